This is an optimization exercise on Yosys and OpenROAD, whose aim is small area and a short achievable clock period, not a production implementation.
Only simulation tests tie the RTL to the original design; equivalence was not proved.
Order is by start time. A run may have started before the one above it ended, and the first run may already hold edits.
Some runs may be left out. An edit can pass the tests and still lose a function that they never use.
Power and IR drop assume default switching activity.

$ cat flow/design.v
module alu(
    input [31:0] a,
    input [31:0] b,
    input [3:0] alu_control,
    output reg [31:0] result,
    output wire zero
);
    localparam ALU_ADD = 4'b0000;
    localparam ALU_SUB = 4'b0001;
    localparam ALU_AND = 4'b0010;
    localparam ALU_OR  = 4'b0011;
    localparam ALU_XOR = 4'b0100;
    localparam ALU_SLL = 4'b0101;
    localparam ALU_SRL = 4'b0110;
    localparam ALU_SRA = 4'b0111;
    localparam ALU_SLT = 4'b1000;
    localparam ALU_SLTU = 4'b1001;
    assign zero = (result == 32'b0);
    always @(*) begin
        case(alu_control)
            ALU_ADD: result = a + b;  
            ALU_SUB: result = a - b;  
            ALU_AND: result = a & b;  
            ALU_OR:  result = a | b;  
            ALU_XOR: result = a ^ b;  
            ALU_SLL: result = a << b[4:0];  
            ALU_SRL: result = a >> b[4:0];  
            ALU_SRA: result = $signed(a) >>> b[4:0];  
            ALU_SLT: result = ($signed(a) < $signed(b)) ? 32'b1 : 32'b0;  
            ALU_SLTU: result = (a < b) ? 32'b1 : 32'b0;  
            default: result = 32'b0;  
        endcase
end
endmodule
module alu_control(
    input [1:0] alu_op,           
    input [2:0] funct3,           
    input [6:0] funct7,           
    output reg [3:0] alu_control  
);
    localparam ALU_ADD = 4'b0000;
    localparam ALU_SUB = 4'b0001;
    localparam ALU_AND = 4'b0010;
    localparam ALU_OR  = 4'b0011;
    localparam ALU_XOR = 4'b0100;
    localparam ALU_SLL = 4'b0101;  
    localparam ALU_SRL = 4'b0110;  
    localparam ALU_SRA = 4'b0111;  
    localparam ALU_SLT = 4'b1000;  
    localparam ALU_SLTU = 4'b1001;  
    localparam ALU_OP_LOAD_STORE = 2'b00;  
    localparam ALU_OP_BRANCH = 2'b01;      
    localparam ALU_OP_R_TYPE = 2'b10;      
    localparam ALU_OP_I_TYPE = 2'b11;      
     always @(*) begin
        case(alu_op)
            ALU_OP_LOAD_STORE: begin
                alu_control = ALU_ADD;
            end
            ALU_OP_BRANCH: begin
                alu_control = ALU_SUB;
            end
            ALU_OP_R_TYPE: begin
                case(funct3)
                    3'b000: begin
                        if (funct7[5]) 
                            alu_control = ALU_SUB;
                        else
                            alu_control = ALU_ADD;
                    end
                    3'b001: alu_control = ALU_SLL;   
                    3'b010: alu_control = ALU_SLT;   
                    3'b011: alu_control = ALU_SLTU;  
                    3'b100: alu_control = ALU_XOR;   
                    3'b101: begin
                        if (funct7[5]) 
                            alu_control = ALU_SRA;
                        else
                            alu_control = ALU_SRL;
                    end
                    3'b110: alu_control = ALU_OR;    
                    3'b111: alu_control = ALU_AND;   
                    default: alu_control = ALU_ADD;  
                endcase
            end
            ALU_OP_I_TYPE: begin
                case(funct3)
                    3'b000: alu_control = ALU_ADD;   
                    3'b001: alu_control = ALU_SLL;   
                    3'b010: alu_control = ALU_SLT;   
                    3'b011: alu_control = ALU_SLTU;  
                    3'b100: alu_control = ALU_XOR;   
                    3'b101: begin
                        if (funct7[5]) 
                            alu_control = ALU_SRA;
                        else
                            alu_control = ALU_SRL;
                    end
                    3'b110: alu_control = ALU_OR;    
                    3'b111: alu_control = ALU_AND;   
                    default: alu_control = ALU_ADD;  
                endcase
            end
            default: alu_control = ALU_ADD;  
        endcase
    end
endmodule
module branch_predictor(
    input clk,
    input reset,
    input [31:0] branch_pc,      
    input branch_outcome,        
    input branch_resolved,       
    output reg branch_prediction  
);
    always @(*) begin
        branch_prediction = (branch_pc[2] == 1'b0) ? 1'b0 : 1'b1;
    end
endmodule
module pipelined_control_unit(
    input [6:0] opcode,
    input [2:0] funct3,
    input [6:0] funct7,
    input stall,
    input flush,
    output reg [1:0] alu_op,
    output reg alu_src,
    output reg reg_write,
    output reg mem_to_reg,
    output reg mem_write,
    output reg mem_read,
    output reg branch,
    output reg jump,
    output reg pc_write
);
    localparam R_TYPE = 7'b0110011;
    localparam I_TYPE_ALU = 7'b0010011;
    localparam I_TYPE_LD = 7'b0000011;
    localparam S_TYPE = 7'b0100011;
    localparam B_TYPE = 7'b1100011;
    localparam J_TYPE_JAL = 7'b1101111;
    localparam I_TYPE_JALR = 7'b1100111;
    reg [1:0] alu_op_temp;
    reg alu_src_temp;
    reg mem_to_reg_temp;
    reg reg_write_temp;
    reg mem_read_temp;
    reg mem_write_temp;
    reg branch_temp;
    reg jump_temp;
    always @(*) begin
        alu_op_temp = 2'b00;
        alu_src_temp = 1'b0;
        mem_to_reg_temp = 1'b0;
        reg_write_temp = 1'b0;
        mem_read_temp = 1'b0;
        mem_write_temp = 1'b0;
        branch_temp = 1'b0;
        jump_temp = 1'b0;
        case(opcode)
            R_TYPE: begin
                alu_op_temp = 2'b10;      
                alu_src_temp = 1'b0;      
                mem_to_reg_temp = 1'b0;   
                reg_write_temp = 1'b1;    
                mem_read_temp = 1'b0;     
                mem_write_temp = 1'b0;    
                branch_temp = 1'b0;       
                jump_temp = 1'b0;         
            end
            I_TYPE_ALU: begin
                alu_op_temp = 2'b11;      
                alu_src_temp = 1'b1;      
                mem_to_reg_temp = 1'b0;   
                reg_write_temp = 1'b1;    
                mem_read_temp = 1'b0;     
                mem_write_temp = 1'b0;    
                branch_temp = 1'b0;       
                jump_temp = 1'b0;         
            end
            I_TYPE_LD: begin
                alu_op_temp = 2'b00;      
                alu_src_temp = 1'b1;      
                mem_to_reg_temp = 1'b1;   
                reg_write_temp = 1'b1;    
                mem_read_temp = 1'b1;     
                mem_write_temp = 1'b0;    
                branch_temp = 1'b0;       
                jump_temp = 1'b0;         
            end
            S_TYPE: begin
                alu_op_temp = 2'b00;      
                alu_src_temp = 1'b1;      
                mem_to_reg_temp = 1'b0;   
                reg_write_temp = 1'b0;    
                mem_read_temp = 1'b0;     
                mem_write_temp = 1'b1;    
                branch_temp = 1'b0;       
                jump_temp = 1'b0;         
            end
            B_TYPE: begin
                alu_op_temp = 2'b01;      
                alu_src_temp = 1'b0;      
                mem_to_reg_temp = 1'b0;   
                reg_write_temp = 1'b0;    
                mem_read_temp = 1'b0;     
                mem_write_temp = 1'b0;    
                branch_temp = 1'b1;       
                jump_temp = 1'b0;         
            end
            J_TYPE_JAL: begin
                alu_op_temp = 2'b00;      
                alu_src_temp = 1'b0;      
                mem_to_reg_temp = 1'b0;   
                reg_write_temp = 1'b1;    
                mem_read_temp = 1'b0;     
                mem_write_temp = 1'b0;    
                branch_temp = 1'b0;       
                jump_temp = 1'b1;         
            end
            I_TYPE_JALR: begin
                alu_op_temp = 2'b00;      
                alu_src_temp = 1'b1;      
                mem_to_reg_temp = 1'b0;   
                reg_write_temp = 1'b1;    
                mem_read_temp = 1'b0;     
                mem_write_temp = 1'b0;    
                branch_temp = 1'b0;       
                jump_temp = 1'b1;         
            end
             default: begin
                alu_op_temp = 2'b00;
                alu_src_temp = 1'b0;
                mem_to_reg_temp = 1'b0;
                reg_write_temp = 1'b0;
                mem_read_temp = 1'b0;
                mem_write_temp = 1'b0;
                branch_temp = 1'b0;
                jump_temp = 1'b0;
            end
        endcase
    end
     always @(*) begin
        if (flush) begin
            alu_op = 2'b00;
            alu_src = 1'b0;
            mem_to_reg = 1'b0;
            reg_write = 1'b0;
            mem_read = 1'b0;
            mem_write = 1'b0;
            branch = 1'b0;
            jump = 1'b0;
            pc_write = 1'b1;
        end
        else if (stall) begin
            alu_op = alu_op_temp;
            alu_src = alu_src_temp;
            mem_to_reg = mem_to_reg_temp;
            reg_write = 1'b0;        
            mem_read = 1'b0;         
            mem_write = 1'b0;        
            branch = branch_temp;
            jump = jump_temp;
            pc_write = 1'b0;         
        end
        else begin
            alu_op = alu_op_temp;
            alu_src = alu_src_temp;
            mem_to_reg = mem_to_reg_temp;
            reg_write = reg_write_temp;
            mem_read = mem_read_temp;
            mem_write = mem_write_temp;
            branch = branch_temp;
            jump = jump_temp;
            pc_write = 1'b1;         
        end
    end
endmodule
module forwarding_unit(
    input [4:0] id_ex_rs1_addr,   
    input [4:0] id_ex_rs2_addr,   
    input [4:0] ex_mem_rd_addr,   
    input [4:0] mem_wb_rd_addr,   
    input ex_mem_reg_write,       
    input mem_wb_reg_write,       
    output reg [1:0] forward_a,   
    output reg [1:0] forward_b,   
    input [4:0] mem_mem_rs2_addr,  
    input mem_mem_write,           
    output reg forward_mem         
);
    localparam NO_FORWARD = 2'b00;     
    localparam FORWARD_FROM_WB = 2'b01;  
    localparam FORWARD_FROM_MEM = 2'b10;  
    always @(*) begin
        forward_a = NO_FORWARD;
        forward_b = NO_FORWARD;
        if (ex_mem_reg_write && ex_mem_rd_addr != 5'b0 && 
            ex_mem_rd_addr == id_ex_rs1_addr) begin
            forward_a = FORWARD_FROM_MEM;
        end
        if (ex_mem_reg_write && ex_mem_rd_addr != 5'b0 && 
            ex_mem_rd_addr == id_ex_rs2_addr) begin
            forward_b = FORWARD_FROM_MEM;
        end
        if (mem_wb_reg_write && mem_wb_rd_addr != 5'b0 && 
            mem_wb_rd_addr == id_ex_rs1_addr && 
            !(ex_mem_reg_write && ex_mem_rd_addr != 5'b0 && ex_mem_rd_addr == id_ex_rs1_addr)) begin
            forward_a = FORWARD_FROM_WB;
        end
        if (mem_wb_reg_write && mem_wb_rd_addr != 5'b0 && 
            mem_wb_rd_addr == id_ex_rs2_addr && 
            !(ex_mem_reg_write && ex_mem_rd_addr != 5'b0 && ex_mem_rd_addr == id_ex_rs2_addr)) begin
            forward_b = FORWARD_FROM_WB;
        end
    end
    always @(*) begin
        forward_mem = 1'b0;  
        if (mem_mem_write && mem_wb_reg_write && mem_wb_rd_addr != 5'b0 && 
            mem_wb_rd_addr == mem_mem_rs2_addr) begin
            forward_mem = 1'b1;
        end
    end
endmodule
module hazard_detection_unit(
    input [4:0] if_id_rs1_addr,       
    input [4:0] if_id_rs2_addr,       
    input [4:0] id_ex_rd_addr,        
    input id_ex_mem_read,             
    input branch_taken,               
    input jump,                       
    output reg stall_pipeline,        
    output reg flush_pipeline         
);
    always @(*) begin
        stall_pipeline = 1'b0;
        flush_pipeline = 1'b0;
        if (id_ex_mem_read && 
            ((id_ex_rd_addr == if_id_rs1_addr && if_id_rs1_addr != 5'b0) || 
             (id_ex_rd_addr == if_id_rs2_addr && if_id_rs2_addr != 5'b0))) begin
            stall_pipeline = 1'b1;    
        end
        if (branch_taken || jump) begin
            flush_pipeline = 1'b1;    
        end
    end
endmodule
module immediate_gen(
    input [31:0] instruction,         
    output reg [31:0] immediate       
);
    wire [6:0] opcode;
    assign opcode = instruction[6:0];
    always @(*) begin
        case(opcode)
            7'b0000011: begin  
                immediate = {{20{instruction[31]}}, instruction[31:20]};
            end
            7'b0010011: begin  
                if (instruction[14:12] == 3'b001 || instruction[14:12] == 3'b101) begin
                    immediate = {27'b0, instruction[24:20]};  
                end else begin
                    immediate = {{20{instruction[31]}}, instruction[31:20]};
                end
            end
            7'b0100011: begin  
                immediate = {{20{instruction[31]}}, instruction[31:25], instruction[11:7]};
            end
            7'b1100011: begin  
                immediate = {{20{instruction[31]}}, instruction[7], instruction[30:25], 
                             instruction[11:8], 1'b0};
            end
            7'b0110111: begin  
                immediate = {instruction[31:12], 12'b0};
            end
            7'b0010111: begin  
                immediate = {instruction[31:12], 12'b0};
            end
            7'b1101111: begin  
                immediate = {{12{instruction[31]}}, instruction[19:12], instruction[20], 
                             instruction[30:21], 1'b0};
            end
            7'b1100111: begin  
                immediate = {{20{instruction[31]}}, instruction[31:20]};
            end
            default: begin
                immediate = 32'b0;  
            end
        endcase
    end
endmodule
module register_file(
    input clk,                     
    input reset,                   
    input [4:0] rs1_addr,          
    input [4:0] rs2_addr,          
    input [4:0] rd_addr,           
    input [31:0] write_data,       
    input reg_write,               
    output [31:0] rs1_data,        
    output [31:0] rs2_data         
);
    reg [31:0] registers [0:31];
    integer i;
    always @(posedge clk) begin
        if (reset) begin
            for (i = 0; i < 32; i = i + 1) begin
                registers[i] <= 32'b0;
            end
        end
        else if (reg_write && rd_addr != 5'b0) begin
            registers[rd_addr] <= write_data;
        end
    end
    assign rs1_data = (rs1_addr == 5'b0) ? 32'b0 : registers[rs1_addr];
    assign rs2_data = (rs2_addr == 5'b0) ? 32'b0 : registers[rs2_addr];
endmodule
module risc_v_pipeline_cpu(
    input clk,                   
    input reset,                 
    output [31:0] instr_addr,    
    input [31:0] instruction,    
    output [31:0] data_addr,     
    output [31:0] data_write,    
    input [31:0] data_read,      
    output mem_write_en,         
    output mem_read_en           
);
    reg [31:0] pc;
    wire [31:0] pc_next;
    wire [31:0] pc_plus4;
    wire [31:0] branch_target;
    wire pc_write;
    wire [31:0] if_instruction;
    reg [31:0] if_id_pc;
    reg [31:0] if_id_instruction;
    wire if_id_write;            
    wire if_id_flush;            
    wire [4:0] id_rs1_addr, id_rs2_addr, id_rd_addr;
    wire [31:0] id_rs1_data, id_rs2_data;
    wire [31:0] id_immediate;
    wire [2:0] id_funct3;
    wire [6:0] id_funct7;
    wire [1:0] id_alu_op;
    wire id_alu_src;
    wire id_mem_to_reg;
    wire id_reg_write;
    wire id_mem_read;
    wire id_mem_write;
    wire id_branch;
    wire id_jump;
    wire stall_pipeline;
    wire flush_pipeline;
    reg [31:0] id_ex_pc;
    reg [31:0] id_ex_rs1_data;
    reg [31:0] id_ex_rs2_data;
    reg [31:0] id_ex_immediate;
    reg [4:0] id_ex_rs1_addr;
    reg [4:0] id_ex_rs2_addr;
    reg [4:0] id_ex_rd_addr;
    reg [2:0] id_ex_funct3;
    reg [6:0] id_ex_funct7;
    reg [1:0] id_ex_alu_op;
    reg id_ex_alu_src;
    reg id_ex_mem_to_reg;
    reg id_ex_reg_write;
    reg id_ex_mem_read;
    reg id_ex_mem_write;
    reg id_ex_branch;
    reg id_ex_jump;
    wire [3:0] ex_alu_control;
    wire [31:0] ex_alu_result;
    wire ex_zero_flag;
    wire ex_branch_taken;
    wire [1:0] forward_a, forward_b;
    reg [31:0] ex_alu_input_a, ex_alu_input_b;
    reg [31:0] ex_alu_input_b_mux_out;
    reg [31:0] ex_mem_pc_plus4;
    reg [31:0] ex_mem_branch_target;
    reg ex_mem_zero_flag;
    reg ex_mem_branch_taken;
    reg [31:0] ex_mem_alu_result;
    reg [31:0] ex_mem_rs2_data;
    reg [4:0] ex_mem_rd_addr;
    reg [2:0] ex_mem_funct3;
    reg ex_mem_mem_to_reg;
    reg ex_mem_reg_write;
    reg ex_mem_mem_read;
    reg ex_mem_mem_write;
    reg ex_mem_branch;
    reg ex_mem_jump;
    wire mem_pc_src;
    wire [31:0] mem_read_data;
    reg [31:0] mem_wb_alu_result;
    reg [31:0] mem_wb_read_data;
    reg [4:0] mem_wb_rd_addr;
    reg mem_wb_mem_to_reg;
    reg mem_wb_reg_write;
    wire [31:0] wb_write_data;
    wire branch_prediction;
    wire branch_resolved;
    wire actual_branch_outcome;
    always @(posedge clk or posedge reset) begin
        if (reset)
            pc <= 32'h00000000;
        else if (pc_write)
            pc <= pc_next;
    end
    assign pc_plus4 = pc + 32'd4;
    assign pc_next = mem_pc_src ? ex_mem_branch_target : pc_plus4;
    assign instr_addr = pc;
    assign if_instruction = instruction;
    branch_predictor branch_pred(
        .clk(clk),
        .reset(reset),
        .branch_pc(id_ex_pc),
        .branch_outcome(actual_branch_outcome),
        .branch_resolved(branch_resolved),
        .branch_prediction(branch_prediction)
    );
    always @(posedge clk or posedge reset) begin
        if (reset) begin
            if_id_pc <= 32'h00000000;
            if_id_instruction <= 32'h00000000;
        end
        else if (if_id_flush) begin
            if_id_pc <= 32'h00000000;
            if_id_instruction <= 32'h00000000;
        end
        else if (if_id_write) begin
            if_id_pc <= pc;
            if_id_instruction <= if_instruction;
        end
    end
    assign id_rs1_addr = if_id_instruction[19:15];
    assign id_rs2_addr = if_id_instruction[24:20];
    assign id_rd_addr = if_id_instruction[11:7];
    assign id_funct3 = if_id_instruction[14:12];
    assign id_funct7 = if_id_instruction[31:25];
    register_file registers(
        .clk(clk),
        .reset(reset),
        .rs1_addr(id_rs1_addr),
        .rs2_addr(id_rs2_addr),
        .rd_addr(mem_wb_rd_addr),
        .write_data(wb_write_data),
        .reg_write(mem_wb_reg_write),
        .rs1_data(id_rs1_data),
        .rs2_data(id_rs2_data)
    );
    immediate_gen imm_gen(
        .instruction(if_id_instruction),
        .immediate(id_immediate)
    );
    pipelined_control_unit control_unit(
        .opcode(if_id_instruction[6:0]),
        .funct3(id_funct3),
        .funct7(id_funct7),
        .stall(stall_pipeline),
        .flush(flush_pipeline),
        .alu_op(id_alu_op),
        .alu_src(id_alu_src),
        .mem_to_reg(id_mem_to_reg),
        .reg_write(id_reg_write),
        .mem_read(id_mem_read),
        .mem_write(id_mem_write),
        .branch(id_branch),
        .jump(id_jump),
        .pc_write(pc_write)
    );
    hazard_detection_unit hazard_detect(
        .if_id_rs1_addr(id_rs1_addr),
        .if_id_rs2_addr(id_rs2_addr),
        .id_ex_rd_addr(id_ex_rd_addr),
        .id_ex_mem_read(id_ex_mem_read),
        .branch_taken(ex_mem_branch_taken),
        .jump(id_ex_jump),
        .stall_pipeline(stall_pipeline),
        .flush_pipeline(flush_pipeline)
    );
    assign if_id_write = ~stall_pipeline;
    assign if_id_flush = flush_pipeline;
    always @(posedge clk or posedge reset) begin
        if (reset) begin
            id_ex_pc <= 32'h00000000;
            id_ex_rs1_data <= 32'h00000000;
            id_ex_rs2_data <= 32'h00000000;
            id_ex_immediate <= 32'h00000000;
            id_ex_rs1_addr <= 5'b00000;
            id_ex_rs2_addr <= 5'b00000;
            id_ex_rd_addr <= 5'b00000;
            id_ex_funct3 <= 3'b000;
            id_ex_funct7 <= 7'b0000000;
            id_ex_alu_op <= 2'b00;
            id_ex_alu_src <= 1'b0;
            id_ex_mem_to_reg <= 1'b0;
            id_ex_reg_write <= 1'b0;
            id_ex_mem_read <= 1'b0;
            id_ex_mem_write <= 1'b0;
            id_ex_branch <= 1'b0;
            id_ex_jump <= 1'b0;
        end
        else if (flush_pipeline) begin
            id_ex_pc <= 32'h00000000;
            id_ex_rs1_data <= 32'h00000000;
            id_ex_rs2_data <= 32'h00000000;
            id_ex_immediate <= 32'h00000000;
            id_ex_rs1_addr <= 5'b00000;
            id_ex_rs2_addr <= 5'b00000;
            id_ex_rd_addr <= 5'b00000;
            id_ex_funct3 <= 3'b000;
            id_ex_funct7 <= 7'b0000000;
            id_ex_alu_op <= 2'b00;
            id_ex_alu_src <= 1'b0;
            id_ex_mem_to_reg <= 1'b0;
            id_ex_reg_write <= 1'b0;
            id_ex_mem_read <= 1'b0;
            id_ex_mem_write <= 1'b0;
            id_ex_branch <= 1'b0;
            id_ex_jump <= 1'b0;
        end
        else begin
            id_ex_pc <= if_id_pc;
            id_ex_rs1_data <= id_rs1_data;
            id_ex_rs2_data <= id_rs2_data;
            id_ex_immediate <= id_immediate;
            id_ex_rs1_addr <= id_rs1_addr;
            id_ex_rs2_addr <= id_rs2_addr;
            id_ex_rd_addr <= id_rd_addr;
            id_ex_funct3 <= id_funct3;
            id_ex_funct7 <= id_funct7;
            id_ex_alu_op <= id_alu_op;
            id_ex_alu_src <= id_alu_src;
            id_ex_mem_to_reg <= id_mem_to_reg;
            id_ex_reg_write <= id_reg_write;
            id_ex_mem_read <= id_mem_read;
            id_ex_mem_write <= id_mem_write;
            id_ex_branch <= id_branch;
            id_ex_jump <= id_jump;
        end
    end
    alu_control alu_ctrl(
        .alu_op(id_ex_alu_op),
        .funct3(id_ex_funct3),
        .funct7(id_ex_funct7),
        .alu_control(ex_alu_control)
    );
    forwarding_unit forwarding(
        .id_ex_rs1_addr(id_ex_rs1_addr),
        .id_ex_rs2_addr(id_ex_rs2_addr),
        .ex_mem_rd_addr(ex_mem_rd_addr),
        .mem_wb_rd_addr(mem_wb_rd_addr),
        .ex_mem_reg_write(ex_mem_reg_write),
        .mem_wb_reg_write(mem_wb_reg_write),
        .forward_a(forward_a),
        .forward_b(forward_b),
        .mem_mem_rs2_addr(5'b00000),
        .mem_mem_write(ex_mem_mem_write),
        .forward_mem()
    );
    always @(*) begin
        case (forward_a)
            2'b00: ex_alu_input_a = id_ex_rs1_data;            
            2'b01: ex_alu_input_a = wb_write_data;             
            2'b10: ex_alu_input_a = ex_mem_alu_result;         
            default: ex_alu_input_a = id_ex_rs1_data;
        endcase
    end
    always @(*) begin
        case (forward_b)
            2'b00: ex_alu_input_b_mux_out = id_ex_rs2_data;    
            2'b01: ex_alu_input_b_mux_out = wb_write_data;     
            2'b10: ex_alu_input_b_mux_out = ex_mem_alu_result;  
            default: ex_alu_input_b_mux_out = id_ex_rs2_data;
        endcase
    end
    always @(*) begin
        ex_alu_input_b = id_ex_alu_src ? id_ex_immediate : ex_alu_input_b_mux_out;
    end
    alu alu_unit(
        .a(ex_alu_input_a),
        .b(ex_alu_input_b),
        .alu_control(ex_alu_control),
        .result(ex_alu_result),
        .zero(ex_zero_flag)
    );
    assign branch_target = id_ex_pc + id_ex_immediate;
    assign ex_branch_taken = (id_ex_branch & ex_zero_flag) | id_ex_jump;
    assign branch_resolved = id_ex_branch | id_ex_jump;
    assign actual_branch_outcome = ex_branch_taken;
    always @(posedge clk or posedge reset) begin
        if (reset) begin
            ex_mem_pc_plus4 <= 32'h00000000;
            ex_mem_branch_target <= 32'h00000000;
            ex_mem_zero_flag <= 1'b0;
            ex_mem_branch_taken <= 1'b0;
            ex_mem_alu_result <= 32'h00000000;
            ex_mem_rs2_data <= 32'h00000000;
            ex_mem_rd_addr <= 5'b00000;
            ex_mem_funct3 <= 3'b000;
            ex_mem_mem_to_reg <= 1'b0;
            ex_mem_reg_write <= 1'b0;
            ex_mem_mem_read <= 1'b0;
            ex_mem_mem_write <= 1'b0;
            ex_mem_branch <= 1'b0;
            ex_mem_jump <= 1'b0;
        end
        else begin
            ex_mem_pc_plus4 <= pc_plus4;
            ex_mem_branch_target <= branch_target;
            ex_mem_zero_flag <= ex_zero_flag;
            ex_mem_branch_taken <= ex_branch_taken;
            ex_mem_alu_result <= ex_alu_result;
            ex_mem_rs2_data <= ex_alu_input_b_mux_out;
            ex_mem_rd_addr <= id_ex_rd_addr;
            ex_mem_funct3 <= id_ex_funct3;
            ex_mem_mem_to_reg <= id_ex_mem_to_reg;
            ex_mem_reg_write <= id_ex_reg_write;
            ex_mem_mem_read <= id_ex_mem_read;
            ex_mem_mem_write <= id_ex_mem_write;
            ex_mem_branch <= id_ex_branch;
            ex_mem_jump <= id_ex_jump;
        end
    end
    assign mem_pc_src = ex_mem_branch_taken;
    assign data_addr = ex_mem_alu_result;
    assign data_write = ex_mem_rs2_data;
    assign mem_write_en = ex_mem_mem_write;
    assign mem_read_en = ex_mem_mem_read;
    assign mem_read_data = data_read;
    always @(posedge clk or posedge reset) begin
        if (reset) begin
            mem_wb_alu_result <= 32'h00000000;
            mem_wb_read_data <= 32'h00000000;
            mem_wb_rd_addr <= 5'b00000;
            mem_wb_mem_to_reg <= 1'b0;
            mem_wb_reg_write <= 1'b0;
        end
        else begin
            mem_wb_alu_result <= ex_mem_alu_result;
            mem_wb_read_data <= mem_read_data;
            mem_wb_rd_addr <= ex_mem_rd_addr;
            mem_wb_mem_to_reg <= ex_mem_mem_to_reg;
            mem_wb_reg_write <= ex_mem_reg_write;
        end
    end
    assign wb_write_data = mem_wb_mem_to_reg ? mem_wb_read_data : mem_wb_alu_result;
endmodule
$ cat flow/run.sh
#!/bin/bash
# synth_recipe.tcl (not shown) runs the flow's synth.tcl, then flattens the netlist and writes it again
# the make line also repeats each setting of config.mk as NAME=value (left out here)
make -C /OpenROAD-flow-scripts/flow DESIGN_CONFIG=/design/flow/config.mk WORK_HOME=/design/flow/orfs CLKGATE_MAP_FILE= SYNTH_SCRIPT=/design/flow/synth_recipe.tcl finish
$ cat flow/config.mk
export PLATFORM = sky130hd
export DESIGN_NAME = risc_v_pipeline_cpu
export DESIGN_NICKNAME = risc_v_pipeline_cpu
export VERILOG_FILES = /design/flow/design.v
export SDC_FILE = /design/flow/constraint.sdc
export NUM_CORES = 4
export LEC_CHECK = 0
export CAP_MARGIN = 20
export CORE_MARGIN = 2
export CORE_UTILIZATION = 40
export SLEW_MARGIN = 20
$ cat flow/constraint.sdc
create_clock -name core_clock -period 9.0 [get_ports {clk}]
set_input_delay 1.8000 -clock core_clock [delete_from_list [all_inputs] [get_ports {clk}]]
set_output_delay 1.8000 -clock core_clock [all_outputs]
set_load 0.01 [all_outputs]
==> run summary, run 1 <==
The initial antenna violation count is 6. In the synthesized netlist, the number of instances is approximately 6.1k. The floorplan has around 160 rows.

The first-pass iteration count of the detailed router is 6. The top fanout value on the critical path came out at 33. In this run the tightest slew margin relative to its limit is around a fifth. The worst-case setup slack after placement is roughly 1.2 ns. The number of hold-repair buffers added at the cts stage came out at 0.

The growth of design area from synthesis to finish is 13.4%. The share of the clock period used by the worst path after layout came out at between 80 and 90%. The number of buffer cells added on primary ports came out at 163. The async set-reset flop share out of synthesis came out at approximately 30%. By area, the combinational part of the netlist is dominated by multiplexers. The fraction of layout instances using a drive strength above 1 is 20.5%. The static leakage power is 34.0 nW. The synthesized-area fraction occupied by xor and xnor cells is 0.733%.

Summing all placed instances gives a cell area of 82500 um2. The cell area power density came out at 225 nW/um2. The hold path startpoint is id_ex_reg_write. The depth of the worst register-to-register path came out at 23.

The number of global-route vias before repair is 54.6k. The critical path depth in cells came out at 23. The worst setup path is captured at a flop. The combined global-route utilization of all metal layers came out at 28.3%. The largest delay contributor family on the critical path is compound AO/OA/AOI/OAI gates.

The via count of the routed design came out at 55.4k. The clock network accounts for 33.5% of the total power. The slew at the pin closest to its max-slew limit came out at 1.18 ns. The arrival time at the worst endpoint is just under 9 ns.

The number of primary I/O pins came out at 164. The fraction of the yosys area taken by sequential cells came out at 53.4%. The horizontal die dimension is 445 um. The deepest level of the CTS H-tree came out at 4. TritonCTS built the clock tree.

The critical path goes through buf_4, mux2i_4, buf_4, nand2_1, o21ai_0, o21ai_0, mux2_2, ha_1, a21oi_1, o21a_1, a31oi_1, a31oi_1, o21ai_0, a21oi_1, o41ai_1, a21boi_0, o31ai_1, a21oi_1, o21bai_1, o221ai_1, a21o_1, or4_1, o41ai_2. Per report_power, the combinational group accounts for 24.6% of the total. The cell at the slowest stage of the critical path is dfrtp_4. The number of nets in the layout is around 6.3k.

The placed wire-length estimate after detailed placement came out at roughly 180 mm. In this run the critical register-to-register path is launched from mem_wb_mem_to_reg. In the layout the commonest cells are 1349 x nor2_1, 1024 x edfxtp_1, 643 x mux4_2. The number of maximum-capacitance constraint violations came out at 0. The die outline area came out at 198000 um2. The least setup slack across all paths after layout came out at 0.979 ns.

The synthesized area per cell came out at 12.8 um2. The largest stage delay on the critical path came out at between 0.8 and 0.9 ns. The final number of setup-violating endpoints came out at 0. The switching share of power came out at 33.9%. The fraction of the mapped netlist area in adder cells came out at roughly 2.2%.

The number of remaining DRC errors came out at 0. After clock tree synthesis, the repair step resized 0 gates. The height of the die came out at 445 um. The number of DRC violations after detailed-routing iteration 0 is 7896. The register-to-register setup slack came out at 0.98 ns. The register with the most flip-flops in the layout has roughly 1.0k of them. The starting density of the core came out at 40.3%. The largest clock skew in the final design came out at 0.0935 ns. The path class of the tightest hold or removal check is reg -> reg. Among all flip-flop cells after synthesis, the most frequent one is edfxtp_1.

The peak supply drop came out at around 0.20 mV. The via density per instance came out at 6.35. The flow ran to the end and the layout has no timing, DRC or antenna violations. The clock slew seen by the registers of the worst setup and hold paths is 0.06 ns. The hold violation total from the final report is 0.

The global route total overflow is 0. At the end of routability-driven placement, the weighted congestion stood at between 1 and 1.5. The worst hold path terminates at ex_mem_reg_write. The root buffer cell is clkbuf_16. After floorplanning, the core was sized to cover 193000 um2.

Summed over all failing endpoints, the final setup total negative slack is 0 ns. The launching element type of the critical path is a flop. For this run, the top clock speed supported by timing is 125 MHz. The required time reported for the critical path endpoint came out at 9.70 ns. The library cell used most frequently in the layout, excluding fill and tap cells, is nor2_1.

The number of synthesized register bits is 1453. The terminus of the critical flop-to-flop path is ex_mem_branch_taken. By startpoint and endpoint, the worst setup path is classified as reg -> reg. The total number of yosys warnings came out at 9. Counting flops per register, the top entry is registers.registers.

The critical path contains buffers and inverters numbering 2 combined. The antenna violation net count after detailed routing came out at 0. In this run, synthesis inferred 1024 flip-flops with an integrated enable. The clock period minus worst slack is 8.02 ns. The maximum clock path buffer count came out at 3. Buffers inserted during clock tree synthesis total 162. Setup repair after global routing left no endpoint under its margin. The internal power of the cells totals 0.0131 W. The post-layout instance area came out at 88000 um2. Multiplexer cells account for 22.9% of the synthesized area. The number of instances on the worst hold path is 0. Synthesis instantiated 97 different standard cells from the library. Clock latency on the worst-skew pair, taken at its later pin, is 0.86 ns. The synthesized-area fraction occupied by and/or/nand/nor cells is between 10% and 20%.

The power share of the sequential group is roughly two fifths. The complex-gate fraction of the synthesized area is 6.80%. Post-CTS timing repair inserted 0 buffers for setup. The final count of pins violating max slew is 0. The largest net degree at the start of global routing is 122.

The cell area after technology mapping came out at 77600 um2. The clock sink count is 1453. The reported net switching power came out at between 0.006 and 0.007 W. The total wire length came out at 282 mm. The first global-routing pass estimated 402 mm of wire. Dividing the detail-routed wire length by the instance count gives about 32 um.
==> per-layer routing <==
| layer | vias up | share of wire [%] | track usage (%) |
|---|---|---|---|
| li1 | 22700 | - | - |
| met1 | 28500 | 37 | 37.5 |
| met2 | 3564 | 47 | 44.7 |
| met3 | 668 | 11 | 6.37 |
| met4 | 10 | 4.9 | 12.4 |
| met5 | - | 0.061 | 0.440 |
==> cell type report <==
cell class / count / area, um2
antenna: 1 / 2.50
clock buffer: 216 / 4370
clock inverter: 84 / 933
fill: 17000 / 105000
inverter: 124 / 473
multi-input combinational: 3973 / 34300
sequential: 1453 / 41500
tap: 2526 / 3160
timing repair buffer: 358 / 3250
==> worst register-to-register path, stage by stage, from the launching register on <==
cell and delay, ns:
dfrtp_4 0.88, buf_4 0.62, mux2i_4 0.33, buf_4 0.38
nand2_1 0.09, o21ai_0 0.10, o21ai_0 0.14, mux2_2 0.31
ha_1 0.44, a21oi_1 0.19, o21a_1 0.14, a31oi_1 0.36
a31oi_1 0.26, o21ai_0 0.51, a21oi_1 0.18, o41ai_1 0.49
a21boi_0 0.26, o31ai_1 0.62, a21oi_1 0.16, o21bai_1 0.27
o221ai_1 0.17, a21o_1 0.21, or4_1 0.57, o41ai_2 0.21
==> stage by stage <==
stage	utilization, %	instances	total power, W	hold slack [ns]
global route	45.7	8734	0.0204	0.370
CTS	45.6	8727	0.0197	0.348
detailed placement	42.9	8427	0.0131	0.335
global placement	42.9	8427	0.0131	0.343
floorplan	-	6083	0.0109	0.331
finish	45.7	8735	0.0198	0.357
==> how the worst max path moves through the flow <==
| stage | start | end |
|---|---|---|
| after floorplan | reset | registers.registers[10][0] |
| after global placement | mem_wb_mem_to_reg | ex_mem_branch_taken |
| after detailed placement | ex_mem_rd_addr[2] | ex_mem_branch_taken |
| after CTS | ex_mem_rd_addr[2] | ex_mem_branch_taken |
| after global routing | mem_wb_mem_to_reg | ex_mem_branch_taken |
| final | mem_wb_mem_to_reg | ex_mem_branch_taken |
==> cells by family (layout without fill, tap and decap cells) <==
| group | count (synthesis) | after routing |
|---|---|---|
| simple gates | 1983 | 1983 |
| flops | 1453 | 1453 |
| mux | 969 | 969 |
| compound gates | 791 | 791 |
| buf+inv | 657 | 782 |
| fa+ha+maj | 133 | 133 |
| xor+xnor | 65 | 65 |
| other cells | 1 | 33 |
==> power groups by stage <==
| stage | registers, W | logic, W | clock network (W) |
|---|---|---|---|
| after floorplan | 0.00808 | 0.00284 | 0 |
| final | 0.00832 | 0.00487 | 0.00664 |
| after global routing | 0.00835 | 0.00510 | 0.00699 |
| after CTS | 0.00830 | 0.00470 | 0.00672 |
| after global placement | 0.00842 | 0.00465 | 0 |
| after detailed placement | 0.00843 | 0.00468 | 0 |
==> synthesized netlist by cell type, drive strengths merged (17+ instances only) <==
cell / instances / share of area, %
a21o: 35 / 0.34
a21oi: 169 / 1.1
a221oi: 24 / 0.33
a22oi: 28 / 0.27
a31oi: 28 / 0.23
and2: 64 / 0.52
and3: 19 / 0.15
buf: 121 / 0.76
clkbuf: 412 / 2.0
dfrtp: 429 / 14
edfxtp: 1024 / 40
ha: 130 / 2.1
inv: 123 / 0.59
mux2: 40 / 0.58
mux2i: 286 / 3.7
mux4: 643 / 19
nand2: 290 / 1.4
nand2b: 20 / 0.16
nand3: 87 / 0.56
nor2: 1352 / 6.5
nor2b: 18 / 0.15
nor3: 60 / 0.39
o211ai: 37 / 0.36
o21ai: 226 / 1.5
o21bai: 17 / 0.18
o221ai: 40 / 0.52
o22ai: 46 / 0.37
xnor2: 49 / 0.55
==> run 2, diff against run 1 <==
==> flow/design.v (replaced) <==
module risc_v_pipeline_cpu(
    input clk,
    input reset,
    output [31:0] instr_addr,
    input [31:0] instruction,
    output [31:0] data_addr,
    output [31:0] data_write,
    input [31:0] data_read,
    output mem_write_en,
    output mem_read_en
);
    reg [31:0] pc;
    reg [31:0] ifid_ins;
    reg        ifid_v;
    reg        ex_rw, ex_mr, ex_mw, ex_br, ex_jp;
    reg        ex_m2r;
    reg [4:0]  ex_rd;
    reg [31:0] ex_a, ex_r2;
    reg [11:0] ex_imm;
    reg [31:0] ex_tgt;
    reg        ex_fa, ex_fs, ex_bM, ex_bI, ex_bR;
    reg        ex_sub, ex_arith, ex_and, ex_or, ex_xor, ex_sl, ex_sh, ex_sra;
    reg        ex_slt, ex_sltu;
    reg        mm_rw, mm_mr, mm_mw, mm_tk;
    reg        mm_m2r;
    reg [4:0]  mm_rd;
    reg [31:0] mm_res, mm_sd, mm_tgt;
    reg        wb_rw;
    reg [4:0]  wb_rd;
    reg [31:0] wb_d;
    reg [32*32-1:0] rf;    
    wire [6:0] op  = ifid_ins[6:0];
    wire [4:0] rs1 = ifid_ins[19:15];
    wire [4:0] rs2 = ifid_ins[24:20];
    wire [4:0] rd  = ifid_ins[11:7];
    wire [2:0] f3  = ifid_ins[14:12];
    wire       f75 = ifid_ins[30];
    wire isR    = (op == 7'b0110011);
    wire isI    = (op == 7'b0010011);
    wire isLD   = (op == 7'b0000011);
    wire isST   = (op == 7'b0100011);
    wire isB    = (op == 7'b1100011);
    wire isJAL  = (op == 7'b1101111);
    wire isJALR = (op == 7'b1100111);
    wire d_rw  = isR | isI | isLD | isJAL | isJALR;
    wire d_src = isI | isLD | isST | isJALR;
    wire flush = mm_tk | ex_jp;
    wire stall = ifid_v & ex_mr &
                 (((ex_rd == rs1) & (rs1 != 5'd0)) | ((ex_rd == rs2) & (rs2 != 5'd0)));
    reg [31:0] rf1, rf2;
    integer k;
    always @(*) begin
        rf1 = 32'd0;
        rf2 = 32'd0;
        for (k = 1; k < 32; k = k + 1) begin
            rf1 = rf1 | ({32{rs1 == k}} & rf[k*32 +: 32]);
            rf2 = rf2 | ({32{rs2 == k}} & rf[k*32 +: 32]);
        end
    end
    wire sel_ld = mm_m2r & ~reset;
    wire sel_al = ~mm_m2r & ~reset;
    wire [31:0] wb_next = ({32{sel_ld}} & data_read) | ({32{sel_al}} & mm_res);
    wire wbh1 = mm_rw & (mm_rd == rs1);
    wire wbh2 = mm_rw & (mm_rd == rs2);
    wire fa_n = ex_rw & (ex_rd == rs1);
    wire fs_n = ex_rw & (ex_rd == rs2);
    wire useF3 = op[4] & ~op[6];
    wire f3_0 = (f3 == 3'b000), f3_1 = (f3 == 3'b001), f3_2 = (f3 == 3'b010),
         f3_3 = (f3 == 3'b011), f3_4 = (f3 == 3'b100), f3_5 = (f3 == 3'b101),
         f3_6 = (f3 == 3'b110), f3_7 = (f3 == 3'b111);
    wire [31:0] immI = {{20{ifid_ins[31]}}, ifid_ins[31:20]};
    wire [31:0] immB = {{20{ifid_ins[31]}}, ifid_ins[7], ifid_ins[30:25], ifid_ins[11:8], 1'b0};
    wire [31:0] immJ = {{12{ifid_ins[31]}}, ifid_ins[19:12], ifid_ins[20], ifid_ins[30:21], 1'b0};
    wire [31:0] timm = op[3] ? immJ : (op[2] ? immI : immB);
    wire [31:0] cs_s = {~(pc[31:2] ^ timm[31:2]), pc[1:0] ^ timm[1:0]};
    wire [31:0] cs_c = {(pc[30:2] | timm[30:2]), pc[1:0] & timm[1:0], 1'b0};
    wire [31:0] tgt  = cs_s + cs_c;
    assign instr_addr = pc;
    always @(posedge clk or posedge reset) begin
        if (reset)
            pc <= 32'd0;
        else if (mm_tk)
            pc <= mm_tgt;
        else if (~stall | ex_jp)
            pc <= pc + 32'd4;
    end
    always @(posedge clk or posedge reset) begin
        if (reset)
            ifid_v <= 1'b0;
        else if (flush)
            ifid_v <= 1'b0;
        else if (~stall)
            ifid_v <= 1'b1;
    end
    always @(posedge clk) begin
        if (~stall)
            ifid_ins <= instruction;
    end
    always @(posedge clk or posedge reset) begin
        if (reset) begin
            ex_rw <= 1'b0; ex_mr <= 1'b0; ex_mw <= 1'b0; ex_br <= 1'b0; ex_jp <= 1'b0;
        end else if (flush) begin
            ex_rw <= 1'b0; ex_mr <= 1'b0; ex_mw <= 1'b0; ex_br <= 1'b0; ex_jp <= 1'b0;
        end else begin
            ex_rw <= ifid_v & ~stall & d_rw & (rd != 5'd0);
            ex_mr <= ifid_v & ~stall & isLD;
            ex_mw <= ifid_v & ~stall & isST;
            ex_br <= ifid_v & isB;
            ex_jp <= ifid_v & (isJAL | isJALR);
        end
    end
    always @(posedge clk) begin
        ex_m2r <= isLD;
        ex_rd  <= rd;
        ex_a   <= wbh1 ? wb_next : rf1;
        ex_r2  <= wbh2 ? wb_next : rf2;
        ex_imm <= isST ? {ifid_ins[31:25], ifid_ins[11:7]} : ifid_ins[31:20];
        ex_tgt <= tgt;
        ex_fa  <= fa_n;
        ex_fs  <= fs_n;
        ex_bM  <= ~d_src & fs_n;
        ex_bI  <= d_src;
        ex_bR  <= ~d_src & ~fs_n;
        ex_sub   <= useF3 & ((f3_0 & f75 & op[5]) | f3_2 | f3_3);
        ex_arith <= ~useF3 | f3_0;
        ex_and   <= useF3 & f3_7;
        ex_or    <= useF3 & f3_6;
        ex_xor   <= useF3 & f3_4;
        ex_sl    <= useF3 & f3_1;
        ex_sh    <= useF3 & (f3_1 | f3_5);
        ex_sra   <= useF3 & f3_5 & f75;
        ex_slt   <= useF3 & f3_2;
        ex_sltu  <= useF3 & f3_3;
    end
    wire [31:0] opA = ex_fa ? mm_res : ex_a;
    wire [31:0] sd  = ex_fs ? mm_res : ex_r2;
    wire [31:0] opB = ({32{ex_bM}} & mm_res) |
                      ({32{ex_bI}} & {{20{ex_imm[11]}}, ex_imm}) |
                      ({32{ex_bR}} & ex_r2);
    wire [31:0] addB = opB ^ {32{ex_sub}};
    wire [32:0] sum  = {1'b0, opA} + {1'b0, addB} + {32'd0, ex_sub};
    wire ltu = ~sum[32];
    wire lt  = (opA[31] ^ opB[31]) ? opA[31] : sum[31];
    function [31:0] rev32(input [31:0] x);
        integer j;
        for (j = 0; j < 32; j = j + 1) rev32[j] = x[31 - j];
    endfunction
    wire [31:0] sh_in  = ex_sl ? rev32(opA) : opA;
    wire        fill   = ex_sra & opA[31];
    wire [63:0] sh_ext = {{32{fill}}, sh_in} >> opB[4:0];
    wire [31:0] sh_out = ex_sl ? rev32(sh_ext[31:0]) : sh_ext[31:0];
    wire [31:0] res = ({32{ex_arith}} & sum[31:0]) |
                      ({32{ex_and}} & (opA & opB)) |
                      ({32{ex_or}}  & (opA | opB)) |
                      ({32{ex_xor}} & (opA ^ opB)) |
                      ({32{ex_sh}}  & sh_out) |
                      {31'd0, (ex_slt & lt) | (ex_sltu & ltu)};
    wire tk = (ex_br & (opA == sd)) | ex_jp;
    always @(posedge clk or posedge reset) begin
        if (reset) begin
            mm_rw <= 1'b0; mm_mr <= 1'b0; mm_mw <= 1'b0; mm_tk <= 1'b0;
        end else begin
            mm_rw <= ex_rw; mm_mr <= ex_mr; mm_mw <= ex_mw; mm_tk <= tk;
        end
    end
    always @(posedge clk) begin
        mm_m2r <= ex_m2r;
        mm_rd  <= ex_rd;
        mm_res <= res;
        mm_sd  <= sd;
        mm_tgt <= ex_tgt;
    end
    assign data_addr    = mm_res;
    assign data_write   = mm_sd;
    assign mem_write_en = mm_mw;
    assign mem_read_en  = mm_mr;
    always @(posedge clk or posedge reset) begin
        if (reset)
            wb_rw <= 1'b0;
        else
            wb_rw <= mm_rw;
    end
    always @(posedge clk) begin
        wb_rd <= mm_rd;
        wb_d  <= wb_next;
    end
    integer w;
    always @(posedge clk) begin
        for (w = 1; w < 32; w = w + 1)
            if (reset | (wb_rw & (wb_rd == w)))
                rf[w*32 +: 32] <= wb_d;
    end
endmodule
==> run summary, run 2 <==
The flow ran to the end and the layout has no timing, DRC or antenna violations. The combined global-route utilization of all metal layers is 34.9% (+6.6 points). The placed cell area is 65700 um2 (-20%). The number of cells upsized or downsized after cts is 0 (unchanged). STA classifies the critical path startpoint as a flop. The number of flip-flops in the largest register came out at 992 (-3.1%). The final hold slack came out at 0.315 ns (-0.0423 ns).

The antenna violation net count after detailed routing came out at 0 (unchanged). The fraction of the yosys area taken by sequential cells is 61.1% (+7.7 points). The library cells used most frequently in the layout, excluding fill and tap cells, are 1024 x edfxtp_1, 441 x a22oi_1, 263 x a221oi_1, 263 x dfxtp_1, 236 x a22o_1.

The clock sink count is 1335 (-8.1%). More flip-flops sit in one register than any other, and that register is rf. The initial antenna violation count is 16 (+10). The peak supply drop was 0.182 mV (-8.3%). The synthesized area per cell came out at 12.8 um2 (-0.44%). The unique cell type count in the Yosys netlist is 92 (-5.2%). The clock tree from TritonCTS is done. The least setup slack across all paths after layout came out at 3.62 ns (+2.64 ns). The number of hold-repair buffers added at the cts stage is 0 (unchanged).

The fraction of layout instances using a drive strength above 1 is 12.4% (-8.0 points). The top fanout value on the critical path is 38 (+15%). The number of DRC violations after detailed-routing iteration 0 is 11.1k (+40%). The total wire length came to 281 mm (-0.32%). The slew at the pin closest to its max-slew limit came out at 1.31 ns (+0.125 ns). The number of synthesized flops with an enable pin came out at 1024 (unchanged). The final count of pins violating max slew came out at 0 (unchanged). The cell area power density is 284 nW/um2 (+26%).

The relative max-transition margin was 12.2% (-8.2 points). The number of buffer cells added on primary ports is 163 (unchanged). The placed wire-length estimate after detailed placement is 164 mm (-8.1%). The deepest level of the CTS H-tree is 4 (unchanged). The worst-case setup slack after placement is 3.78 ns (+2.53 ns). The height of the die is 394 um (-11%). The total number of yosys warnings is 1 (-8). The number of primary I/O pins came out at 164 (unchanged). The final number of setup-violating endpoints is 0 (unchanged).

The number of synthesized register bits is 1335 (-8.1%). The share of the clock period used by the worst path after layout came out at 59.8% (-29 points). Ranked by total cell area, the synthesized netlist is headed by edfxtp_1 51%, dfxtp_1 8.8%, a22oi_1 5.4%. Setup repair after global routing left no endpoint under its margin. The average wire per cell in the routed design is 39.8 um (+23%). The global route total overflow was 0 (unchanged).

The die outline area was 155000 um2 (-21%). The peak clock frequency supported by timing came out at 186 MHz (+49%). The first-pass iteration count of the detailed router came out at 14 (+8). The most frequent standard cell in the layout excluding fill and tap cells is edfxtp_1. The number of nets in the layout is 5136 (-18%). The area share of the largest cell type after synthesis is 50.5% (+11 points). In the synthesized netlist, the cells that appear most often are 1024 x edfxtp_1, 441 x a22oi_1, 280 x nor2_1. The placer congestion estimate came out at 1.00 (-1.7%). The latest clock arrival within the worst-skew pair came out at 0.81 ns (-0.05 ns).

The hold violation total from the final report came out at 0 (unchanged). The maximum clock path buffer count was 3 (unchanged). The async set-reset flop share out of synthesis came to 3.22% (-26 points). The number of global-route vias before repair is 47.3k (-13%). The area of the core came out at 152000 um2 (-21%). By instance count, the leading cell after synthesis is edfxtp_1. The clock slew seen by the registers of the worst setup and hold paths came out at 0.07 ns (about the same). edfxtp_1 takes more of the synthesized area than any other cell. The clock period minus worst slack came out at 5.38 ns (-2.64 ns).

The number of maximum-capacitance constraint violations came out at 0 (unchanged). The static leakage power came out at 25.1 nW (-26%). The via density per instance is 7.14 (+13%). The cell count after synthesis came out at 4767 (-21%).

The first-pass GRT wire length is 380 mm (-5.5%). The row count came out at 143 (-11%). The post-CTS repair timing setup buffer count is 0 (unchanged).

The starting density of the core is 40.2% (-0.14 points). The critical path endpoint category is a flop. The growth of design area from synthesis to finish is 15.8%. The arrival time at the worst endpoint came to 6.07 ns (-2.65 ns).

The post-layout instance area was 70500 um2 (-20%). The share of the core filled with cells in the final layout came to 46.5% (+0.82 points). The via count of the routed design came out at 50.5k (-8.9%). The kind of critical path is reg -> reg. The number of buffers inserted during clock tree synthesis came out at 139 (-14%). The largest clock skew in the final design came to 0.0424 ns (-0.0510 ns). The tightest min-delay check is of the reg -> reg type. The horizontal die dimension was 394 um (-11%). The aggregate negative setup slack is 0 ns (unchanged). The cell area after technology mapping came out at 60900 um2 (-22%). The cell sitting at the root of the clock tree is a clkbuf_16. The largest net degree at the start of global routing is 65 (-47%). The required time reported for the critical path endpoint was 9.68 ns (-0.02 ns). For this run, the leading register cell type out of synthesis is edfxtp_1. The number of remaining DRC errors was 0 (unchanged).
==> run 2: changes by cell type after synthesis, moves of 131 or more <==
| cell | delta |
|---|---|
| mux2i_1 | -205 |
| dfrtp_1 | -386 |
| a221oi_1 | +243 |
| clkbuf_1 | -142 |
| a22o_1 | +235 |
| nand2_1 | -139 |
| a22oi_1 | +413 |
| nor2_1 | -1071 |
| mux4_2 | -614 |
| dfxtp_1 | +268 |
| nand4_1 | +131 |
==> run 2: power by group <==
group / switching (W) / total, W / internal [W] / leakage (nW)
Sequential: 0.00122 / 0.00951 / 0.00828 / 13.3
Combinational: 0.00284 / 0.00451 / 0.00167 / 9.59
Clock: 0.00261 / 0.00599 / 0.00338 / 2.29
==> run 2: path summary, 6_finish.rpt <==
check	cells past startpoint	startpoint	slack, ns	to
worst max-delay path	18	ex_bR	3.62	mm_res[26]
worst min-delay path	0	ex_tgt[4]	0.31	mm_tgt[4]
worst max register to register	18	ex_bR	3.62	mm_res[26]
worst min register to register	0	ex_tgt[4]	0.31	mm_tgt[4]
max in group asynchronous	3	reset	6.40	mm_tk
min in group asynchronous	3	reset	2.13	wb_rw
==> run 2: cell families after synthesis <==
group | Yosys count | synth area share, %
AO/OA/AOI/OAI | 1547 | 19.3
XOR/XNOR | 133 | 1.93
adder cells (fa/ha/maj) | 159 | 3.29
buffers and inverters | 499 | 3.20
flip-flops | 1335 | 61.1
multiplexers | 182 | 3.96
AND/OR/NAND/NOR | 912 | 7.24
==> run 2: cell type report <==
class | count | area, um2
inverters | 182 | 686
flip-flops and latches | 1335 | 37200
clock inverters | 74 | 892
fillers | 13300 | 81000
repair buffers | 320 | 2810
diodes | 14 | 35.0
well taps | 2030 | 2540
multi-input cells | 2933 | 22500
clock buffers | 181 | 3830
==> run 2: routing by layer <==
| layer | up-vias | track usage, % | wire length [um] |
|---|---|---|---|
| met2 | 5087 | 50.1 | 116000 |
| met5 | - | 1.35 | 493 |
| met4 | 25 | 24.1 | 24500 |
| met3 | 1404 | 14.8 | 45500 |
| li1 | 19600 | - | - |
| met1 | 24400 | 42.1 | 94400 |
==> run 2: metrics by stage <==
step / std cells / power [W]
finish: 7069 / 0.0200
global route: 7059 / 0.0206
CTS: 7054 / 0.0198
detailed placement: 6799 / 0.0139
global placement: 6799 / 0.0139
floorplan: 4767 / 0.0117
==> run 2: critical path: stages, from the launching register on <==
cell and delay (ns):
dfxtp_1 0.30, buf_4 0.34, a22oi_1 0.16, nand2_1 0.12
buf_4 0.33, inv_1 0.07, buf_4 0.28, xnor2_1 0.27
inv_1 0.10, fa_1 0.43, nor2b_1 0.22, o311ai_1 0.14
a2111oi_1 0.91, o21ai_1 0.33, a211oi_1 0.42, or2_1 0.21
a41o_1 0.20, xor2_1 0.07, a221o_1 0.35
==> run 3, diff against run 2 <==
--- a/flow/design.v
+++ b/flow/design.v
@@ -16,11 +16,14 @@
     reg        ex_m2r;
     reg [4:0]  ex_rd;
     reg [31:0] ex_a, ex_r2;
-    reg [11:0] ex_imm;
-    reg [31:0] ex_tgt;
-    reg        ex_fa, ex_fs, ex_bM, ex_bI, ex_bR;
-    reg        ex_sub, ex_arith, ex_and, ex_or, ex_xor, ex_sl, ex_sh, ex_sra;
-    reg        ex_slt, ex_sltu;
+    reg [20:0] ex_imm;
+    reg        ex_bub;
+    reg        ex_fa, ex_fs, ex_bMp, ex_bMn, ex_bI, ex_bR;
+    reg        ex_fa_n, ex_fs_n, ex_bMp_n, ex_bMn_n, ex_bI_n, ex_bR_n;
+    reg        ex_sub, ex_arith, ex_and, ex_or, ex_xor, ex_sl, ex_sr, ex_sra;
+    reg        ex_sltx, ex_slts;
+    reg        ex_shM;
+    reg [4:0]  ex_shX;
     reg        mm_rw, mm_mr, mm_mw, mm_tk;
     reg        mm_m2r;
     reg [4:0]  mm_rd;
@@ -29,6 +32,7 @@
     reg [4:0]  wb_rd;
     reg [31:0] wb_d;
     reg [32*32-1:0] rf;    
+    reg        rst_q;      
     wire [6:0] op  = ifid_ins[6:0];
     wire [4:0] rs1 = ifid_ins[19:15];
     wire [4:0] rs2 = ifid_ins[24:20];
@@ -68,13 +72,12 @@
     wire f3_0 = (f3 == 3'b000), f3_1 = (f3 == 3'b001), f3_2 = (f3 == 3'b010),
          f3_3 = (f3 == 3'b011), f3_4 = (f3 == 3'b100), f3_5 = (f3 == 3'b101),
          f3_6 = (f3 == 3'b110), f3_7 = (f3 == 3'b111);
-    wire [31:0] immI = {{20{ifid_ins[31]}}, ifid_ins[31:20]};
-    wire [31:0] immB = {{20{ifid_ins[31]}}, ifid_ins[7], ifid_ins[30:25], ifid_ins[11:8], 1'b0};
-    wire [31:0] immJ = {{12{ifid_ins[31]}}, ifid_ins[19:12], ifid_ins[20], ifid_ins[30:21], 1'b0};
-    wire [31:0] timm = op[3] ? immJ : (op[2] ? immI : immB);
-    wire [31:0] cs_s = {~(pc[31:2] ^ timm[31:2]), pc[1:0] ^ timm[1:0]};
-    wire [31:0] cs_c = {(pc[30:2] | timm[30:2]), pc[1:0] & timm[1:0], 1'b0};
-    wire [31:0] tgt  = cs_s + cs_c;
+    wire sub_n = useF3 & ((f3_0 & f75 & op[5]) | f3_2 | f3_3);
+    wire [20:0] immI = {{9{ifid_ins[31]}}, ifid_ins[31:20]};
+    wire [20:0] immS = {{9{ifid_ins[31]}}, ifid_ins[31:25], ifid_ins[11:7]};
+    wire [20:0] immB = {{9{ifid_ins[31]}}, ifid_ins[7], ifid_ins[30:25], ifid_ins[11:8], 1'b0};
+    wire [20:0] immJ = {ifid_ins[31], ifid_ins[19:12], ifid_ins[20], ifid_ins[30:21], 1'b0};
+    wire [20:0] imm_n = isJAL ? immJ : isB ? immB : ((isST ? immS : immI) ^ {21{sub_n}});
     assign instr_addr = pc;
     always @(posedge clk or posedge reset) begin
         if (reset)
@@ -113,49 +116,68 @@
         ex_m2r <= isLD;
         ex_rd  <= rd;
         ex_a   <= wbh1 ? wb_next : rf1;
-        ex_r2  <= wbh2 ? wb_next : rf2;
-        ex_imm <= isST ? {ifid_ins[31:25], ifid_ins[11:7]} : ifid_ins[31:20];
-        ex_tgt <= tgt;
+        ex_r2  <= (wbh2 ? wb_next : rf2) ^ {32{sub_n}};
+        ex_imm <= imm_n;
+        ex_bub <= stall;
         ex_fa  <= fa_n;
         ex_fs  <= fs_n;
-        ex_bM  <= ~d_src & fs_n;
+        ex_bMp <= ~d_src & fs_n & ~sub_n;
+        ex_bMn <= ~d_src & fs_n & sub_n;
         ex_bI  <= d_src;
         ex_bR  <= ~d_src & ~fs_n;
-        ex_sub   <= useF3 & ((f3_0 & f75 & op[5]) | f3_2 | f3_3);
+        ex_fa_n  <= ~fa_n;
+        ex_fs_n  <= ~fs_n;
+        ex_bMp_n <= ~(~d_src & fs_n & ~sub_n);
+        ex_bMn_n <= ~(~d_src & fs_n & sub_n);
+        ex_bI_n  <= ~d_src;
+        ex_bR_n  <= ~(~d_src & ~fs_n);
+        ex_sub   <= sub_n;
         ex_arith <= ~useF3 | f3_0;
         ex_and   <= useF3 & f3_7;
         ex_or    <= useF3 & f3_6;
         ex_xor   <= useF3 & f3_4;
         ex_sl    <= useF3 & f3_1;
-        ex_sh    <= useF3 & (f3_1 | f3_5);
+        ex_sr    <= useF3 & f3_5;
         ex_sra   <= useF3 & f3_5 & f75;
-        ex_slt   <= useF3 & f3_2;
-        ex_sltu  <= useF3 & f3_3;
-    end
-    wire [31:0] opA = ex_fa ? mm_res : ex_a;
-    wire [31:0] sd  = ex_fs ? mm_res : ex_r2;
-    wire [31:0] opB = ({32{ex_bM}} & mm_res) |
-                      ({32{ex_bI}} & {{20{ex_imm[11]}}, ex_imm}) |
-                      ({32{ex_bR}} & ex_r2);
-    wire [31:0] addB = opB ^ {32{ex_sub}};
-    wire [32:0] sum  = {1'b0, opA} + {1'b0, addB} + {32'd0, ex_sub};
-    wire ltu = ~sum[32];
-    wire lt  = (opA[31] ^ opB[31]) ? opA[31] : sum[31];
-    function [31:0] rev32(input [31:0] x);
-        integer j;
-        for (j = 0; j < 32; j = j + 1) rev32[j] = x[31 - j];
-    endfunction
-    wire [31:0] sh_in  = ex_sl ? rev32(opA) : opA;
-    wire        fill   = ex_sra & opA[31];
-    wire [63:0] sh_ext = {{32{fill}}, sh_in} >> opB[4:0];
-    wire [31:0] sh_out = ex_sl ? rev32(sh_ext[31:0]) : sh_ext[31:0];
-    wire [31:0] res = ({32{ex_arith}} & sum[31:0]) |
-                      ({32{ex_and}} & (opA & opB)) |
-                      ({32{ex_or}}  & (opA | opB)) |
-                      ({32{ex_xor}} & (opA ^ opB)) |
-                      ({32{ex_sh}}  & sh_out) |
-                      {31'd0, (ex_slt & lt) | (ex_sltu & ltu)};
+        ex_sltx  <= useF3 & (f3_2 | f3_3);
+        ex_slts  <= useF3 & f3_2;
+        ex_shM   <= ~d_src & fs_n;
+        ex_shX   <= d_src ? ifid_ins[24:20] : (wbh2 ? wb_next[4:0] : rf2[4:0]);
+    end
+    wire [31:0] immA = {{20{ex_imm[11]}}, ex_imm[11:0]};
+    wire [31:0] opA, sd, opB;
+    assign opA[15:0]  = ex_fa ? mm_res[15:0] : ex_a[15:0];
+    assign opA[31:16] = ex_fa_n ? ex_a[31:16] : mm_res[31:16];
+    assign sd[15:0]   = ex_fs ? mm_res[15:0] : ex_r2[15:0];
+    assign sd[31:16]  = ex_fs_n ? ex_r2[31:16] : mm_res[31:16];
+    assign opB[15:0]  = ({16{ex_bMp}} & mm_res[15:0]) |
+                        ({16{ex_bMn}} & ~mm_res[15:0]) |
+                        ({16{ex_bI}}  & immA[15:0]) |
+                        ({16{ex_bR}}  & ex_r2[15:0]);
+    assign opB[31:16] = ~(({16{ex_bMp_n}} | ~mm_res[31:16]) &
+                          ({16{ex_bMn_n}} | mm_res[31:16]) &
+                          ({16{ex_bI_n}}  | ~immA[31:16]) &
+                          ({16{ex_bR_n}}  | ~ex_r2[31:16]));
+    wire ea = ex_slts & opA[31];
+    wire eb = ex_slts ? opB[31] : 1'b1;
+    wire [32:0] sum  = {ea, opA} + {eb, opB} + {32'd0, ex_sub};
+    wire [4:0]  shamt = ex_shM ? mm_res[4:0] : ex_shX;
+    wire [31:0] shl = opA << shamt;
+    wire        fill = ex_sra & opA[31];
+    wire [63:0] shr = {{32{fill}}, opA} >> shamt;
+    wire [31:0] other = ({32{ex_and}} & (opA & opB)) |
+                        ({32{ex_or}}  & (opA | opB)) |
+                        ({32{ex_xor}} & (opA ^ opB)) |
+                        ({32{ex_sl}}  & shl) |
+                        ({32{ex_sr}}  & shr[31:0]);
+    wire [31:0] res = ({32{ex_arith}} & sum[31:0]) | other |
+                      {31'd0, ex_sltx & sum[32]};
     wire tk = (ex_br & (opA == sd)) | ex_jp;
+    wire [31:0] t_y = {{11{ex_imm[20]}}, ex_imm};
+    wire [31:0] t_z = ex_bub ? 32'hFFFFFFFC : 32'hFFFFFFF8;
+    wire [31:0] t_s = pc ^ t_y ^ t_z;
+    wire [31:0] t_c = {(pc[30:0] & t_y[30:0]) | (pc[30:0] & t_z[30:0]) | (t_y[30:0] & t_z[30:0]), 1'b0};
+    wire [31:0] tgt = t_s + t_c;
     always @(posedge clk or posedge reset) begin
         if (reset) begin
             mm_rw <= 1'b0; mm_mr <= 1'b0; mm_mw <= 1'b0; mm_tk <= 1'b0;
@@ -168,7 +190,7 @@
         mm_rd  <= ex_rd;
         mm_res <= res;
         mm_sd  <= sd;
-        mm_tgt <= ex_tgt;
+        mm_tgt <= tgt;
     end
     assign data_addr    = mm_res;
     assign data_write   = mm_sd;
@@ -183,11 +205,12 @@
     always @(posedge clk) begin
         wb_rd <= mm_rd;
         wb_d  <= wb_next;
+        rst_q <= reset;
     end
     integer w;
     always @(posedge clk) begin
         for (w = 1; w < 32; w = w + 1)
-            if (reset | (wb_rw & (wb_rd == w)))
+            if (rst_q | (wb_rw & (wb_rd == w)))
                 rf[w*32 +: 32] <= wb_d;
     end
 endmodule
==> flow/flow/run.sh (new file) <==
#!/bin/bash
# Standard ORFS layout, with a stronger setup target for repair_timing.
# The SDC (clock period, I/O delays) is the standard flow's and is not changed.
set -euo pipefail
bash standard.sh SETUP_SLACK_MARGIN=6 finish > make_finish.log 2>&1
==> flow/standard.sh (new file) <==
#!/bin/bash
# synth_recipe.tcl (not shown) runs the flow's synth.tcl, then flattens the netlist and writes it again
# the make line also repeats each setting of config.mk as NAME=value (left out here)
make -C /OpenROAD-flow-scripts/flow DESIGN_CONFIG=/design/flow/config.mk WORK_HOME=/design/flow/orfs CLKGATE_MAP_FILE= SYNTH_SCRIPT=/design/flow/synth_recipe.tcl "${@:-finish}"
--- a/flow/config.mk
+++ b/flow/config.mk
@@ -7,5 +7,8 @@
 export LEC_CHECK = 0
 export CAP_MARGIN = 20
 export CORE_MARGIN = 2
-export CORE_UTILIZATION = 40
+export CORE_UTILIZATION = 55
+export CTS_CLUSTER_DIAMETER = 60
+export CTS_CLUSTER_SIZE = 20
 export SLEW_MARGIN = 20
+export TNS_END_PERCENT = 10
removed: flow/run.sh
==> run summary, run 3 <==
The run finished with no timing, DRC or antenna violations. The worst min-delay path category is reg -> reg. The clock sink count is 1327 (-0.60%).

The number of flip-flops in the largest register came out at 992 (unchanged). The horizontal die dimension was 341 um (-14%). The slew at the pin closest to its max-slew limit is 1.23 ns (-0.0749 ns). The placed cell area is 66200 um2 (+0.86%). The top fanout value on the critical path is 7 (-82%). The total wire length was 290 mm (+3.1%).

The number of global-route vias before repair was 49.8k (+5.3%). The critical path goes through clkdlybuf4s15_2. The number of buffer and inverter stages on the critical path is 1 (-4). The slowest stage of the critical path is the dfxtp_2 cell. The area of the core is 112000 um2 (-26%).

The initial antenna violation count came out at 12 (-4). Among all flip-flop cells after synthesis, the most frequent one is edfxtp_1. The number of DRC violations after detailed-routing iteration 0 is 11.8k (+6.8%). The row count came out at 123 (-14%).

The largest net degree at the start of global routing came out at 68 (+4.6%). The least setup slack across all paths after layout is 5.66 ns (+2.04 ns). The root buffer cell is clkbuf_16. The placed wire-length estimate after detailed placement came out at 160 mm (-2.3%). The peak clock frequency supported by timing was 299 MHz (+61%). The largest stage delay on the critical path came to 0.49 ns (-0.42 ns). The number of primary I/O pins came out at 164 (unchanged). The total of fill cells in the finished design came to 8610 (-35%). The cell count after synthesis came out at 5161 (+8.3%). The number of nets in the layout is 5616 (+9.3%). The via density per instance is 7.67 (+7.5%).

The first-pass iteration count of the detailed router is 12 (-2). The number of buffer cells added on primary ports is 163 (unchanged). rf holds more flip-flops than any other register. The cell area power density is 275 nW/um2 (-3.2%). The cell area after technology mapping is 62300 um2 (+2.4%). The largest clock skew in the final design came to 0.0468 ns (+0.00438 ns). The final count of pins violating max slew is 0 (unchanged). The post-layout instance area came out at 73200 um2 (+3.7%). In the layout the commonest cells are 1024 x edfxtp_1, 661 x a22oi_1, 354 x nand2_1. The most numerous cell in the Yosys netlist is edfxtp_1. The fraction of layout instances using a drive strength above 1 is 16.8% (+4.4 points). The starting density of the core came out at 55.4% (+15 points).

The number of buffers inserted during clock tree synthesis is 111 (-20%). The global route total overflow is 0 (unchanged). Setup repair after global routing could not meet its margin everywhere.

The synthesized area per cell was 12.1 um2 (-5.4%). The latest clock arrival within the worst-skew pair came out at 0.76 ns (-0.05 ns). The clock period minus worst slack came to 3.34 ns (-2.04 ns).

The critical path endpoint category is a primary output. The die outline area came out at 116000 um2 (-25%). The relative max-transition margin is 17.7% (+5.6 points). The worst-case setup slack after placement is 4.75 ns (+0.976 ns). Of all cell types, the one taking the most synthesized area is edfxtp_1. The static leakage power is 27.5 nW (+9.6%). The number of synthesized register bits came out at 1327 (-0.60%). The final number of setup-violating endpoints came to 0 (unchanged). The required time reported for the critical path endpoint came out at 7.20 ns (-2.48 ns). The share of the clock period used by the worst path after layout came out at 37.1% (-23 points). The arrival time at the worst endpoint is 1.54 ns (-4.53 ns).

The number of maximum-capacitance constraint violations is 0 (unchanged). The via count of the routed design came out at 53.9k (+6.8%). The worst setup path is of the reg -> out kind. The aggregate negative setup slack came out at 0 ns (unchanged). The placer congestion estimate is 1.00 (-0.46%). The area share of the largest cell type after synthesis came out at 49.3% (-1.2 points).

The number of remaining DRC errors is 0 (unchanged). The launching element type of the critical path is a flop. The register-to-register setup slack is 5.68 ns (+2.06 ns). The first-pass GRT wire length is 392 mm (+3.3%). Ranked by total cell area, the synthesized netlist is headed by edfxtp_1 49%, dfxtp_1 8.4%, a22oi_1 8.0%. The hold violation total from the final report is 0 (unchanged). The clock slew seen by the registers of the worst setup and hold paths came to 0.08 ns (about the same). The antenna violation net count after detailed routing is 0 (unchanged).

The unique cell type count in the Yosys netlist is 92 (unchanged). The height of the die came to 341 um (-14%). The total number of yosys warnings was 1 (unchanged). The growth of design area from synthesis to finish is 17.4%. The cell family contributing the most delay on the critical path is flip-flops. The library cell used most frequently in the layout, excluding fill and tap cells, is edfxtp_1. The deepest level of the CTS H-tree is 3 (-1).

The number of synthesized flops with an enable pin is 1024 (unchanged). The clock tree from TritonCTS is done. The async set-reset flop share out of synthesis came out at 3.24% (+0.019 points). The fraction of the yosys area taken by sequential cells is 59.4% (-1.7 points).

The combined global-route utilization of all metal layers came to 48.5% (+14 points). The maximum clock path buffer count came out at 3 (unchanged). The peak supply drop is 0.216 mV (+19%). Sorting the synthesized cells by how often they occur yields 1024 x edfxtp_1, 665 x a22oi_1, 371 x nand2_1. The average wire per cell in the routed design came to 41.3 um (+3.8%).
==> run 3: changes by cell type in the layout (fill, tap and decap cells not counted), sizes merged, moves of 41 or more <==
cell / before / now
a21oi: 193 / 152
nand4: 144 / 90
inv: 194 / 274
clkbuf: 182 / 126
a22oi: 441 / 665
mux2i: 102 / 212
buf: 157 / 320
a221oi: 263 / 134
dlygate4sd2: 0 / 92
clkdlybuf4s50: 162 / 64
nand2: 151 / 371
a22o: 236 / 131
==> run 3: per-stage QoR <==
stage,hold WS [ns],util (%),total power [W],std cells
after floorplan,0.310,-,0.0119,5161
after global placement,0.313,58.9,0.0141,6625
after detailed placement,0.318,58.9,0.0141,6625
after CTS,0.334,64.1,0.0196,6951
after global routing,0.341,65.0,0.0207,7019
final,0.335,65.0,0.0201,7026
==> run 3: logic make-up (layout without fill, tap and decap cells) <==
group           after synthesis  after routing  synth area share (%)
compound gates             1573           1573                  18.9
xor+xnor                    125            125                  1.76
fa+ha+maj                   129            129                  2.64
buf+inv                     565            921                  3.68
flops                      1327           1327                  59.4
mux                         273            273                  4.80
other cells                   0              7                     0
simple gates               1169           1171                  8.77
==> run 3: timing repair <==
| item | in CTS | in global routing |
|---|---|---|
| buffers inserted | 113 | 66 |
| resized for setup | 394 | 105 |
| gates cloned | 2 | 1 |
| pin swaps | 52 | 48 |
| endpoints found under the setup margin | 229 | 254 |
| hold buffers | 0 | 0 |
==> run 3: worst register-to-register path, cell delays in order, from the launching register on <==
cell and delay, ns:
dfxtp_1 0.36, buf_12 0.24, mux2i_4 0.50, inv_1 0.22
and2_1 0.39, nor2_1 0.21, a21oi_1 0.13, mux2_2 0.36
and2_1 0.16, o21ai_0 0.42, o2111ai_1 0.19
==> run 3: final cells by class <==
cell class                      instances  area [um2]  share of cell area [%]
Multi-Input combinational cell       3271       25000                    34.2
Tap cell                             1500        1880                    2.57
Timing Repair Buffer                  482        4260                    5.82
Clock inverter                         86        1090                    1.49
Antenna cell                            7        17.5                  0.0239
Sequential cell                      1327       37200                    50.8
Inverter                              228         860                    1.18
Clock buffer                          125        2870                    3.93
==> run 3: final timing paths <==
kind / from / cells after the start / end
hold / removal: ex_m2r / 0 / mm_m2r
setup / recovery: mm_res[2] / 1 / data_addr[2]
setup reg to reg: ex_fa_n / 10 / mm_res[14]
min in group asynchronous: reset / 3 / wb_rw
max in group asynchronous: reset / 3 / pc[13]
hold reg to reg: ex_m2r / 0 / mm_m2r
==> run 3: report_power, final <==
part	leakage, nW	internal [W]	total [W]	switching (W)
sequential	13.2	0.00824	0.00951	0.00127
combinational	12.4	0.00202	0.00529	0.00327
clock	1.93	0.00264	0.00531	0.00266
==> run 3: metal layers <==
metal	GRT usage (%)	wire length, um	up-vias
met5	0.980	379	-
met4	30.2	23600	14
met3	20.9	50100	1546
met2	69.3	119000	5600
met1	60.4	96800	25900
li1	-	-	20900
==> run 4, diff against run 3 <==
--- a/flow/design.v
+++ b/flow/design.v
@@ -160,16 +160,21 @@
                           ({16{ex_bR_n}}  | ~ex_r2[31:16]));
     wire ea = ex_slts & opA[31];
     wire eb = ex_slts ? opB[31] : 1'b1;
-    wire [32:0] sum  = {ea, opA} + {eb, opB} + {32'd0, ex_sub};
+    wire [33:0] sumx = {ea, opA, 1'b1} + {eb, opB, ex_sub};
+    wire [32:0] sum  = sumx[33:1];
     wire [4:0]  shamt = ex_shM ? mm_res[4:0] : ex_shX;
-    wire [31:0] shl = opA << shamt;
-    wire        fill = ex_sra & opA[31];
-    wire [63:0] shr = {{32{fill}}, opA} >> shamt;
+    function [31:0] rev32(input [31:0] x);
+        integer j;
+        for (j = 0; j < 32; j = j + 1) rev32[j] = x[31 - j];
+    endfunction
+    wire [31:0] sh_in = ex_sl ? rev32(opA) : opA;
+    wire        fill  = ex_sra & opA[31];
+    wire [63:0] shr   = {{32{fill}}, sh_in} >> shamt;
+    wire [31:0] sh_out = ex_sl ? rev32(shr[31:0]) : shr[31:0];
     wire [31:0] other = ({32{ex_and}} & (opA & opB)) |
                         ({32{ex_or}}  & (opA | opB)) |
                         ({32{ex_xor}} & (opA ^ opB)) |
-                        ({32{ex_sl}}  & shl) |
-                        ({32{ex_sr}}  & shr[31:0]);
+                        ({32{ex_sl | ex_sr}} & sh_out);
     wire [31:0] res = ({32{ex_arith}} & sum[31:0]) | other |
                       {31'd0, ex_sltx & sum[32]};
     wire tk = (ex_br & (opA == sd)) | ex_jp;
==> run summary, run 4 <==
The reported net switching power is 0.00712 W (-1.3%). The row count came out at 122 (-0.81%). STA classifies the critical path endpoint as a flop. The switching share of power came out at 35.3% (-0.56 points). The power share of the sequential group came out at 47.4% (about the same). The number of DRC violations after detailed-routing iteration 0 is 12.4k (+4.8%). The number of buffer cells added on primary ports came out at 163 (unchanged). The launching element type of the critical path is a flop. The clock slew seen by the registers of the worst setup and hold paths is 0.08 ns (about the same). The largest net degree at the start of global routing is 65 (-4.4%). The run finished with no timing, DRC or antenna violations. The unique cell type count in the Yosys netlist was 82 (-11%).

The combined global-route utilization of all metal layers came out at 48.1% (-0.38 points). The arrival time at the worst endpoint came to 4.16 ns (+2.62 ns). The clock tree from TritonCTS is done. The number of remaining DRC errors is 0 (unchanged). The placed wire-length estimate after detailed placement is 159 mm (-0.60%).

The total wire length is 287 mm (-1.1%). The cell area power density came out at 277 nW/um2 (+0.60%). The final number of setup-violating endpoints is 0 (unchanged).

The placer congestion estimate was 0.996 (-0.36%). The static leakage power was 26.7 nW (-3.0%). The aggregate negative setup slack is 0 ns (unchanged). The latest clock arrival within the worst-skew pair was 0.78 ns (+0.02 ns). The area share of the largest cell type after synthesis came to 50.0% (+0.67 points). The height of the die came out at 338 um (-0.67%).

The slew at the pin closest to its max-slew limit came out at 1.23 ns (-0.00283 ns). The number of global-route vias before repair is 48.8k (-2.0%). Counting instances in the post-synthesis netlist gives the leading cell types as 1024 x edfxtp_1, 464 x a22oi_1, 284 x nor2_1.

The register with the most flip-flops is rf. The worst hold path belongs to the class reg -> reg. The tree is rooted in a clkbuf_16. The clock period minus worst slack is 3.48 ns (+0.137 ns). The placed cell area came out at 65700 um2 (-0.88%). The relative max-transition margin is 17.8% (+0.082 points). The fraction of layout instances using a drive strength above 1 is 19.3% (+2.4 points). The least setup slack across all paths after layout is 5.52 ns (-0.137 ns). The number of buffers inserted during clock tree synthesis is 111 (unchanged).

The cell count after synthesis is 4900 (-5.1%). The synthesized area per cell is 12.5 um2 (+3.9%). edfxtp_1 takes more of the synthesized area than any other cell. The horizontal die dimension is 338 um (-0.67%). The antenna violation net count after detailed routing came out at 0 (unchanged).

The average wire per cell in the routed design is 42.3 um (+2.5%). The number of hold-repair buffers added at the cts stage is 0 (unchanged). Leaving out fill and tap cells, the most frequent cells in the layout are 1024 x edfxtp_1, 463 x a22oi_1, 270 x buf_4.

The fraction of the yosys area taken by sequential cells came out at 60.2% (+0.81 points). The post-layout instance area was 72900 um2 (-0.31%). The total of fill cells in the finished design came to 8304 (-3.6%). The worst setup path is of the reg -> reg kind. The number of primary I/O pins came out at 164 (unchanged). The initial antenna violation count is 11 (-1). The peak supply drop is 0.199 mV (-8.0%). The number of flip-flops in the largest register came out at 992 (unchanged). The top fanout value on the critical path was 19 (+12). The number of maximum-capacitance constraint violations was 0 (unchanged). The most frequent standard cell in the layout excluding fill and tap cells is edfxtp_1. The required time reported for the critical path endpoint came out at 9.68 ns (+2.48 ns). The peak clock frequency supported by timing was 287 MHz (-3.9%). Setup repair after global routing could not meet its margin everywhere.

The first-pass GRT wire length is 386 mm (-1.6%). The total number of yosys warnings is 1 (unchanged). The die outline area was 114000 um2 (-1.3%). The growth of design area from synthesis to finish is 18.6%. The largest clock skew in the final design was 0.0780 ns (+0.0312 ns). The worst-case setup slack after placement came out at 4.75 ns (-0.00125 ns). The number of nets in the layout is 5384 (-4.1%). The most numerous cell in the Yosys netlist is edfxtp_1. The async set-reset flop share out of synthesis is 3.24% (unchanged). In the synthesized netlist the dominant register cell turns out to be edfxtp_1. The hold violation total from the final report is 0 (unchanged). The via count of the routed design is 53.3k (-1.2%).

The final count of pins violating max slew came to 0 (unchanged). The deepest level of the CTS H-tree came out at 3 (unchanged). The via density per instance is 7.86 (+2.4%).

By area the synthesized netlist is led by edfxtp_1 50%, dfxtp_1 8.5%, a22oi_1 5.7%. The clock sink count came out at 1327 (unchanged). The area of the core was 111000 um2 (-1.5%). The relative contribution of combinational cells to total power came to 26.2% (about the same). The number of placed instances, taps included is 6375 (-3.8%). The number of synthesized flops with an enable pin is 1024 (unchanged). The final cell count without fillers is 6781 (-3.5%). The design internal power came out at 0.0130 W (+1.2%). The maximum clock path buffer count came to 3 (unchanged).

The clock power share came to 26.4% (about the same). The global route total overflow is 0 (unchanged). The starting density of the core is 55.5% (+0.082 points). The cell area after technology mapping came out at 61500 um2 (-1.3%). The number of synthesized register bits was 1327 (unchanged).

The first-pass iteration count of the detailed router is 13 (+1). The share of the clock period used by the worst path after layout is 38.7% (+1.5 points).
-- run 4: cell types whose count changed after synthesis, sizes merged, moves of 49 or more --
cell    previous run  this run
a22oi            665       464
nand2            371       189
a221oi           134       238
a22o             131       229
mux2i            212       149
nand4             90       142
buf              106        57
-- run 4: what timing repair did --
| item | 4_1_cts | 5_1_grt |
|---|---|---|
| pin swaps | 50 | 69 |
| setup endpoints to repair | 217 | 241 |
| resized for setup | 394 | 173 |
| cloned | 3 | 5 |
| buffers inserted | 107 | 75 |
-- run 4: cell type report --
cell class                 count  area (um2)  share of cell area [%]
multi-input combinational   3038       24300                    33.4
antenna                        7        17.5                  0.0240
clock inverter                82        1060                    1.45
tap                         1488        1860                    2.55
sequential                  1327       37200                    51.0
clock buffer                 127        2930                    4.02
timing repair buffer         506        4730                    6.49
inverter                     206         787                    1.08
-- run 4: path summary, 6_finish.rpt --
check	startpoint	endpoint	slack (ns)	cells after the start
setup reg to reg	ifid_ins[16]	ex_a[15]	5.52	8
hold / removal	ex_m2r	mm_m2r	0.33	0
max in group asynchronous	reset	pc[2]	6.95	4
setup / recovery	ifid_ins[16]	ex_a[15]	5.52	8
min in group asynchronous	reset	pc[20]	1.42	2
hold reg to reg	ex_m2r	mm_m2r	0.33	0
-- run 4: cell families (layout without fill, tap and decap cells) --
kind of cell | count (synthesis) | count (layout) | synth area share (%)
flops | 1327 | 1327 | 60.2
simple gates | 976 | 978 | 7.72
buf+inv | 537 | 921 | 3.40
other cells | 0 | 7 | 0
xor+xnor | 111 | 111 | 1.58
compound gates | 1578 | 1578 | 19.3
fa+ha+maj | 128 | 128 | 2.64
mux | 243 | 243 | 5.10
-- run 4: per-stage QoR --
step | utilization (%) | power [W] | hold WS [ns]
3_5_place_dp | 59.2 | 0.0140 | 0.313
3_3_place_gp | 59.2 | 0.0140 | 0.312
2_1_floorplan | - | 0.0117 | 0.310
4_1_cts | 64.6 | 0.0196 | 0.330
6_report | 65.8 | 0.0202 | 0.329
5_1_grt | 65.8 | 0.0207 | 0.346
-- run 4: power by group through the flow --
stage	Combinational, W	Clock [W]	Sequential (W)
after floorplan	0.00267	0	0.00906
after global placement	0.00444	0	0.00957
after detailed placement	0.00445	0	0.00957
after CTS	0.00487	0.00529	0.00945
after global routing	0.00553	0.00554	0.00963
final	0.00529	0.00533	0.00955
-- run 4: critical path, cell delays in order (launching register included) --
cell      delay [ns]
edfxtp_1        0.53
nand2b_2        0.45
nor2_4          0.89
buf_4           0.65
a22o_1          0.25
a221oi_1        0.06
nand4_1         0.18
nor3_1          0.14
a21oi_1         0.20
-- run 4: routing by layer --
metal | global-route usage, % | vias up | part of all wire, %
met5 | 1.79 | - | 0.12
met4 | 31.5 | 12 | 9.1
met3 | 21.5 | 1671 | 17
li1 | - | 20200 | -
met2 | 67.2 | 5904 | 40
met1 | 60.1 | 25400 | 33
==> run 5, diff against run 4 <==
--- a/flow/design.v
+++ b/flow/design.v
@@ -16,8 +16,8 @@
     reg        ex_m2r;
     reg [4:0]  ex_rd;
     reg [31:0] ex_a, ex_r2;
-    reg [20:0] ex_imm;
-    reg        ex_bub;
+    reg [11:0] ex_imm;     
+    reg [21:0] ex_toff;    
     reg        ex_fa, ex_fs, ex_bMp, ex_bMn, ex_bI, ex_bR;
     reg        ex_fa_n, ex_fs_n, ex_bMp_n, ex_bMn_n, ex_bI_n, ex_bR_n;
     reg        ex_sub, ex_arith, ex_and, ex_or, ex_xor, ex_sl, ex_sr, ex_sra;
@@ -77,7 +77,11 @@
     wire [20:0] immS = {{9{ifid_ins[31]}}, ifid_ins[31:25], ifid_ins[11:7]};
     wire [20:0] immB = {{9{ifid_ins[31]}}, ifid_ins[7], ifid_ins[30:25], ifid_ins[11:8], 1'b0};
     wire [20:0] immJ = {ifid_ins[31], ifid_ins[19:12], ifid_ins[20], ifid_ins[30:21], 1'b0};
-    wire [20:0] imm_n = isJAL ? immJ : isB ? immB : ((isST ? immS : immI) ^ {21{sub_n}});
+    wire [11:0] imm_n = (isST ? immS[11:0] : immI[11:0]) ^ {12{sub_n}};
+    wire [21:0] timm  = isJAL ? {immJ[20], immJ} : isB ? {immB[20], immB} : {immI[20], immI};
+    wire [21:0] toff8 = timm - 22'd8;
+    wire [21:0] toff4 = timm - 22'd4;
+    wire [21:0] toff  = stall ? toff4 : toff8;
     assign instr_addr = pc;
     always @(posedge clk or posedge reset) begin
         if (reset)
@@ -117,8 +121,8 @@
         ex_rd  <= rd;
         ex_a   <= wbh1 ? wb_next : rf1;
         ex_r2  <= (wbh2 ? wb_next : rf2) ^ {32{sub_n}};
-        ex_imm <= imm_n;
-        ex_bub <= stall;
+        ex_imm  <= imm_n;
+        ex_toff <= toff;
         ex_fa  <= fa_n;
         ex_fs  <= fs_n;
         ex_bMp <= ~d_src & fs_n & ~sub_n;
@@ -178,11 +182,7 @@
     wire [31:0] res = ({32{ex_arith}} & sum[31:0]) | other |
                       {31'd0, ex_sltx & sum[32]};
     wire tk = (ex_br & (opA == sd)) | ex_jp;
-    wire [31:0] t_y = {{11{ex_imm[20]}}, ex_imm};
-    wire [31:0] t_z = ex_bub ? 32'hFFFFFFFC : 32'hFFFFFFF8;
-    wire [31:0] t_s = pc ^ t_y ^ t_z;
-    wire [31:0] t_c = {(pc[30:0] & t_y[30:0]) | (pc[30:0] & t_z[30:0]) | (t_y[30:0] & t_z[30:0]), 1'b0};
-    wire [31:0] tgt = t_s + t_c;
+    wire [31:0] tgt = pc + {{10{ex_toff[21]}}, ex_toff};
     always @(posedge clk or posedge reset) begin
         if (reset) begin
             mm_rw <= 1'b0; mm_mr <= 1'b0; mm_mw <= 1'b0; mm_tk <= 1'b0;
==> run summary, run 5 <==
The run finished with no timing, DRC or antenna violations. The initial antenna violation count was 13 (+2). The peak clock frequency supported by timing came out at 291 MHz (+1.3%). The clock sink count came out at 1339 (+0.90%). The top fanout value on the critical path is 19 (unchanged). The number of primary I/O pins is 164 (unchanged). The final hold slack is 0.326 ns (-0.00325 ns).

The met2 demand-to-capacity share in global routing came out at 67.4% (+0.13 points). The hold violation total from the final report came out at 0 (unchanged). The row count is 122 (unchanged).

The final number of setup-violating endpoints is 0 (unchanged). The relative contribution of combinational cells to total power came out at 25.0% (-1.2 points). The aggregate negative setup slack came out at 0 ns (unchanged). The largest total area in the synthesized netlist belongs to edfxtp_1. The number of global-route vias before repair came out at 49.1k (+0.65%). The average wire per cell in the routed design is 42.4 um (about the same). Leaving out fill and tap cells, the most frequent cells in the layout are 1024 x edfxtp_1, 421 x a22oi_1, 271 x buf_4.

Clock tree synthesis selected as its root buffer the cell clkbuf_16. Counting flops per register, the top entry is rf. The final count of pins violating max slew was 0 (unchanged). The share of the clock period used by the worst path after layout came to 38.2% (-0.51 points). Setup repair after global routing could not meet its margin everywhere. The total wire length came out at 287 mm (+0.10%). The global-route track usage on met3 came out at 23.6% (+2.1 points). The cell area power density came to 268 nW/um2 (-3.0%). The number of buffers inserted during clock tree synthesis is 106 (-4.5%). The clock power share is 26.0% (-0.4 points).

The relative max-transition margin is 13.2% (-4.6 points). The share of the core filled with cells in the final layout came out at 65.7% (-0.15 points). The unique cell type count in the Yosys netlist came out at 84 (+2.4%). The number of nets in the layout is 5362 (-0.41%). The kind of critical path is reg -> reg. The most used flip-flop cell after synthesis is edfxtp_1. The busiest layer in global routing is met2. The starting density of the core came to 55.6% (+0.14 points). The cell area after technology mapping was 61700 um2 (+0.39%). The die outline area came to 115000 um2 (+0.38%).

The slew at the pin closest to its max-slew limit came out at 1.30 ns (+0.0668 ns). The power share of the sequential group came out at 49.0% (+1.6 points). The number of DRC violations after detailed-routing iteration 0 came out at 11.8k (-4.7%). The reported net switching power came out at 0.00682 W (-4.2%). The number of buffer cells added on primary ports came to 163 (unchanged). The area of the core came out at 111000 um2 (+0.14%). The growth of design area from synthesis to finish came out at 18.1%. The design internal power is 0.0127 W (-2.4%).

The switching share of power is 34.9% (-0.43 points). The global route total overflow came to 0 (unchanged). The number of remaining DRC errors is 0 (unchanged). The via density per instance is 7.87 (+0.15%). The number of maximum-capacitance constraint violations is 0 (unchanged).

The clock slew seen by the registers of the worst setup and hold paths is 0.09 ns (about the same). The most numerous cell in the Yosys netlist is edfxtp_1. The first-pass GRT wire length is 388 mm (+0.63%). The height of the die is 339 um (+0.19%). The antenna violation net count after detailed routing is 0 (unchanged).

By count the netlist is led by 1024 x edfxtp_1, 422 x a22oi_1, 284 x nor2_1. The via count of the routed design is 53.4k (+0.18%). The latest clock arrival within the worst-skew pair came out at 0.77 ns (about the same). The most frequent standard cell in the layout excluding fill and tap cells is edfxtp_1.

The required time reported for the critical path endpoint is 9.61 ns (-0.07 ns). The number of flip-flops in the largest register came out at 992 (unchanged). The cell count after synthesis came out at 4906 (+0.12%). The placed wire-length estimate after detailed placement is 159 mm (-0.41%). The horizontal die dimension is 339 um (+0.19%). The number of hold-repair buffers added at the cts stage is 0 (unchanged). The fraction of layout instances using a drive strength above 1 came out at 19.0% (-0.29 points). The number of synthesized flops with an enable pin is 1024 (unchanged). The placer congestion estimate came out at 1.01 (+1.1%).

TritonCTS built the clock tree. The number of synthesized register bits came to 1339 (+0.90%). The clock period minus worst slack is 3.43 ns (-0.0458 ns).

The async set-reset flop share out of synthesis came out at 3.21% (-0.029 points). The post-layout instance area is 72900 um2 (about the same). The global-route track usage on met1 came to 60.1% (about the same). STA classifies the critical path startpoint as a flop. The static leakage power is 26.2 nW (-1.8%). The deepest level of the CTS H-tree came out at 3 (unchanged). The largest clock skew in the final design was 0.0710 ns (-0.00702 ns).

The first-pass iteration count of the detailed router came out at 14 (+1). The synthesized area per cell is 12.6 um2 (+0.26%). The worst setup path is captured at a flop.

The peak supply drop came to 0.220 mV (+11%). The largest net degree at the start of global routing came out at 65 (unchanged). The area share of the largest cell type after synthesis is 49.8% (-0.19 points). The fraction of the yosys area taken by sequential cells came out at 60.4% (+0.16 points). The total of fill cells in the finished design came out at 8364 (+0.72%).

The arrival time at the worst endpoint came out at 4.04 ns (-0.12 ns). Yosys attributes the largest share of cell area to edfxtp_1 50%, dfxtp_1 8.8%, a22oi_1 5.1%. The maximum clock path buffer count is 3 (unchanged). The worst hold path belongs to the class reg -> reg.

The total number of yosys warnings came to 1 (unchanged). The placed cell area came out at 65800 um2 (+0.16%). The combined global-route utilization of all metal layers is 48.4% (+0.30 points).
run 5: cell count changes in the layout (fill, tap and decap cells not counted), moves of 17 or more:
cell      previous run  this run
a22o_1             229       256
nand3_1            116       136
dfxtp_1            212       229
inv_1              180        97
xnor2_1             90       108
ha_1                99        81
buf_6               28        46
a21oi_1            154       181
a22oi_1            463       421
a221oi_1           232       263
run 5: path summary, 6_finish.rpt:
check                             startpoint  endpoint  slack (ns)  cells past startpoint
worst max register to register  ifid_ins[22]  ex_r2[7]        5.57                     10
worst min register to register        ex_m2r    mm_m2r        0.33                      0
worst min-delay path                  ex_m2r    mm_m2r        0.33                      0
min in group asynchronous              reset     mm_rw        1.51                      3
max in group asynchronous              reset     pc[4]        6.89                      3
worst max-delay path            ifid_ins[22]  ex_r2[7]        5.57                     10
run 5: final cells by class:
type,count,area [um2],area share [%]
Inverter,113,428,0.587
Timing Repair Buffer,513,4640,6.37
Antenna cell,8,20.0,0.0275
Clock inverter,73,970,1.33
Tap cell,1488,1860,2.56
Clock buffer,127,2780,3.81
Sequential cell,1339,37400,51.4
Multi-Input combinational cell,3122,24700,33.9
run 5: timing repair:
action / CTS / global route
gates resized for setup: 396 / 110
pin swaps: 42 / 38
gates cloned: 3 / 0
setup buffers: 130 / 72
setup endpoints to repair: 265 / 341
run 5: power by group through the flow:
stage               Sequential [W]  Combinational, W  Clock, W
finish                     0.00958           0.00488   0.00509
global route               0.00966           0.00507   0.00531
CTS                        0.00949           0.00452   0.00507
detailed placement         0.00963           0.00406         0
global placement           0.00962           0.00404         0
floorplan                  0.00916           0.00236         0
run 5: layer usage:
layer | up-vias | share of wire (%) | routed length [um]
met5 | - | 0.24 | 679
met1 | 25600 | 33 | 95100
li1 | 20400 | - | -
met4 | 26 | 8.5 | 24500
met3 | 1642 | 18 | 51400
met2 | 5672 | 40 | 116000
run 5: worst max-delay path: stages (launching register included):
cell and delay [ns]:
edfxtp_1 0.57, or3b_2 0.68, nor2_4 0.14, buf_8 0.34, buf_6 0.35, a22o_1 0.20
a221oi_1 0.06, nand4_1 0.15, or3_1 0.35, o21ai_0 0.24, xnor2_1 0.19
run 5: per-stage QoR:
stage | power (W) | setup WS, ns | std cells
6_report | 0.0196 | 5.57 | 6783
3_5_place_dp | 0.0137 | 4.35 | 6369
2_1_floorplan | 0.0115 | 5.07 | 4906
5_1_grt | 0.0200 | 5.48 | 6776
4_1_cts | 0.0191 | 5.61 | 6702
3_3_place_gp | 0.0137 | 4.45 | 6369
run 5: cell families after synthesis:
family	count (synthesis)	synth area share, %
AO/OA/AOI/OAI	1584	19.3
adder cells (fa/ha/maj)	101	2.07
flip-flops	1339	60.4
XOR/XNOR	141	2.00
multiplexers	246	5.12
buffers and inverters	446	2.84
AND/OR/NAND/NOR	1049	8.28
==> run 6, diff against run 5 <==
--- a/flow/config.mk
+++ b/flow/config.mk
@@ -9,6 +9,6 @@
 export CORE_MARGIN = 2
 export CORE_UTILIZATION = 55
 export CTS_CLUSTER_DIAMETER = 60
-export CTS_CLUSTER_SIZE = 20
+export CTS_CLUSTER_SIZE = 24
 export SLEW_MARGIN = 20
 export TNS_END_PERCENT = 10
==> run summary, run 6 <==
The clock sink count is 1339 (unchanged). The number of flip-flops in the largest register came out at 992 (unchanged). Among all flip-flop cells after synthesis, the most frequent one is edfxtp_1.

The number of hold-repair buffers added at the cts stage came out at 0 (unchanged). The average wire per cell in the routed design was 42.3 um (about the same). The share of the clock period used by the worst path after layout came to 38.6% (+0.49 points). The fraction of the yosys area taken by sequential cells was 60.4% (unchanged). The worst setup path is of the reg -> reg kind. The total chip power is 0.0197 W (+0.86%). The clock slew seen by the registers of the worst setup and hold paths came to 0.09 ns (about the same).

The number of primary I/O pins came to 164 (unchanged). The clock period minus worst slack is 3.48 ns (+0.0445 ns). The latest clock arrival within the worst-skew pair is 0.78 ns (about the same). The largest clock skew in the final design came out at 0.0780 ns (+0.00704 ns).

By area the synthesized netlist is led by edfxtp_1 50%, dfxtp_1 8.8%, a22oi_1 5.1%. The flow ran to the end and the layout has no timing, DRC or antenna violations. Yosys instantiated no cell more often than edfxtp_1. The min-delay analysis places its worst path in the category reg -> reg. The number of remaining DRC errors came to 0 (unchanged). The worst-case setup slack after placement is 4.35 ns (unchanged). The placed wire-length estimate after detailed placement is 159 mm (unchanged). The deepest level of the CTS H-tree came to 3 (unchanged). The number of maximum-capacitance constraint violations is 0 (unchanged).

The number of buffers inserted during clock tree synthesis is 105 (-0.94%). The critical path endpoint category is a flop. The fraction of layout instances using a drive strength above 1 came out at 19.4% (+0.39 points). The die outline area came out at 115000 um2 (unchanged).

The required time reported for the critical path endpoint came out at 9.62 ns (about the same). The static leakage power came out at 26.3 nW (+0.31%). The number of synthesized register bits came out at 1339 (unchanged). The area share of the largest cell type after synthesis is 49.8% (unchanged). The arrival time at the worst endpoint came out at 4.10 ns (+0.06 ns). The final count of pins violating max slew is 0 (unchanged). The synthesized area per cell is 12.6 um2 (unchanged). The global route total overflow is 0 (unchanged). The total of fill cells in the finished design was 8346 (-0.22%). The first-pass GRT wire length came out at 389 mm (about the same). The top fanout value on the critical path was 19 (unchanged). The horizontal die dimension came out at 339 um (unchanged). Setup repair after global routing could not meet its margin everywhere. The first-pass iteration count of the detailed router came out at 14 (unchanged). The largest net degree at the start of global routing is 65 (unchanged). The via count of the routed design is 53.6k (+0.42%).

The number of buffer cells added on primary ports was 163 (unchanged). The final number of setup-violating endpoints was 0 (unchanged). The async set-reset flop share out of synthesis is 3.21% (unchanged). The maximum clock path buffer count came out at 3 (unchanged).

The least setup slack across all paths after layout was 5.52 ns (-0.0445 ns). The total number of yosys warnings is 1 (unchanged). The clock tree from TritonCTS is done. Leaving out fill and tap cells, the most frequent cell in the layout is edfxtp_1. The number of nets in the layout is 5368 (+0.11%).

The unique cell type count in the Yosys netlist is 84 (unchanged). The largest individual stage delay along the critical path comes from the cell or3b_2. The storage element area is 37400 um2 (about the same). The number of synthesized flops with an enable pin came out at 1024 (unchanged). The combined global-route utilization of all metal layers came to 48.4% (about the same). The aggregate negative setup slack came to 0 ns (unchanged).

The number of buffer and inverter stages on the critical path is 3 (+1). The area of the core came to 111000 um2 (unchanged). The cell area power density is 270 nW/um2 (+0.53%). The initial antenna violation count came to 12 (-1). The number of global-route vias before repair is 49.1k (-0.083%). The cell area after technology mapping was 61700 um2 (unchanged). The via density per instance came out at 7.89 (+0.25%). The number of DRC violations after detailed-routing iteration 0 came out at 12.3k (+4.1%). The height of the die is 339 um (unchanged). The growth of design area from synthesis to finish is 18.4%. The critical path goes through buf_2, or3b_2, nor2_4, buf_8, buf_6, a22o_1, a221oi_1, nand4_1, or3_1, o21ai_0, xnor2_1. The cell taking the most area after synthesis is edfxtp_1. The hold violation total from the final report is 0 (unchanged). The starting density of the core was 55.6% (unchanged). The largest stage delay on the critical path came to 0.60 ns (-0.08 ns).

The final cell count without fillers is 6794 (+0.16%). The row count came out at 122 (unchanged). The root buffer cell is clkbuf_16. Ranked by flip-flop count, first place goes to rf. Counting instances in the post-synthesis netlist gives the leading cell types as 1024 x edfxtp_1, 422 x a22oi_1, 284 x nor2_1. The placer congestion estimate came out at 1.01 (unchanged).

The top cell types in the final layout, fill and taps aside, are 1024 x edfxtp_1, 421 x a22oi_1, 281 x buf_4. The number of placed instances, taps included came out at 6369 (unchanged). The total wire length came out at 288 mm (+0.12%).

The worst setup path is launched from a flop. The peak clock frequency supported by timing came to 287 MHz (-1.3%). The cell count after synthesis came to 4906 (unchanged). The area of the multi-input gates was 24800 um2 (+0.31%).

The peak supply drop is 0.250 mV (+13%). The slew at the pin closest to its max-slew limit was 1.24 ns (-0.0600 ns). The largest delay contributor family on the critical path is simple AND/OR/NAND/NOR gates. The antenna violation net count after detailed routing is 0 (unchanged). The relative max-transition margin was 17.3% (+4.0 points).
[run 6: area by class of cell]
class,instances,share of cell area [%]
Inverter,113,0.589
Tap cell,1488,2.55
Multi-Input combinational cell,3123,33.9
Clock inverter,88,1.66
Sequential cell,1339,51.2
Timing Repair Buffer,519,6.38
Antenna cell,13,0.0445
Clock buffer,111,3.64
[run 6: worst reg2reg max path, cell delays in order, from the launching register on]
cell      delay (ns)
edfxtp_1        0.52
buf_2           0.23
or3b_2          0.60
nor2_4          0.15
buf_8           0.34
buf_6           0.36
a22o_1          0.21
a221oi_1        0.06
nand4_1         0.14
or3_1           0.33
o21ai_0         0.23
xnor2_1         0.18
[run 6: logic make-up after synthesis]
kind of cell    after synthesis  share of synthesized area, %
xor+xnor                    141                          2.00
flops                      1339                          60.4
fa+ha+maj                   101                          2.07
buf+inv                     446                          2.84
mux                         246                          5.12
compound gates             1584                          19.3
simple gates               1049                          8.28
[run 6: report_power, final]
| part | total (W) | switching, W | internal [W] |
|---|---|---|---|
| sequential | 0.00958 | 0.00127 | 0.00831 |
| combinational | 0.00492 | 0.00303 | 0.00189 |
| clock | 0.00522 | 0.00264 | 0.00258 |
| total | 0.0197 | 0.00694 | 0.0128 |
[run 6: per-layer routing]
layer,wire (um),up-vias,GRT usage (%)
li1,-,20500,-
met1,96300,25700,60.5
met2,116000,5776,67.6
met3,50800,1642,23.3
met4,24100,20,29.3
met5,300,-,0.917
[run 6: through the flow]
step	instance area [um2]	hold WS, ns	utilization [%]
6_report	73100	0.322	65.9
5_1_grt	73100	0.321	65.8
4_1_cts	71800	0.326	64.7
3_5_place_dp	65800	0.312	59.3
3_3_place_gp	65800	0.312	59.3
2_1_floorplan	61700	0.310	-
[run 6: worst paths after layout]
kind | from | slack, ns | end | cells past startpoint
setup / recovery | ifid_ins[23] | 5.52 | ex_r2[7] | 11
hold / removal | ex_m2r | 0.32 | mm_m2r | 0
setup reg to reg | ifid_ins[23] | 5.52 | ex_r2[7] | 11
hold reg to reg | ex_m2r | 0.32 | mm_m2r | 0
max in group asynchronous | reset | 6.90 | pc[2] | 3
min in group asynchronous | reset | 1.51 | mm_rw | 3
[run 6: what timing repair did]
action | 4_1_cts | 5_1_grt
cloned | 3 | 1
setup endpoints to repair | 265 | 326
resized for setup | 393 | 125
buffers inserted | 128 | 80
pin swaps | 44 | 40
==> run 7, diff against run 6 <==
==> flow/design.v: back to that of run 3 <==
--- a/flow/config.mk
+++ b/flow/config.mk
@@ -7,7 +7,7 @@
 export LEC_CHECK = 0
 export CAP_MARGIN = 20
 export CORE_MARGIN = 2
-export CORE_UTILIZATION = 55
+export CORE_UTILIZATION = 60
 export CTS_CLUSTER_DIAMETER = 60
 export CTS_CLUSTER_SIZE = 24
 export SLEW_MARGIN = 20
==> run summary, run 7 <==
The run finished with no timing, DRC or antenna violations. The cell count after synthesis came out at 5161 (+5.2%). The share of the core filled with cells in the final layout came out at 70.9% (+5.0 points). The number of maximum-capacitance constraint violations is 0 (unchanged). The final hold slack came out at 0.331 ns (+0.00935 ns). The final count of pins violating max slew came out at 0 (unchanged). The largest delay contributor family on the critical path is flip-flops. The area of the core is 103000 um2 (-7.0%).

The fraction of layout instances using a drive strength above 1 is 17.1% (-2.2 points). The total wire length is 284 mm (-1.1%). The launching point of the worst reg2reg path is ifid_ins[17].

The largest net degree at the start of global routing came out at 73 (+12%). In the synthesized netlist the dominant register cell turns out to be edfxtp_1. The starting density of the core is 60.4% (+4.8 points). The number of buffer and inverter stages on the critical path came out at 1 (-2). The first-pass GRT wire length came out at 384 mm (-1.3%). The cell area after technology mapping came out at 62300 um2 (+0.97%).

The number of instances on the worst hold path came out at 0 (unchanged). The number of buffers inserted during clock tree synthesis was 106 (+0.95%). The number of DRC violations after detailed-routing iteration 0 was 13.7k (+11%). Setup repair after global routing could not meet its margin everywhere. The complex-gate fraction of the synthesized area came to 18.9% (-0.35 points). The clock slew seen by the registers of the worst setup and hold paths came out at 0.09 ns (about the same). By area, the combinational part of the netlist is dominated by compound AO/OA/AOI/OAI gates. The number of primary I/O pins came out at 164 (unchanged). The static leakage power came out at 27.6 nW (+4.9%). The height of the die came to 326 um (-3.7%). The first-pass iteration count of the detailed router came out at 15 (+1). The number of remaining DRC errors came to 0 (unchanged). The synthesized area per cell is 12.1 um2 (-4.0%). The die outline area is 106000 um2 (-7.4%).

The most frequent standard cell in the layout excluding fill and tap cells is edfxtp_1. The total chip power is 0.0201 W (+2.1%). For this design, the slowest cell found on the critical path is dfxtp_2. The clock sink count is 1327 (-0.90%).

STA classifies the critical path startpoint as a flop. The cell taking the most area after synthesis is edfxtp_1. The number of hold-repair buffers added at the cts stage is 0 (unchanged). The number of synthesized flops with an enable pin came out at 1024 (unchanged).

STA classifies the critical path endpoint as a primary output. The least setup slack across all paths after layout came to 5.64 ns (+0.119 ns). The global route total overflow came out at 0 (unchanged).

In this run the clock root is driven by a clkbuf_16. The fraction of the yosys area taken by sequential cells was 59.4% (-0.97 points). The clock tree from TritonCTS is done. The via count of the routed design is 54.8k (+2.2%). Among all cell types in the netlist, the one instantiated most often is edfxtp_1. The fraction of the mapped netlist area in adder cells came to 2.64% (+0.57 points). The number of global-route vias before repair is 50.0k (+2.0%).

The depth of the worst register-to-register path is 11 (unchanged). The worst hold path belongs to the class reg -> reg. The number of synthesized register bits is 1327 (-0.90%).

The synthesized-area fraction occupied by and/or/nand/nor cells is 8.77% (+0.49 points). The placed wire-length estimate after detailed placement is 157 mm (-0.94%). The maximum clock path buffer count is 3 (unchanged). The arrival time at the worst endpoint came out at 1.56 ns (-2.54 ns). The growth of design area from synthesis to finish is 17.4%.

The deepest level of the CTS H-tree is 3 (unchanged). The hold path startpoint is ex_m2r. The combined global-route utilization of all metal layers is 51.5% (+3.1 points).

The antenna violation net count after detailed routing is 0 (unchanged). The worst hold path terminates at mm_m2r. The portion of netlist area occupied by mux cells came out at 4.80% (-0.32 points). The average wire per cell in the routed design is 41.1 um (-2.9%). The area of the multi-input gates is 24900 um2 (+0.53%). The peak supply drop came to 0.236 mV (-5.8%). The via density per instance was 7.92 (+0.35%).

Yosys attributes the largest share of cell area to edfxtp_1 49%, dfxtp_1 8.4%, a22oi_1 8.0%. The largest stage delay on the critical path came out at 0.49 ns (-0.11 ns). The area share of the largest cell type after synthesis came out at 49.3% (-0.48 points).

The horizontal die dimension came out at 326 um (-3.7%). The top fanout value on the critical path is 7 (-12). The hold violation total from the final report was 0 (unchanged). The synthesized-area fraction occupied by xor and xnor cells is 1.76% (-0.24 points). The cell area power density came out at 275 nW/um2 (+2.0%). The latest clock arrival within the worst-skew pair is 0.76 ns (-0.02 ns). Walking the worst path, the cells encountered are dlygate4sd2_1. The total number of yosys warnings came to 1 (unchanged). The number of nets in the layout is 5623 (+4.8%). The register-to-register setup slack is 5.64 ns (+0.12 ns).

The clock period minus worst slack is 3.36 ns (-0.119 ns). The aggregate negative setup slack came to 0 ns (unchanged). The required time reported for the critical path endpoint is 7.20 ns (-2.42 ns).

The commonest cells after synthesis are 1024 x edfxtp_1, 665 x a22oi_1, 371 x nand2_1. The unique cell type count in the Yosys netlist is 92 (+9.5%). The placer congestion estimate is 1.00 (-0.44%).

The number of buffer cells added on primary ports is 163 (unchanged). The endpoint identified for the worst register-to-register timing path is ex_a[17]. The largest clock skew in the final design was 0.0623 ns (-0.0157 ns). The initial antenna violation count came out at 14 (+2). The register with the most flip-flops in the final layout is rf. The slew at the pin closest to its max-slew limit was 1.19 ns (-0.0492 ns). The row count came out at 118 (-3.3%). The number of flip-flops in the largest register is 992 (unchanged).

The final number of setup-violating endpoints came out at 0 (unchanged). By startpoint and endpoint, the worst setup path is classified as reg -> out. The total of fill cells in the finished design is 7272 (-13%). The peak clock frequency supported by timing is 298 MHz (+3.6%). The storage element area is 37200 um2 (-0.69%).

The async set-reset flop share out of synthesis came out at 3.24% (+0.029 points). The worst-case setup slack after placement is 4.75 ns (+0.399 ns). The share of the clock period used by the worst path after layout is 37.3% (-1.3 points). The relative max-transition margin came out at 20.1% (+2.9 points). In the layout the commonest cells are 1024 x edfxtp_1, 662 x a22oi_1, 357 x nand2_1.
run 7: cell type report:
type	instances	area share [%]
Tap cell	1380	2.36
Antenna cell	19	0.0650
Multi-Input combinational cell	3270	34.1
Clock buffer	113	3.85
Clock inverter	89	1.62
Inverter	228	1.18
Timing Repair Buffer	495	6.01
Sequential cell	1327	50.8
run 7: how the worst max path moves through the flow:
stage          startpoint        endpoint  slack [ns]  cells after the start
4_1_cts         mm_sd[14]  data_write[14]        5.64                      1
2_1_floorplan    wb_rd[2]         rf[640]        5.07                      4
6_report        mm_res[3]    data_addr[3]        5.64                      1
3_3_place_gp        ex_fa      mm_res[26]        4.86                     13
3_5_place_dp        ex_fa      mm_res[26]        4.75                     13
5_1_grt             ex_fa      mm_res[31]        5.52                     17
run 7: layer usage:
layer  vias up  part of all wire, %  global-route usage (%)  wire [um]
li1      20900                    -                       -          -
met4        18                  9.2                    33.2      26300
met1     25800                   32                    63.2      91100
met2      6150                   40                    71.4     113000
met3      1886                   19                    26.3      53200
met5         -                 0.15                   0.532        420
run 7: what timing repair did:
action / 4_1_cts / 5_1_grt
resized for setup: 372 / 113
buffers inserted: 119 / 65
cloned: 2 / 2
endpoints found under the hold margin: 0 / 0
endpoints found under the setup margin: 253 / 282
pin swaps: 54 / 38
run 7: power breakdown:
part | internal, W | total [W] | switching, W
sequential | 0.00823 | 0.00948 | 0.00125
clock | 0.00261 | 0.00530 | 0.00269
combinational | 0.00205 | 0.00535 | 0.00331
total | 0.0129 | 0.0201 | 0.00724
run 7: per-stage QoR:
stage / cells / area [um2]
after floorplan: 5161 / 62300
after global placement: 6512 / 66100
after detailed placement: 6512 / 66100
after CTS: 6835 / 72000
after global routing: 6904 / 73100
final: 6921 / 73200
run 7: cell families (layout without fill, tap and decap cells):
| logic type | after synthesis | after routing |
|---|---|---|
| AOI/OAI and AO/OA | 1573 | 1573 |
| xor gates and xnor gates | 125 | 125 |
| adders and majority gates | 129 | 129 |
| buffers and inverters | 565 | 925 |
| DFF | 1327 | 1327 |
| muxes | 273 | 273 |
| other | 0 | 19 |
| and+or+nand+nor | 1169 | 1170 |
==> run 8, diff against run 7 <==
--- a/flow/config.mk
+++ b/flow/config.mk
@@ -7,8 +7,8 @@
 export LEC_CHECK = 0
 export CAP_MARGIN = 20
 export CORE_MARGIN = 2
-export CORE_UTILIZATION = 60
-export CTS_CLUSTER_DIAMETER = 60
-export CTS_CLUSTER_SIZE = 24
+export CORE_UTILIZATION = 55
+export CTS_CLUSTER_DIAMETER = 100
+export CTS_CLUSTER_SIZE = 25
 export SLEW_MARGIN = 20
 export TNS_END_PERCENT = 10
==> run summary, run 8 <==
The synthesized design spends more area on one cell type than any other, namely edfxtp_1. The placed wire-length estimate after detailed placement came to 160 mm (+2.0%). The maximum clock path buffer count came out at 3 (unchanged). The tightest min-delay check is of the reg -> reg type. The synthesized area per cell is 12.1 um2 (unchanged).

The horizontal die dimension came to 341 um (+4.4%). The clock period minus worst slack is 3.33 ns (-0.0311 ns). The peak clock frequency supported by timing is 300 MHz (+0.93%). Among all flip-flop cells after synthesis, the most frequent one is edfxtp_1. The number of flip-flops in the largest register came out at 992 (unchanged). The number of primary I/O pins came to 164 (unchanged).

The deepest level of the CTS H-tree came out at 3 (unchanged). The least setup slack across all paths after layout came to 5.67 ns (+0.0311 ns). The starting density of the core came to 55.4% (-5.0 points). The global-route track usage on met1 came out at 60.7% (-2.5 points). The top fanout value on the critical path is 32 (+25). The depth of the worst register-to-register path is 9 (-2). The first-pass GRT wire length is 392 mm (+2.2%).

Leaving out fill and tap cells, the most frequent cell in the layout is edfxtp_1. The area share of the largest cell type after synthesis is 49.3% (unchanged). The slew at the pin closest to its max-slew limit came out at 1.21 ns (+0.0275 ns). TritonCTS built the clock tree. The clock sink count came out at 1327 (unchanged).

The largest clock skew in the final design came to 0.0406 ns (-0.0217 ns). The worst setup path is launched from a flop. Among all cell types in the netlist, the one instantiated most often is edfxtp_1. The unique cell type count in the Yosys netlist is 92 (unchanged).

The average wire per cell in the routed design came out at 41.7 um (+1.6%). The fraction of layout instances using a drive strength above 1 is 15.1% (-2.0 points). The number of buffers inserted during clock tree synthesis is 66 (-38%). The number of global-route vias before repair is 49.3k (-1.5%).

The total number of yosys warnings came out at 1 (unchanged). The total of fill cells in the finished design is 8818 (+21%). The total wire length was 290 mm (+2.0%). rf holds more flip-flops than any other register. The launching point of the worst reg2reg path is ifid_ins[24]. The peak supply drop came out at 0.221 mV (-6.1%).

The critical path depth in cells came to 9 (+8). In the layout the commonest cells are 1024 x edfxtp_1, 664 x a22oi_1, 358 x nand2_1. The final cell count without fillers is 6950 (+0.42%).

The initial antenna violation count came out at 17 (+3). The global-route track usage on met3 was 20.8% (-5.5 points). The cell count after synthesis came out at 5161 (unchanged).

In this design, the largest share of critical-path delay is due to simple AND/OR/NAND/NOR gates. The share of the core filled with cells in the final layout came to 63.4% (-7.5 points). The number of DRC violations after detailed-routing iteration 0 came out at 12.0k (-12%). The met2 demand-to-capacity share in global routing was 69.2% (-2.2 points). In this run the worst setup path begins at ifid_ins[24]. The fraction of the yosys area taken by sequential cells is 59.4% (unchanged).

The run finished with no timing, DRC or antenna violations. The largest net degree at the start of global routing is 68 (-6.8%). The relative max-transition margin came to 18.7% (-1.4 points).

The root buffer cell is clkbuf_16. The arrival time at the worst endpoint came out at 3.91 ns (+2.35 ns). The placer congestion estimate came out at 1.00 (-0.34%). The via count of the routed design was 53.7k (-2.1%).

The commonest cells after synthesis are 1024 x edfxtp_1, 665 x a22oi_1, 371 x nand2_1. The terminus of the critical flop-to-flop path is ex_shX[1]. The number of remaining DRC errors came out at 0 (unchanged). The required time reported for the critical path endpoint was 9.58 ns (+2.38 ns). The die outline area is 116000 um2 (+9.0%). The aggregate negative setup slack was 0 ns (unchanged). The first-pass iteration count of the detailed router came out at 13 (-2).

After synthesis, the cell types taking the most area are edfxtp_1 49%, dfxtp_1 8.4%, a22oi_1 8.0%. After global routing, the most crowded layer is met2. The largest stage delay on the critical path came out at 0.60 ns (+0.11 ns).

The number of buffer cells added on primary ports is 163 (unchanged). The number of buffer and inverter stages on the critical path is 2 (+1). The row count is 123 (+4.2%). The static leakage power was 26.7 nW (-3.5%). The cell area after technology mapping was 62300 um2 (unchanged). The hold violation total from the final report is 0 (unchanged). The latest clock arrival within the worst-skew pair is 0.72 ns (-0.04 ns). Traced cell by cell, the critical path runs through buf_4, or3b_1, nor2_4, buf_6, a222oi_1, nand3_1, nor3_1, a31oi_1, mux2_2. The cell area power density came to 257 nW/um2 (-6.5%). The async set-reset flop share out of synthesis came out at 3.24% (unchanged). The final count of pins violating max slew came to 0 (unchanged). The number of maximum-capacitance constraint violations was 0 (unchanged). The via density per instance came out at 7.72 (-2.5%). The total chip power is 0.0184 W (-8.8%). The number of synthesized flops with an enable pin came out at 1024 (unchanged). The final number of setup-violating endpoints is 0 (unchanged). Setup repair after global routing could not meet its margin everywhere. The worst-case setup slack after placement is 4.75 ns (+0.00458 ns).

The share of the clock period used by the worst path after layout came out at 37.0% (-0.35 points). The area of the core came to 112000 um2 (+9.0%). The register-to-register setup slack came out at 5.67 ns (+0.03 ns).

The antenna violation net count after detailed routing is 0 (unchanged). The area growth from synthesis to layout is 14.5%. The number of nets in the layout came out at 5584 (-0.69%). The combined global-route utilization of all metal layers is 48.5% (-3.0 points). The number of placed instances, taps included is 6625 (+1.7%).

The worst setup path endpoint is ex_shX[1]. The slowest stage of the critical path is the nor3_1 cell. The number of synthesized register bits is 1327 (unchanged).

The global route total overflow came out at 0 (unchanged). The clock slew seen by the registers of the worst setup and hold paths came out at 0.10 ns (about the same). The critical path endpoint category is a flop.

The critical path in this run is classified as reg -> reg. The height of the die came out at 341 um (+4.4%).
[run 8: cell counts after synthesis]
Identical to the previous run, type by type.
[run 8: worst reg2reg max path, delay by kind of cell, from the launching register on]
family / cells / cell delay [ns]
buffers and inverters: 2 / 0.47
AOI/OAI and AO/OA: 2 / 0.81
DFF: 1 / 0.37
and+or+nand+nor: 4 / 1.23
muxes: 1 / 0.37
[run 8: worst min path at each step]
stage	startpoint	end	slack, ns	cells past startpoint
after detailed placement	ex_m2r	mm_m2r	0.32	0
after global routing	ex_m2r	mm_m2r	0.34	0
after floorplan	ex_m2r	mm_m2r	0.31	0
after global placement	ex_m2r	mm_m2r	0.31	0
final	ex_m2r	mm_m2r	0.33	0
after CTS	ex_m2r	mm_m2r	0.34	0
[run 8: area by class of cell]
class | count | area (um2) | share of cell area [%]
Antenna cell | 10 | 25.0 | 0.0351
Multi-Input combinational cell | 3271 | 25000 | 35.0
Timing Repair Buffer | 495 | 4430 | 6.20
Sequential cell | 1327 | 37200 | 52.1
Inverter | 228 | 860 | 1.20
Clock inverter | 14 | 180 | 0.253
Clock buffer | 105 | 1840 | 2.58
Tap cell | 1500 | 1880 | 2.63
[run 8: cell families (layout without fill, tap and decap cells)]
group,count (synthesis),after routing,share of synthesized area [%]
AOI/OAI and AO/OA,1573,1573,18.9
DFF,1327,1327,59.4
and+or+nand+nor,1169,1171,8.77
buffers and inverters,565,842,3.68
muxes,273,273,4.80
adders and majority gates,129,129,2.64
xor gates and xnor gates,125,125,1.76
other,0,10,0
[run 8: report_power, final]
group	internal [W]	leakage, nW	switching [W]	total [W]
Clock	0.00147	0.966	0.00210	0.00356
Combinational	0.00202	12.5	0.00332	0.00534
Sequential	0.00823	13.2	0.00123	0.00947
[run 8: through the flow]
step / area, um2 / hold slack, ns
global placement: 66200 / 0.313
detailed placement: 66200 / 0.318
floorplan: 62300 / 0.310
global route: 71300 / 0.345
finish: 71400 / 0.333
CTS: 70400 / 0.336
[run 8: metal layers]
metal  vias to the layer above  part of all wire [%]
met5                         -                  0.17
li1                      20700                     -
met1                     25700                    33
met2                      5577                    41
met4                        24                   8.5
met3                      1573                    17
[run 8: what timing repair did]
action | in CTS | in global routing
hold endpoints to repair | 0 | 0
pin swaps | 49 | 42
gates cloned | 2 | 1
gates resized for setup | 391 | 107
setup buffers | 130 | 63
hold buffers | 0 | 0
setup endpoints to repair | 228 | 294

[afterwards: timing with drivers on the ports]
Ports are ideal in the flow. The routed layouts listed here were re-timed in OpenROAD. Step 1 sets driving cells, clkbuf_16 on the clock port and buf_2 on the other inputs (assumed; they add their load-dependent delay and slew). Step 2, shift: input delay + t, output delay - t, t = (earliest + latest rising clock arrival at the registers) / 2. This alone moves slack from input paths to output paths. Three values: ideal, step 1, step 2; two values: the first two.
| run | t (ns) | slack for setup (ns) | hold slack, ns | slew at the worst register clock pin (ns) |
|---|---|---|---|---|
| run 1 | 0.901 | 0.979 / 0.979 / 0.979 | 0.357 / 0.357 / 0.357 | 0.07 / 0.07 |
| run 2 | 0.871 | 3.617 / 3.617 / 3.617 | 0.315 / 0.315 / 0.315 | 0.07 / 0.07 |
| run 3 | 0.810 | 5.657 / 5.584 / 4.988 | 0.335 / 0.335 / 0.335 | 0.09 / 0.09 |
| run 4 | 0.813 | 5.520 / 5.520 / 5.107 | 0.329 / 0.329 / 0.329 | 0.09 / 0.09 |
| run 5 | 0.814 | 5.566 / 5.509 / 4.857 | 0.326 / 0.326 / 0.326 | 0.09 / 0.09 |
| run 6 | 0.830 | 5.522 / 5.518 / 4.921 | 0.322 / 0.322 / 0.322 | 0.09 / 0.09 |
| run 7 | 0.803 | 5.641 / 5.565 / 5.040 | 0.331 / 0.331 / 0.331 | 0.10 / 0.10 |
| run 8 | 0.777 | 5.672 / 5.636 / 5.109 | 0.333 / 0.333 / 0.333 | 0.11 / 0.11 |
After both steps every run listed still meets setup and hold. The setup slack of run 5, which loses most, moves by -0.057 ns with the drivers and by -0.709 ns with both steps.
